Source: an optimization exercise on an open RTL-to-GDS flow (aim: small area). Production flows keep margins and buffers that such runs may drop. In this exercise RTL edits were held to simulation tests only and were not proved equivalent to the original. Order is by start time. A run may have started before the one above it ended, and the first run may already hold edits. Some runs may be left out. An edit can pass the tests and still lose a function that they never use. The clock port is modelled as an ideal driver; clocking choices that lean on that would not hold on a real chip. Power and IR drop assume default switching activity.

==> design.v <==
`timescale 1ns / 1ps
module tel (input clk,
        input rst,
        input startCall, answerCall,
        input endCall,
        input sendChar,
        input [7:0] charSent,
        output reg [63:0] statusMsg,
        output reg [63:0] sentMsg
);
parameter IDLE = 0;
parameter BUSY = 1;
parameter REJECTED = 2;
parameter RINGING = 3;
parameter CALL = 4;
parameter COST = 5;
reg [2:0] curr_state, next_state;
reg [4:0] counter;
reg [15:0] cost;
reg counter_clr;
always @ (posedge clk or posedge rst)
begin
    if(rst)
        counter <= 0;
    else
    if(counter_clr)
        counter <= 0;
    else
    if(curr_state == RINGING | curr_state == REJECTED | curr_state == BUSY | curr_state == COST)begin
        if(counter == 10)
            counter <= 0;
        else
            counter <= counter + 1;
    end 
        else
            counter <= counter;
end
always @ (posedge clk or posedge rst)
begin
    if(rst)
        curr_state <= 0;
    else
        curr_state <= next_state;
end
always @ (*) begin
    counter_clr = 0;
    case(curr_state)
        IDLE:begin
            if(startCall == 1)
                next_state = RINGING;
            else
                next_state = IDLE;
        end
        RINGING:begin
            if(endCall == 1)
                begin
                    next_state = REJECTED;
                    counter_clr = 1;
                end
            else if(answerCall == 1)
                begin
                    next_state = CALL;
                    counter_clr = 1;
                end
            else if(counter == 10)
                next_state = BUSY;   
            else 
                next_state = RINGING;   
        end
        BUSY:begin
            if(counter == 10)
                next_state = IDLE;
            else
                next_state = BUSY;
        end
        REJECTED:begin
            if(counter == 10)
                next_state = IDLE;
            else
                next_state = REJECTED;
        end
        CALL:begin
            if(endCall == 1)
                next_state = COST;
            else if(charSent == 127)
                next_state = COST;
            else
                next_state = CALL;
        end
        COST:begin
            if(counter == 5)
                begin
                    next_state = IDLE;
                    counter_clr = 1;
                end
            else
                next_state = COST;
        end
        default:
            next_state = IDLE;
    endcase
end
always @ (posedge clk or posedge rst)begin
    if(rst)begin
        statusMsg <= 0;
        sentMsg[7:0] <= " ";
        sentMsg[15:8] <= " ";
        sentMsg[23:16] <= " ";
        sentMsg[31:24] <= " ";
        sentMsg[39:32] <= " ";
        sentMsg[47:40] <= " ";
        sentMsg[55:48] <= " ";
        sentMsg[63:56] <= " ";
        cost <= 0;
    end
    else begin
        case(curr_state)
            IDLE:begin
                statusMsg[7:0] <= " ";
                statusMsg[15:8] <= " ";
                statusMsg[23:16] <= " ";
                statusMsg[31:24] <= " ";
                statusMsg[39:32] <= "E";
                statusMsg[47:40] <= "L";
                statusMsg[55:48] <= "D";
                statusMsg[63:56] <= "I";
                sentMsg[7:0] <= " ";
                sentMsg[15:8] <= " ";
                sentMsg[23:16] <= " ";
                sentMsg[31:24] <= " ";
                sentMsg[39:32] <= " ";
                sentMsg[47:40] <= " ";
                sentMsg[55:48] <= " ";
                sentMsg[63:56] <= " ";
                cost <= 0;
            end
            RINGING:begin
                statusMsg[7:0] <= " ";
                statusMsg[15:8] <= "G";
                statusMsg[23:16] <= "N";
                statusMsg[31:24] <= "I";
                statusMsg[39:32] <= "G";
                statusMsg[47:40] <= "N";
                statusMsg[55:48] <= "I";
                statusMsg[63:56] <= "R"; 
            end
            REJECTED:begin
                statusMsg[7:0] <= "D";
                statusMsg[15:8] <= "E";
                statusMsg[23:16] <= "T";
                statusMsg[31:24] <= "C";
                statusMsg[39:32] <= "E";
                statusMsg[47:40] <= "J";
                statusMsg[55:48] <= "E";
                statusMsg[63:56] <= "R";
            end
            BUSY:begin
                statusMsg[7:0] <= " ";
                statusMsg[15:8] <= " ";
                statusMsg[23:16] <= " ";
                statusMsg[31:24] <= " ";
                statusMsg[39:32] <= "Y";
                statusMsg[47:40] <= "S";
                statusMsg[55:48] <= "U";
                statusMsg[63:56] <= "B";
            end
            CALL:begin
                statusMsg[7:0] <= " ";
                statusMsg[15:8] <= " ";
                statusMsg[23:16] <= " ";
                statusMsg[31:24] <= " ";
                statusMsg[39:32] <= "L";
                statusMsg[47:40] <= "L";
                statusMsg[55:48] <= "A";
                statusMsg[63:56] <= "C";
                if((charSent == 127) & (sendChar == 1))
                    cost <= cost + 2;  
                else if((charSent >= 48) & (charSent <= 57) & (sendChar == 1))
                    begin
                        cost <= cost + 1;
                        sentMsg[63:8] <= sentMsg[55:0];
                        sentMsg[7:0] <= charSent;
                    end
                else if((charSent >= 32) & (charSent <= 126) & (sendChar == 1))
                    begin
                        cost <= cost + 2;
                        sentMsg[63:8] <= sentMsg[55:0];
                        sentMsg[7:0] <= charSent;
                    end
            end
            COST:begin
                statusMsg[7:0] <= " ";
                statusMsg[15:8] <= " ";
                statusMsg[23:16] <= " ";
                statusMsg[31:24] <= " ";
                statusMsg[39:32] <= "T";
                statusMsg[47:40] <= "S";
                statusMsg[55:48] <= "O";
                statusMsg[63:56] <= "C"; 
                sentMsg <= {48'b0, cost};
            end
        endcase
    end
end
endmodule
==> run.sh <==
#!/bin/bash
# synth_recipe.tcl (not shown) runs the flow's synth.tcl, then flattens the netlist and writes it again
# the make line also repeats each setting of config.mk as NAME=value (left out here)
make -C /OpenROAD-flow-scripts/flow DESIGN_CONFIG=/design/flow/config.mk WORK_HOME=/design/flow/orfs CLKGATE_MAP_FILE= SYNTH_SCRIPT=/design/flow/synth_recipe.tcl finish
==> config.mk <==
export PLATFORM = sky130hd
export DESIGN_NAME = tel
export DESIGN_NICKNAME = tel
export VERILOG_FILES = /design/flow/design.v
export SDC_FILE = /design/flow/constraint.sdc
export NUM_CORES = 4
export LEC_CHECK = 0
export CAP_MARGIN = 20
export CORE_MARGIN = 2
export CORE_UTILIZATION = 40
export SLEW_MARGIN = 20
==> constraint.sdc <==
create_clock -name core_clock -period 4.0 [get_ports {clk}]
set_input_delay 0.8000 -clock core_clock [delete_from_list [all_inputs] [get_ports {clk}]]
set_output_delay 0.8000 -clock core_clock [all_outputs]
set_load 0.01 [all_outputs]
==> key figures, run 1 <==
Run status
  – Status: no timing/DRC/antenna violations

Global routing
  – Largest net degree at the start of global routing: 65
  – Initial antenna violation count: 0
  – Vias in the first global route: 4317
  – GRT Resource Usage Total: 0.178
  – Global-route wire length before repair: 22.5 mm
  – GR Overflow Total: 0

Route
  – Routed wire length: 13.7 mm
  – Vias/cell: roughly 5
  – Initial drt markers: 301
  – Drc violations: 0
  – Drt wl/cell: 15.6 µm
  – Post-route ant nets: 0
  – Detailed-route via count: roughly 4.4k
  – 1st-pass router iterations: 5

Yosys
  – Top-count cell post-synth: dfrtp_1
  – Number of synthesized flops with an enable pin: 0
  – Synth Flop Type: dfrtp_1
  – Post-synthesis mux area share: 0.152
  – Synthesized-area fraction occupied by adder cells: 0.0106
  – Largest family of logic cells by synthesized area: multiplexers
  – Syn Area/Cell: 10.1 µm²
  – Compound-cell area share of the yosys netlist: 0.0975
  – Largest area contributor in the netlist: dfrtp_1
  – Distinct cell type count after synthesis: 65
  – Synth Instances: 586
  – Synth Register Bits: 113
  – Sequential fraction of the synthesis area: 0.481
  – Synth area leaders: dfrtp_1, mux2i_1, buf_4
  – Yosys top cell area share: 0.445
  – Top cells by count, synth: dfrtp_1, nand2_1, mux2i_1
  – Post-synth ARST share: 1.00
  – Simple-gate share of the synthesized area: 0.136
  – Synth warn: 1
  – Post-synthesis cell area: 5900 µm²
  – Xor-xnor portion of the synthesized cell area: 0.00148

Floorplan
  – Core area: 14500 µm²
  – IO Pins: 142
  – Die width: 125 µm
  – Initial Util: 0.408
  – Die area: 15700 µm²
  – Cell Rows: 44
  – Chip height: 125 µm

CTS
  – Worst-Skew Late Latency: 0.41 ns
  – Root buf cell: clkbuf_16
  – Clk sinks: 113
  – CTS Hold Buffers Added: 0
  – Post-CTS Setup Repair Bufs: 0
  – CTS buffer count: 17
  – Reg clk slew, reported paths: approximately 0.05 ns
  – H-Tree Depth: 4
  – Clock tree from TritonCTS: yes
  – PostCTS Resize Cnt: 0
  – Clk buf depth: 2

Pwr
  – Leak: 0.00353 µW
  – Internal: 2570 µW
  – Pwr Density: 481 nW/µm²
  – Clock Power Share: 0.386
  – Switch share: 0.294
  – Logic pwr share: 0.237
  – Flop pwr share: 0.377
  – Pwr Total: 3650 µW
  – Switching Power: 1070 µW
  – Peak supply drop: 304 µV

Timing
  – Final Cycle Share: 0.651
  – Max-slew violation count: 0
  – Skew final: between 0.01 and 0.015 ns
  – # setup viols final: 0
  – Final Hold Viols: 0
  – Least-Margin Pin Slew: 1.02 ns
  – RSZ-0062 raised after global routing: no
  – Max Freq: 384 MHz
  – Final min period: 2.60 ns
  – Relative slew margins: 0.321
  – Worst Slack Setup Final: 1.40 ns
  – Setup_tns: 0 ns

Placed design
  – # port buffers: 119
  – RePlAce Congestion: roughly 0.82
  – Detail Placement HPWL: 9.61 mm
  – Post-Place Setup Slack: 1.05 ns

Final layout
  – Util after Layout: 0.523
  – Syn-to-layout area delta: 28.3%
  – ANT cells: 0
  – Final #Nets: roughly 700
  – Layout fillers: 1331
  – Layout cells sized above 1: 0.111

Setup path
  – FF-to-FF setup slack: 1.40 ns
  – Setup crit end kind: register
  – CP Class: reg2reg
  – CP max FO: 22
  – Worst Setup Start Kind: register
  – Worst Path Arrival: 2.95 ns
  – Critical Path RT: 4.34 ns

Flow run
  – Max-Cap Viols: 0

Hold path
  – Hold WC Path Type: reg2reg
power groups by stage:
stage	clock (µW)	combinational (µW)	sequential (µW)
after global routing	1480	930	1400
after detailed placement	0	868	1390
after floorplan	0	602	1370
after global placement	0	862	1380
final	1410	864	1370
after CTS	1430	871	1380
layout by cell type (no fill, tap or decap), types with 3 or more instances in the layout:
| cell type | instances |
|---|---|
| dfstp_2 | 8 |
| clkbuf_8 | 3 |
| nand3_1 | 13 |
| clkdlybuf4s50_1 | 119 |
| buf_4 | 5 |
| conb_1 | 22 |
| a21oi_1 | 18 |
| nor3_1 | 9 |
| inv_1 | 59 |
| o311ai_0 | 3 |
| o22ai_1 | 3 |
| clkinv_2 | 7 |
| nor2_1 | 34 |
| a31oi_1 | 5 |
| mux2_2 | 5 |
| a211o_1 | 4 |
| a21o_1 | 9 |
| dfrtp_1 | 105 |
| clkbuf_16 | 17 |
| mux2i_1 | 63 |
| nand2_1 | 75 |
| o21ai_0 | 18 |
| nor3b_1 | 3 |
| clkinvlp_4 | 3 |
| mux2_4 | 14 |
| a22oi_1 | 4 |
| nor4_1 | 3 |
| ha_1 | 5 |
| nand4_1 | 3 |
| nor2b_1 | 4 |
| nand2b_1 | 4 |
final timing paths:
path,start,endpoint,cells past startpoint
setup reg to reg,curr_state[2],cost[12],6
max in group asynchronous,rst,sentMsg[45],3
hold / removal,sentMsg[61],sentMsg[61],2
hold reg to reg,sentMsg[61],sentMsg[61],2
setup / recovery,curr_state[2],cost[12],6
min in group asynchronous,rst,sentMsg[62],2
registers in the layout (all words and copies together) (netlist names):
| register | count |
|---|---|
| counter | 5 |
| sentMsg | 64 |
| curr_state | 3 |
| cost | 16 |
| statusMsg | 25 |
critical path, cell delays in order (launching register included):
cell	delay [ns]
dfrtp_1	0.76
buf_4	0.33
nor3b_4	0.26
o2111ai_1	0.52
nor4_1	0.45
a22oi_1	0.12
nand2_1	0.10
routing by layer:
layer	GRT usage	share of wire	wire length, µm
met1	0.241	0.46	6360
met2	0.276	0.48	6600
met3	0.0441	0.039	540
met4	0.0647	0.017	227
met5	0	0	0
layout make-up:
type,instances,area [µm²],share of cell area
flip-flops and latches,113,2840,0.375
repair buffers,126,1270,0.168
multi-input cells,364,2450,0.323
clock buffers,21,470,0.0621
well taps,184,230,0.0304
inverters,61,231,0.0306
clock inverters,11,87.6,0.0116
cells by family (layout without fill, tap and decap cells):
group	after synthesis	in the layout
other cells	1	22
mux	82	82
xor+xnor	1	1
buf+inv	130	219
fa+ha+maj	5	5
simple gates	168	168
flops	113	113
compound gates	86	86
stage by stage:
stage               hold WS [ns]  cell area, µm²  std cells
floorplan                  0.450            5980        607
global placement           0.459            7010        848
detailed placement         0.465            7010        848
CTS                        0.474            7570        880
global route               0.490            7570        880
finish                     0.471            7570        880
==> run 2: changes to the inputs <==
==> design.v (replaced) <==
module tel (input clk,
        input rst,
        input startCall, answerCall,
        input endCall,
        input sendChar,
        input [7:0] charSent,
        output [63:0] statusMsg,
        output [63:0] sentMsg
);
localparam [2:0] IDLE = 3'd0, RINGING = 3'd1, BUSY = 3'd2, REJECTED = 3'd3,
                 CALL = 3'd4, COST = 3'd5, NONE = 3'd7;
reg [2:0] state;      
reg [2:0] shown;      
reg [3:0] counter;    
reg [15:0] cost;      
reg [41:0] msg_hi;    
reg [15:0] msg_lo;    
wire s_idle = state == IDLE;
wire s_ring = state == RINGING;
wire s_busy = state == BUSY;
wire s_rej  = state == REJECTED;
wire s_call = state == CALL;
wire s_cost = state == COST;
wire c10 = counter == 4'd10;
wire c5  = counter == 4'd5;
wire is_del   = charSent == 8'd127;
wire is_digit = charSent[7:4] == 4'h3 && charSent[3:0] <= 4'd9;
wire is_print = charSent >= 8'd32 && charSent <= 8'd126;
wire shift    = s_call && sendChar && is_print;
wire charge   = s_call && sendChar && (is_print || is_del);
reg [2:0] next_state;
always @(*) begin
    case (state)
        IDLE:     next_state = startCall ? RINGING : IDLE;
        RINGING:  next_state = endCall ? REJECTED : answerCall ? CALL : c10 ? BUSY : RINGING;
        BUSY:     next_state = c10 ? IDLE : BUSY;
        REJECTED: next_state = c10 ? IDLE : REJECTED;
        CALL:     next_state = (endCall || is_del) ? COST : CALL;
        COST:     next_state = c5 ? IDLE : COST;
        default:  next_state = IDLE;
    endcase
end
wire count = (s_ring && !endCall && !answerCall && !c10) ||
             ((s_busy || s_rej) && !c10) || (s_cost && !c5);
always @(posedge clk or posedge rst) begin
    if (rst) begin
        state <= IDLE;
        shown <= NONE;
    end else begin
        state <= next_state;
        shown <= state;
    end
end
always @(posedge clk) begin
    counter <= count ? counter + 4'd1 : 4'd0;
    if (s_call || s_cost)
        cost <= cost + (charge ? (is_digit ? 16'd1 : 16'd2) : 16'd0);
    else
        cost <= 16'd0;
end
localparam [41:0] SPACES = {6{7'h20}};
always @(posedge clk or posedge rst) begin
    if (rst) begin
        msg_hi <= SPACES;
        msg_lo <= 16'h2020;
    end else if (s_call) begin
        if (shift) begin
            msg_hi <= {msg_hi[34:0], msg_lo[14:8]};
            msg_lo <= {1'b0, msg_lo[6:0], 1'b0, charSent[6:0]};
        end
    end else if (s_cost) begin
        msg_hi <= 42'd0;
        msg_lo <= cost;
    end else begin
        msg_hi <= SPACES;
        msg_lo <= 16'h2020;
    end
end
assign sentMsg = {1'b0, msg_hi[41:35], 1'b0, msg_hi[34:28], 1'b0, msg_hi[27:21],
                  1'b0, msg_hi[20:14], 1'b0, msg_hi[13:7], 1'b0, msg_hi[6:0], msg_lo};
reg [63:0] status;
always @(*) begin
    case (shown)
        IDLE:     status = "IDLE    ";
        RINGING:  status = "RINGING ";
        BUSY:     status = "BUSY    ";
        REJECTED: status = "REJECTED";
        CALL:     status = "CALL    ";
        COST:     status = "COST    ";
        default:  status = 64'd0;
    endcase
end
assign statusMsg = status;
endmodule
==> key figures, run 2 <==
Floorplan
  – Die width: 108 µm
  – Core area: 10400 µm²
  – Die area: 11700 µm²
  – Chip height: 108 µm
  – Cell Rows: 37
  – IO Pins: between 100 and 150
  – Initial Util: 0.416

Timing
  – RSZ-0062 raised after global routing: no
  – # setup viols final: 0
  – Relative slew margins: 0.458
  – Max Freq: 301 MHz
  – Final min period: 3.32 ns
  – Final hold slack: 0.487 ns
  – Worst Slack Setup Final: approximately 0.7 ns
  – Max-slew violation count: 0
  – Setup_tns: 0 ns
  – Skew final: 0.0186 ns
  – Final Cycle Share: 0.829
  – Final Hold Viols: 0
  – Least-Margin Pin Slew: 0.811 ns

Setup path
  – Worst Setup Start Kind: primary input
  – Crit-path slowest cell: clkdlybuf4s50_1
  – Critical R2R Launch: state[2]
  – Critical Path RT: 4.29 ns
  – CP cell instances: clkdlybuf4s50_1 > nor2_1 > or4b_4 > nor2_1 > ha_1 > inv_1 > fa_1 > or4_1 > a21oi_1
  – CP peak stage delay: 0.61 ns
  – Most used cell, CP: nor2_1
  – Setup crit start: charSent[6]
  – Setup crit end kind: register
  – CP Class: in2reg
  – Worst Path Arrival: 3.61 ns
  – CP max FO: 10

Placed design
  – Post-Place Setup Slack: about 0.31 ns
  – Detail Placement HPWL: 7.15 mm
  – # port buffers: approximately 110
  – Post-DP Area: around 5300 µm²
  – RePlAce Congestion: slightly above 0.8

Final layout
  – ANT cells: 0
  – Most flop-heavy register: msg_hi
  – Most common cell after layout, fill and taps aside: clkdlybuf4s50_1
  – Util after Layout: 0.529
  – Max reg flops: 42
  – Largest regs: msg_hi: 42 flops, cost: 16 flops, msg_lo: 16 flops
  – Final instance area: 5510 µm²
  – Syn-to-layout area delta: 27.2%
  – Commonest cells after routing, fill and taps aside: clkdlybuf4s50_1, dfrtp_1, nor2_1, nand3_1, conb_1
  – Layout cells sized above 1: 0.0996
  – Final #Nets: ~550

Hold path
  – Hold WC Path Type: reg2reg
  – Worst min-delay path startpoint: counter[0]

Yosys
  – Synth Instances: roughly 440
  – Syn Area/Cell: 9.77 µm²
  – Top-count cell post-synth: dfrtp_1
  – Synth Flop Type: dfrtp_1
  – Distinct cell type count after synthesis: 53
  – Post-synthesis cell area: about 4300 µm²
  – Synth area leaders: dfrtp_1, dfxtp_1, buf_4
  – Sequential fraction of the synthesis area: 0.466
  – Synth Register Bits: 84
  – Top cells by count, synth: dfrtp_1, buf_4, nor2_1
  – Largest area contributor in the netlist: dfrtp_1
  – Number of synthesized flops with an enable pin: 0
  – Yosys top cell area share: 0.306
  – Synth warn: 1
  – Post-synth ARST share: 0.762

Global routing
  – GRT Resource Usage Total: 0.180
  – GR Overflow Total: 0
  – Global-route wire length before repair: 16.6 mm
  – Largest net degree at the start of global routing: 34
  – Initial antenna violation count: 0
  – Vias in the first global route: between 3k and 4k

Route
  – Initial drt markers: between 150 and 200
  – Routed wl met2: 5.04 mm
  – Met3 wire len: 435 µm
  – 1st-pass router iterations: 6
  – Post-route ant nets: 0
  – Routed wire length: between 10 and 15 mm
  – Vias/cell: around 5.2
  – Drt wl/cell: around 15 µm
  – Drc violations: 0
  – Wire length on met1: 4.59 mm
  – Detailed-route via count: 3445
  – Top sig layer: met4

CTS
  – Clk buf depth: 2
  – CTS Hold Buffers Added: 0
  – Clk sinks: 84
  – Clock tree from TritonCTS: yes
  – Reg clk slew, reported paths: around 0.090 ns
  – Worst-Skew Late Latency: 0.36 ns
  – Post-CTS Setup Repair Bufs: 0
  – Root buf cell: clkbuf_8
  – PostCTS Resize Cnt: 0
  – H-Tree Depth: 3
  – CTS buffer count: 9

Pwr
  – Leak: roughly 0.0022 µW
  – Logic pwr share: 0.414
  – Flop pwr share: 0.363
  – Clock Power Share: 0.223
  – Peak supply drop: 331 µV
  – Internal: between 1500 and 2000 µW
  – Pwr Density: between 500 and 600 nW/µm²
  – Switching Power: between 900 and 1000 µW
  – Switch share: 0.351

Flow run
  – Max-Cap Viols: 0

Run status
  – Status: no timing/DRC/antenna violations
[run 2: cell count changes after synthesis, moves of 7 or more]
cell | previous run | this run
nand2_1 | 75 | 16
dfrtp_1 | 105 | 53
mux2i_1 | 63 | 13
inv_1 | 60 | 20
dfxtp_1 | 0 | 20
nand3_1 | 13 | 33
a22o_1 | 2 | 16
mux2_4 | 14 | 0
a21oi_1 | 18 | 27
buf_4 | 41 | 50
a21o_1 | 9 | 1
o21ai_1 | 0 | 8
mux2_2 | 5 | 12
[run 2: critical path: cells and delay by family]
family | cells | cell delay, ns
compound gates | 1 | 0.14
fa+ha+maj | 2 | 0.68
buf+inv | 2 | 0.66
simple gates | 4 | 1.32
[run 2: final timing paths]
path	slack (ns)	cells past startpoint	to
max reg2reg	0.75	9	cost[12]
max	0.68	9	cost[12]
min in group asynchronous	0.83	3	msg_hi[37]
min reg2reg	0.49	1	counter[0]
max in group asynchronous	2.82	3	shown[2]
min	0.49	1	counter[0]
[run 2: area by class of cell]
| type | instances | area [µm²] |
|---|---|---|
| fillers | 987 | 4910 |
| flip-flops and latches | 84 | 2020 |
| multi-input cells | 290 | 1840 |
| repair buffers | 122 | 1200 |
| well taps | 136 | 170 |
| clock buffers | 9 | 124 |
| clock inverters | 7 | 82.6 |
| inverters | 20 | 75.1 |
[run 2: stage by stage]
| stage | power, µW | instances |
|---|---|---|
| global route | 2990 | 668 |
| detailed placement | 2220 | 652 |
| floorplan | 1760 | 470 |
| finish | 2820 | 668 |
| global placement | 2210 | 652 |
| CTS | 2860 | 668 |
[run 2: power by group through the flow]
stage	clock network [µW]	registers [µW]	logic, µW
6_report	628	1020	1170
5_1_grt	685	1040	1260
4_1_cts	651	1030	1180
3_5_place_dp	0	1040	1180
3_3_place_gp	0	1040	1170
2_1_floorplan	0	1000	757
[run 2: per-layer routing]
metal,vias up,GRT usage
met5,-,0
met4,0,0.0586
met3,13,0.0277
met2,96,0.297
met1,1686,0.244
li1,1650,-
[run 2: logic make-up after synthesis]
logic type | share of synthesized area
AND/OR/NAND/NOR | 0.155
other | 0.000866
multiplexers | 0.0613
adder cells (fa/ha/maj) | 0.0191
buffers and inverters | 0.133
flip-flops | 0.466
AO/OA/AOI/OAI | 0.141
XOR/XNOR | 0.0243
==> run 3: changes to the inputs <==
--- a/design.v
+++ b/design.v
@@ -13,4 +13,3 @@
 reg [2:0] shown;      
-reg [3:0] counter;    
-reg [15:0] cost;      
+reg [15:0] acc;       
 reg [41:0] msg_hi;    
@@ -23,9 +22,10 @@
 wire s_cost = state == COST;
-wire c10 = counter == 4'd10;
-wire c5  = counter == 4'd5;
+wire cost_first = s_cost & (shown == CALL);
+wire c10 = acc[3] & acc[1];
+wire cost_done = s_cost & ~cost_first & acc[2];
 wire is_del   = charSent == 8'd127;
-wire is_digit = charSent[7:4] == 4'h3 && charSent[3:0] <= 4'd9;
-wire is_print = charSent >= 8'd32 && charSent <= 8'd126;
-wire shift    = s_call && sendChar && is_print;
-wire charge   = s_call && sendChar && (is_print || is_del);
+wire in_range = ~charSent[7] & (charSent[6] | charSent[5]);       
+wire is_digit = charSent[7:4] == 4'h3 && !(charSent[3] && (charSent[2] || charSent[1]));
+wire shift    = sendChar & in_range & ~is_del;                    
+wire charge   = s_call & sendChar & in_range;
 reg [2:0] next_state;
@@ -38,3 +38,3 @@
         CALL:     next_state = (endCall || is_del) ? COST : CALL;
-        COST:     next_state = c5 ? IDLE : COST;
+        COST:     next_state = cost_done ? IDLE : COST;
         default:  next_state = IDLE;
@@ -42,4 +42,2 @@
 end
-wire count = (s_ring && !endCall && !answerCall && !c10) ||
-             ((s_busy || s_rej) && !c10) || (s_cost && !c5);
 always @(posedge clk or posedge rst) begin
@@ -53,10 +51,26 @@
 end
-always @(posedge clk) begin
-    counter <= count ? counter + 4'd1 : 4'd0;
-    if (s_call || s_cost)
-        cost <= cost + (charge ? (is_digit ? 16'd1 : 16'd2) : 16'd0);
-    else
-        cost <= 16'd0;
-end
+wire acc_clr = s_idle | cost_first | (s_ring & (endCall | answerCall)) |
+               ((s_ring | s_busy | s_rej) & c10);
+wire inc1 = ~s_call | (charge & is_digit);        
+wire inc2 = charge & ~is_digit;
+wire c1 = inc2 | (inc1 & acc[0]);
+wire [15:0] ones;    
+assign ones[0] = 1'b0;
+assign ones[1] = 1'b1;
+genvar i;
+generate
+    for (i = 2; i < 16; i = i + 1) begin : g_ones
+        assign ones[i] = ones[i-1] & acc[i-1];
+    end
+endgenerate
+wire [15:0] carry = {{15{c1}} & ones[15:1], inc1};
+wire [15:0] acc_sum = acc ^ carry;
+always @(posedge clk)
+    acc <= {16{~acc_clr}} & acc_sum;
 localparam [41:0] SPACES = {6{7'h20}};
+wire sel_shift = s_call & shift;                               
+wire sel_hold  = (s_call & ~shift) | (s_cost & ~cost_first);   
+wire sel_space = ~s_call & ~s_cost;                            
+wire [41:0] hi_in = {msg_hi[34:0], msg_lo[14:8]};
+wire [15:0] lo_in = {1'b0, msg_lo[6:0], 1'b0, charSent[6:0]};
 always @(posedge clk or posedge rst) begin
@@ -65,13 +79,6 @@
         msg_lo <= 16'h2020;
-    end else if (s_call) begin
-        if (shift) begin
-            msg_hi <= {msg_hi[34:0], msg_lo[14:8]};
-            msg_lo <= {1'b0, msg_lo[6:0], 1'b0, charSent[6:0]};
-        end
-    end else if (s_cost) begin
-        msg_hi <= 42'd0;
-        msg_lo <= cost;
     end else begin
-        msg_hi <= SPACES;
-        msg_lo <= 16'h2020;
+        msg_hi <= ({42{sel_shift}} & hi_in) | ({42{s_call & ~shift}} & msg_hi) | ({42{sel_space}} & SPACES);
+        msg_lo <= ({16{sel_shift}} & lo_in) | ({16{sel_hold}} & msg_lo) | ({16{sel_space}} & 16'h2020)
+                | ({16{cost_first}} & acc);
     end
==> flow/run.sh (new file) <==
#!/bin/bash
# Layout flow: the standard flow (standard.sh) with these changes:
#  - synthesis runs the standard flow's synthesis script unchanged, but ABC maps the logic with an
#    area-recovering script (flow/abc_area.script) in place of ORFS's abc_speed.script;
#    registers are mapped by the same dfflibmap step, so they keep their names and cells
#  - after floorplanning, logic cells are swapped to their smallest drive strength
#    (flow/downsize.tcl); later repair steps upsize where slew, capacitance or timing need it
#  - ports are buffered with buf_1
#  - constant outputs share one tie cell (no repair_tie_fanout)
#  - CTS builds its tree from clkbuf_8 without dummy loads; then each clock buffer is shrunk
#    while the flip-flop clock-pin slews stay under 110 ps (flow/clkdown.tcl)
# Each tool's output is in synth.log and layout.log here, and ORFS's own logs under orfs/logs.
set -euo pipefail
here=$(pwd)
flow=$here/flow
rm -rf "$here/scripts_abc"
cp -r "$FLOW_HOME/scripts" "$here/scripts_abc"
cp "$flow/abc_area.script" "$here/scripts_abc/abc_speed.script"
bash standard.sh synth "SCRIPTS_DIR=$here/scripts_abc" > "$here/synth.log" 2>&1
bash standard.sh finish \
  "BUFFER_PORTS_ARGS=-buffer_cell sky130_fd_sc_hd__buf_1" \
  "CTS_ARGS=-sink_clustering_enable -repair_clock_nets -dont_use_dummy_load -buf_list {sky130_fd_sc_hd__clkbuf_8}" \
  "POST_FLOORPLAN_TCL=$flow/downsize.tcl" \
  "POST_CTS_TCL=$flow/cts_post.tcl" \
  CLK_SLEW_TARGET=0.11 SKIP_REPAIR_TIE_FANOUT=1 > "$here/layout.log" 2>&1
==> flow/abc_area.script (new file) <==
&get -n
&st
&dch -f
&nf -a -R 1000
&put
strash
&get -n
&st
&syn2
&dch -f
&nf -a -R 1000
&put
topo
stime -c
==> flow/clkdown.tcl (new file) <==
set target [expr {[info exists ::env(CLK_SLEW_TARGET)] ? $::env(CLK_SLEW_TARGET) : 0.090}]
set db [ord::get_db]
set sizes {}
foreach s {1 2 4 8 16} { lappend sizes [$db findMaster sky130_fd_sc_hd__clkbuf_$s] }
proc max_clk_slew {} {
  estimate_parasitics -placement
  set mx 0
  foreach pin [all_registers -clock_pins] {
    foreach e {rise fall} {
      set s [get_property $pin slew_max_$e]
      if {$s > $mx} { set mx $s }
    }
  }
  return $mx
}
set bufs {}
foreach inst [[ord::get_db_block] getInsts] {
  if {[string match sky130_fd_sc_hd__clkbuf_* [[$inst getMaster] getName]] && [string match clkbuf_* [$inst getName]]} {
    lappend bufs $inst
  }
}
# leaves (names with _leaf_ or deeper levels) first, the root last
set bufs [lsort -command {apply {{a b} {string compare [$b getName] [$a getName]}}} $bufs]
set start [max_clk_slew]
set limit [expr {max($target, $start)}]
puts "clkdown: start max slew $start"
foreach inst $bufs {
  set orig [$inst getMaster]
  foreach m $sizes {
    if {[$m getWidth] >= [$orig getWidth]} { break }
    $inst swapMaster $m
    if {[max_clk_slew] <= $limit} { break }
    $inst swapMaster $orig
  }
  puts "clkdown: [$inst getName] [$orig getName] -> [[$inst getMaster] getName]"
}
puts "clkdown: end max slew [max_clk_slew]"
detailed_placement
==> flow/cts_post.tcl (new file) <==
source [file join [file dirname [info script]] clkdown.tcl]
==> flow/downsize.tcl (new file) <==
# Swap every logic cell to the smallest-area master of the same function family
# (same base name, any drive strength); later repair steps upsize where needed.
set db [ord::get_db]
set best [dict create]
foreach lib [$db getLibs] {
  foreach m [$lib getMasters] {
    set n [$m getName]
    if {![regexp {^(sky130_fd_sc_hd__[a-z0-9]+)_([0-9]+)$} $n -> base drv]} continue
    if {[string match *lpflow* $n] || [string match *probe* $n]} continue
    set a [expr {[$m getWidth] * [$m getHeight]}]
    if {![dict exists $best $base] || $a < [lindex [dict get $best $base] 1]} {
      dict set best $base [list $m $a]
    }
  }
}
set n_swapped 0
foreach inst [[ord::get_db_block] getInsts] {
  set m [$inst getMaster]
  set n [$m getName]
  if {![regexp {^(sky130_fd_sc_hd__[a-z0-9]+)_([0-9]+)$} $n -> base drv]} continue
  if {[string match *tap* $n] || [string match *fill* $n] || [string match *decap* $n] || [string match *conb* $n]} continue
  if {![dict exists $best $base]} continue
  lassign [dict get $best $base] bm ba
  set a [expr {[$m getWidth] * [$m getHeight]}]
  if {$ba < $a} {
    $inst swapMaster $bm
    incr n_swapped
  }
}
puts "downsize: swapped $n_swapped instances"
==> standard.sh (new file) <==
#!/bin/bash
# synth_recipe.tcl (not shown) runs the flow's synth.tcl, then flattens the netlist and writes it again
# the make line also repeats each setting of config.mk as NAME=value (left out here)
make -C /OpenROAD-flow-scripts/flow DESIGN_CONFIG=/design/flow/config.mk WORK_HOME=/design/flow/orfs CLKGATE_MAP_FILE= SYNTH_SCRIPT=/design/flow/synth_recipe.tcl "${@:-finish}"
removed: run.sh
==> key figures, run 3 <==
Route
  – Drt wl/cell: 14.8 µm
  – Vias/cell: ~5.3
  – Drc violations: 0
  – 1st-pass router iterations: 6
  – Routed wire length: roughly 7.5 mm
  – Initial drt markers: 145
  – Detailed-route via count: 2658
  – Post-route ant nets: 0

Setup path
  – FF-to-FF setup slack: 0.89 ns
  – Critical Path RT: 4.42 ns
  – Critical R2R Launch: state[1]
  – Setup crit end kind: register
  – Reg2Reg Depth: 12
  – Worst Setup Start Kind: register
  – RR Endpoint: acc[15]
  – CP Class: reg2reg
  – Critical Path End: acc[15]
  – CP max FO: 10
  – Worst Path Arrival: 3.54 ns
  – Setup crit start: state[1]

Final layout
  – Final #Nets: roughly 420
  – Most flop-heavy register: msg_hi
  – ANT cells: 0
  – Max reg flops: 42
  – Fin cells: just over 500
  – Layout cells sized above 1: 0.0680
  – Syn-to-layout area delta: 8.52%
  – Commonest cells after routing, fill and taps aside: buf_1, dfrtp_1, a22o_1, nor2_1, nand2_1
  – Largest regs: msg_hi: 42 flops, acc: 16 flops, msg_lo: 16 flops
  – Most common cell after layout, fill and taps aside: buf_1

Yosys
  – Top-count cell post-synth: dfrtp_1
  – Distinct cell type count after synthesis: 34
  – Post-synthesis cell area: 3510 µm²
  – Yosys top cell area share: 0.378
  – Synth area leaders: dfrtp_1, buf_4, a22o_1
  – Sequential fraction of the synthesis area: 0.552
  – Number of synthesized flops with an enable pin: 0
  – Synth Instances: 321
  – Post-synth ARST share: 0.800
  – Synth Register Bits: 80
  – Largest area contributor in the netlist: dfrtp_1
  – Top cells by count, synth: dfrtp_1, buf_4, a22o_1
  – Synth Flop Type: dfrtp_1
  – Syn Area/Cell: 10.9 µm²
  – Synth warn: 1

CTS
  – Worst-Skew Late Latency: 0.49 ns
  – Clock tree from TritonCTS: yes
  – Clk sinks: 80
  – Reg clk slew, reported paths: approximately 0.1 ns

Timing
  – Final Cycle Share: 0.779
  – Max Freq: 321 MHz
  – Final min period: 3.11 ns
  – Setup_tns: 0 ns
  – Relative slew margins: 0.438
  – # setup viols final: 0
  – Least-Margin Pin Slew: about 0.84 ns
  – RSZ-0062 raised after global routing: no
  – Final Hold Viols: 0
  – Max-slew violation count: 0
  – Skew final: 0.0252 ns

Global routing
  – Initial antenna violation count: 0
  – Largest net degree at the start of global routing: 57
  – Vias in the first global route: 2535
  – GRT Resource Usage Total: 0.161
  – GR Overflow Total: 0
  – Global-route wire length before repair: about 13 mm

Pwr
  – Clock Power Share: 0.167
  – Flop pwr share: 0.479
  – Pwr Density: between 500 and 600 nW/µm²
  – Internal: 1250 µW
  – Switching Power: 838 µW
  – Leak: 0.00158 µW
  – Peak supply drop: 262 µV
  – Logic pwr share: 0.353
  – Switch share: 0.401

Flow run
  – Max-Cap Viols: 0

Placed design
  – Detail Placement HPWL: approximately 5.2 mm
  – RePlAce Congestion: about 0.83
  – Placed insts: 496
  – # port buffers: 113

Hold path
  – Hold WC Path Type: reg2reg
  – Worst min-delay path startpoint: acc[5]

Floorplan
  – Die width: between 90 and 100 µm
  – Cell Rows: 34
  – Chip height: 97.7 µm
  – IO Pins: 142
  – Die area: roughly 9500 µm²
  – Initial Util: 0.408
  – Core area: 8590 µm²

Run status
  – Status: no timing/DRC/antenna violations
## run 3: cell types whose count changed in the layout (fill, tap and decap cells not counted), moves of 9 or more
cell / before / now
clkdlybuf4s50_1: 113 / 0
a21oi_1: 26 / 11
clkinv_1: 0 / 18
a222oi_1: 0 / 12
nor2_1: 37 / 27
a22o_1: 16 / 38
mux2_2: 12 / 0
buf_1: 0 / 113
conb_1: 28 / 1
o21ai_0: 19 / 10
mux2i_1: 13 / 0
nand3_1: 33 / 3
inv_1: 19 / 0
## run 3: cells by family (layout without fill, tap and decap cells)
group | after synthesis | in the layout | synth area share
buf+inv | 69 | 145 | 0.127
xor+xnor | 2 | 2 | 0.00499
other cells | 1 | 1 | 0.00107
compound gates | 89 | 89 | 0.203
simple gates | 78 | 78 | 0.104
fa+ha+maj | 2 | 2 | 0.00713
flops | 80 | 80 | 0.552
## run 3: through the flow
step | power, µW | utilization | cell area [µm²] | hold slack, ns | setup WS [ns]
floorplan | 1660 | - | 3510 | 0.388 | 0.770
global placement | 1760 | 0.434 | 3730 | 0.415 | 0.661
detailed placement | 1760 | 0.434 | 3730 | 0.423 | 0.548
global route | 2250 | 0.443 | 3810 | 0.439 | 0.516
finish | 2090 | 0.443 | 3810 | 0.431 | 0.886
## run 3: final cells by class
| cell class | count | area (µm²) |
|---|---|---|
| fillers | 846 | 4790 |
| inverters | 19 | 72.6 |
| repair buffers | 117 | 454 |
| clock buffers | 9 | 77.6 |
| flip-flops and latches | 80 | 1940 |
| well taps | 108 | 135 |
| multi-input cells | 172 | 1130 |
## run 3: power by group through the flow
stage          sequential [µW]  clock [µW]  combinational [µW]
6_report                  1000         349                 737
5_1_grt                   1020         400                 830
3_5_place_dp              1020           0                 744
3_3_place_gp              1020           0                 742
2_1_floorplan             1000           0                 659
## run 3: worst min-delay path by stage
stage / end / slack (ns) / depth (start not counted)
6_report: msg_lo[5] / 0.43 / 2
5_1_grt: state[1] / 0.44 / 2
3_5_place_dp: msg_lo[5] / 0.42 / 2
3_3_place_gp: msg_lo[5] / 0.42 / 2
2_1_floorplan: msg_lo[5] / 0.39 / 2
## run 3: metal layers
metal  track usage  wire, µm  vias up
met4        0.0385         8        0
met3        0.0496       475        2
li1              -         -     1281
met2         0.241      3380       94
met5             0         0        -
met1         0.229      3630     1281
## run 3: critical path, cell delays in order, from the launching register on
cell and delay, ns:
dfrtp_1 0.45, nand2b_1 0.40, nor2_1 0.19, o31ai_1 0.11, ha_1 0.18, a31oi_1 0.05
nor3b_1 0.39, and3_1 0.27, and2_0 0.19, and4_1 0.22, nand2_1 0.11, or3_1 0.36
a21oi_1 0.14
==> run 4: changes to the inputs <==
--- a/design.v
+++ b/design.v
@@ -15,3 +15,3 @@
 reg [41:0] msg_hi;    
-reg [15:0] msg_lo;    
+reg [13:0] msg_lo;    
 wire s_idle = state == IDLE;
@@ -51,5 +51,5 @@
 end
-wire acc_clr = s_idle | cost_first | (s_ring & (endCall | answerCall)) |
-               ((s_ring | s_busy | s_rej) & c10);
-wire inc1 = ~s_call | (charge & is_digit);        
+wire acc_clr_hi = s_idle | (s_ring & (endCall | answerCall)) | ((s_ring | s_busy | s_rej) & c10);
+wire acc_clr_lo = acc_clr_hi | cost_first;
+wire inc1 = ~(s_call | cost_first) | (charge & is_digit);    
 wire inc2 = charge & ~is_digit;
@@ -68,3 +68,3 @@
 always @(posedge clk)
-    acc <= {16{~acc_clr}} & acc_sum;
+    acc <= {{13{~acc_clr_hi}}, {3{~acc_clr_lo}}} & acc_sum;
 localparam [41:0] SPACES = {6{7'h20}};
@@ -73,4 +73,5 @@
 wire sel_space = ~s_call & ~s_cost;                            
-wire [41:0] hi_in = {msg_hi[34:0], msg_lo[14:8]};
-wire [15:0] lo_in = {1'b0, msg_lo[6:0], 1'b0, charSent[6:0]};
+wire [41:0] hi_in = {msg_hi[34:0], msg_lo[13:7]};
+wire [13:0] lo_in = {msg_lo[6:0], charSent[6:0]};
+wire [13:0] bill  = {acc[14:8], acc[6:0]};
 always @(posedge clk or posedge rst) begin
@@ -78,11 +79,13 @@
         msg_hi <= SPACES;
-        msg_lo <= 16'h2020;
+        msg_lo <= {7'h20, 7'h20};
     end else begin
         msg_hi <= ({42{sel_shift}} & hi_in) | ({42{s_call & ~shift}} & msg_hi) | ({42{sel_space}} & SPACES);
-        msg_lo <= ({16{sel_shift}} & lo_in) | ({16{sel_hold}} & msg_lo) | ({16{sel_space}} & 16'h2020)
-                | ({16{cost_first}} & acc);
+        msg_lo <= ({14{sel_shift}} & lo_in) | ({14{sel_hold}} & msg_lo) | ({14{sel_space}} & {7'h20, 7'h20})
+                | ({14{cost_first}} & bill);
     end
 end
+wire show_bill = shown == COST;
 assign sentMsg = {1'b0, msg_hi[41:35], 1'b0, msg_hi[34:28], 1'b0, msg_hi[27:21],
-                  1'b0, msg_hi[20:14], 1'b0, msg_hi[13:7], 1'b0, msg_hi[6:0], msg_lo};
+                  1'b0, msg_hi[20:14], 1'b0, msg_hi[13:7], 1'b0, msg_hi[6:0],
+                  show_bill & acc[15], msg_lo[13:7], show_bill & acc[7], msg_lo[6:0]};
 reg [63:0] status;
==> key figures, run 4 <==
Timing
  – Worst Slack Setup Final: slightly above 0.6 ns
  – Least-Margin Pin Slew: between 0.8 and 0.9 ns
  – Setup_tns: 0 ns
  – # setup viols final: 0
  – Skew final: between 0.015 and 0.02 ns
  – Relative slew margins: 0.465
  – Final min period: between 3 and 4 ns
  – RSZ-0062 raised after global routing: no
  – Max Freq: 295 MHz
  – Max-slew violation count: 0
  – Final Hold Viols: 0
  – Final Cycle Share: 0.847

Final layout
  – Final #Nets: ~400
  – ANT cells: 0
  – Most common cell after layout, fill and taps aside: buf_1
  – Max reg flops: 42
  – Largest regs: msg_hi: 42 flops, acc: 16 flops, msg_lo: 14 flops
  – Layout cells sized above 1: 0.0742
  – Commonest cells after routing, fill and taps aside: buf_1, dfrtp_1, a22o_1, nand2_1, nor2_1
  – Syn-to-layout area delta: 9.06%
  – Most flop-heavy register: msg_hi

Floorplan
  – Chip height: approximately 97 µm
  – Core area: 8260 µm²
  – Die area: about 9400 µm²
  – IO Pins: 142
  – Initial Util: 0.417
  – Die width: 96.7 µm
  – Cell Rows: 33

Yosys
  – Post-synthesis cell area: 3440 µm²
  – Post-synth ARST share: 0.795
  – Distinct cell type count after synthesis: 33
  – Sequential fraction of the synthesis area: 0.548
  – Synth area leaders: dfrtp_1, buf_4, dfxtp_1
  – Number of synthesized flops with an enable pin: 0
  – Top-count cell post-synth: dfrtp_1
  – Synth warn: 1
  – Largest area contributor in the netlist: dfrtp_1
  – Syn Area/Cell: 11.0 µm²
  – Top cells by count, synth: dfrtp_1, buf_4, a22o_1
  – Synth Instances: 313
  – Yosys top cell area share: 0.371
  – Synth Register Bits: just under 80
  – Synth Flop Type: dfrtp_1

Route
  – Initial drt markers: 184
  – Drc violations: 0
  – Post-route ant nets: 0
  – Vias/cell: about 5.3
  – 1st-pass router iterations: 6
  – Routed wire length: around 7.5 mm
  – Detailed-route via count: 2640
  – Drt wl/cell: 15.1 µm

Hold path
  – Hold WC Path Type: reg2reg
  – Worst min-delay path startpoint: acc[5]
  – Hold path depth: 2
  – WHS Endpoint: msg_lo[5]

CTS
  – Worst-Skew Late Latency: 0.48 ns
  – Clk sinks: 78
  – Clock tree from TritonCTS: yes
  – Reg clk slew, reported paths: about 0.1 ns

Setup path
  – FF-to-FF setup slack: 0.61 ns
  – Critical R2R Launch: state[1]
  – CP Class: reg2reg
  – Critical Path RT: 4.38 ns
  – Worst Setup Start Kind: register
  – Worst Path Arrival: roughly 3.8 ns
  – Reg2Reg Depth: 14
  – CP max FO: 9
  – RR Endpoint: acc[15]
  – Setup crit end kind: register

Global routing
  – GRT Resource Usage Total: 0.161
  – Initial antenna violation count: 0
  – Largest net degree at the start of global routing: 43
  – Vias in the first global route: 2404
  – Global-route wire length before repair: 12.2 mm
  – GR Overflow Total: 0

Run status
  – Status: no timing/DRC/antenna violations

Placed design
  – RePlAce Congestion: 0.787
  – # port buffers: 113
  – Post-Place Setup Slack: 0.560 ns
  – Detail Placement HPWL: 5.34 mm

Flow run
  – Max-Cap Viols: 0

Pwr
  – Leak: between 0.0015 and 0.002 µW
  – Pwr Density: 541 nW/µm²
  – Peak supply drop: 318 µV
==> run 4: cell types whose count changed after synthesis, sizes merged, moves of 3 or more <==
cell / previous run / this run
nor2: 27 / 20
and3: 6 / 9
nor3: 8 / 11
o21ai: 10 / 7
==> run 4: area by class of cell <==
cell class,instances,area (µm²)
sequential,78,1890
timing repair buffer,119,469
multi-input combinational,167,1120
inverter,18,67.6
clock buffer,9,77.6
fill,798,4510
tap,105,131
==> run 4: critical path: stages (launching register included) <==
cell and delay [ns]:
dfrtp_1 0.45, nand2b_1 0.34, nor2_1 0.33, nand2_1 0.17, o22ai_1 0.18, ha_1 0.18, a31oi_1 0.05, nor3b_1 0.22
buf_4 0.16, and3_1 0.23, and3_1 0.23, and3_1 0.26, and3_1 0.27, and3_1 0.18, nor3_1 0.04
==> run 4: metrics by stage <==
step	util	total power (µW)	instances	hold WS, ns	instance area (µm²)
3_5_place_dp	0.445	1700	487	0.412	3670
3_3_place_gp	0.445	1690	487	0.415	3670
6_report	0.454	2030	496	0.429	3750
5_1_grt	0.454	2170	496	0.459	3750
2_1_floorplan	-	1590	313	0.387	3440
==> run 4: worst max-delay path by stage <==
stage,from,endpoint,cells past startpoint
detailed placement,charSent[6],acc[15],15
finish,state[1],acc[15],14
global placement,charSent[5],acc[15],15
floorplan,charSent[5],msg_lo[12],6
global route,state[1],acc[15],14
==> run 4: layer usage <==
layer | part of all wire | track usage | up-vias
met5 | 0 | 0 | -
met1 | 0.47 | 0.229 | 1300
met3 | 0.061 | 0.0585 | 4
li1 | - | - | 1258
met2 | 0.46 | 0.238 | 78
met4 | 0.0045 | 0.0314 | 0
==> run 4: cell families (layout without fill, tap and decap cells) <==
kind of cell / Yosys count / after routing / synth area share
simple gates: 74 / 74 / 0.105
other cells: 1 / 1 / 0.00109
flops: 78 / 78 / 0.548
compound gates: 86 / 86 / 0.199
xor+xnor: 4 / 4 / 0.0102
buf+inv: 68 / 146 / 0.129
fa+ha+maj: 2 / 2 / 0.00727
==> run 4: where the power goes <==
part / switching, µW / total, µW / internal, µW
Clock: 231 / 350 / 119
Sequential: 106 / 988 / 882
Combinational: 463 / 690 / 227
Total: 799 / 2030 / 1230
==> run 5: changes to the inputs <==
--- a/flow/run.sh
+++ b/flow/run.sh
@@ -8,2 +8,4 @@
 #  - ports are buffered with buf_1
+#  - before detailed placement, cells left above their smallest size are shrunk where that
+#    adds no slew or capacitance violation and keeps setup slack above 0.3 ns (flow/shrink.tcl)
 #  - constant outputs share one tie cell (no repair_tie_fanout)
@@ -24,2 +26,3 @@
   "POST_CTS_TCL=$flow/cts_post.tcl" \
+  "PRE_DETAIL_PLACE_TCL=$flow/shrink.tcl" \
   CLK_SLEW_TARGET=0.11 SKIP_REPAIR_TIE_FANOUT=1 > "$here/layout.log" 2>&1
==> flow/shrink.tcl (new file) <==
# Before detailed placement: try each logic cell that is not at its smallest drive strength
# (clock and port buffers aside) at smaller sizes, and keep the smallest one that adds no
# max-slew or max-capacitance violation and keeps the worst setup slack above a margin.
set db [ord::get_db]
set fam [dict create]
foreach lib [$db getLibs] {
  foreach m [$lib getMasters] {
    set n [$m getName]
    if {![regexp {^(sky130_fd_sc_hd__[a-z0-9]+)_([0-9]+)$} $n -> base drv]} continue
    if {[string match *lpflow* $n] || [string match *probe* $n]} continue
    dict lappend fam $base $m
  }
}
# plain buffers may also become a smaller buf
proc area_of {m} { return [expr {[$m getWidth] * [$m getHeight]}] }
proc check {} {
  estimate_parasitics -placement
  return [list [sta::max_slew_violation_count] [sta::max_capacitance_violation_count] [sta::worst_slack_cmd max]]
}
set margin [expr {[info exists ::env(SHRINK_SLACK_MARGIN)] ? $::env(SHRINK_SLACK_MARGIN) : 0.3e-9}]
lassign [check] s0 c0 w0
set wmin [expr {min($w0, $margin)}]
puts "shrink: start slew $s0 cap $c0 ws $w0"
set saved 0.0
set cands {}
foreach inst [[ord::get_db_block] getInsts] {
  set m [$inst getMaster]
  set n [$m getName]
  if {[$inst isFixed]} continue
  if {[string match *clkbuf* $n] || [string match *tap* $n] || [string match *fill* $n] || [string match *conb* $n]} continue
  if {[string match input* [$inst getName]] || [string match output* [$inst getName]]} continue
  if {![regexp {^(sky130_fd_sc_hd__[a-z0-9]+)_([0-9]+)$} $n -> base drv]} continue
  lappend cands $inst
}
foreach inst $cands {
  set orig [$inst getMaster]
  regexp {^(sky130_fd_sc_hd__[a-z0-9]+)_([0-9]+)$} [$orig getName] -> base drv
  set opts {}
  foreach m [dict get $fam $base] { if {[area_of $m] < [area_of $orig]} { lappend opts $m } }
  set opts [lsort -command {apply {{a b} {expr {[area_of $a] - [area_of $b]}}}} $opts]
  foreach m $opts {
    $inst swapMaster $m
    lassign [check] s c w
    if {$s <= $s0 && $c <= $c0 && $w >= $wmin} {
      set saved [expr {$saved + ([area_of $orig] - [area_of $m]) / 1e6}]
      puts "shrink: [$inst getName] [$orig getName] -> [$m getName]"
      break
    }
    $inst swapMaster $orig
  }
}
lassign [check] s c w
puts "shrink: end slew $s cap $c ws $w saved $saved um2"
==> key figures, run 5 <==
Yosys
  – Synth area leaders: dfrtp_1, buf_4, dfxtp_1
  – Post-synthesis mux area share: 0
  – Distinct cell type count after synthesis: 33
  – Simple-gate share of the synthesized area: 0.105
  – Top-count cell post-synth: dfrtp_1
  – Largest family of logic cells by synthesized area: compound AO/OA/AOI/OAI gates
  – Synth Instances: 313
  – Number of synthesized flops with an enable pin: 0
  – Synth warn: 1
  – Synthesized-area fraction occupied by adder cells: 0.00728
  – Sequential fraction of the synthesis area: 0.548
  – Post-synth ARST share: 0.795
  – Xor-xnor portion of the synthesized cell area: 0.0102
  – Top cells by count, synth: dfrtp_1, buf_4, a22o_1
  – Post-synthesis cell area: 3440 µm²
  – Largest area contributor in the netlist: dfrtp_1
  – Syn Area/Cell: 11.0 µm²
  – Yosys top cell area share: 0.371
  – Synth Flop Type: dfrtp_1
  – Synth Register Bits: 78
  – Compound-cell area share of the yosys netlist: 0.199

Pwr
  – Leak: 0.00157 µW
  – Peak supply drop: 233 µV
  – Pwr Density: 543 nW/µm²

Timing
  – Max-slew violation count: 0
  – Least-Margin Pin Slew: roughly 0.89 ns
  – Skew final: ~0.028 ns
  – Worst Slack Setup Final: 0.574 ns
  – Setup_tns: 0 ns
  – Final Hold Viols: 0
  – Final min period: roughly 3.4 ns
  – Final Cycle Share: 0.856
  – Relative slew margins: 0.403
  – # setup viols final: 0
  – Max Freq: around 300 MHz
  – RSZ-0062 raised after global routing: no

Setup path
  – CP Class: reg2reg
  – Worst Path Arrival: ~3.7 ns
  – CP max FO: 9
  – FF-to-FF setup slack: 0.57 ns
  – Critical R2R Launch: state[1]
  – Setup crit start: state[1]
  – Critical Path RT: 4.28 ns
  – Setup crit end kind: register
  – Worst Setup Start Kind: register

Route
  – Vias/cell: 5.30
  – Post-route ant nets: 0
  – Initial drt markers: 210
  – Routed wire length: between 7 and 8 mm
  – Drt wl/cell: 15.0 µm
  – 1st-pass router iterations: 6
  – Drc violations: 0
  – Detailed-route via count: 2627

Floorplan
  – Die width: 96.7 µm
  – Die area: slightly above 9000 µm²
  – Chip height: around 97 µm
  – Cell Rows: 33
  – Core area: ~8300 µm²
  – Initial Util: 0.417
  – IO Pins: 142

CTS
  – Clock tree from TritonCTS: yes
  – Reg clk slew, reported paths: 0.10 ns
  – Clk sinks: 78
  – Worst-Skew Late Latency: around 0.4 ns

Final layout
  – Final #Nets: 409
  – Most common cell after layout, fill and taps aside: buf_1
  – Register area: approximately 1900 µm²
  – Layout cells sized above 1: 0.0639
  – Syn-to-layout area delta: 8.40%
  – Largest regs: msg_hi: 42 flops, acc: 16 flops, msg_lo: 14 flops
  – ANT cells: 0
  – Max reg flops: 42
  – Most flop-heavy register: msg_hi
  – Footprint of the multi-input gates: 1110 µm²
  – Commonest cells after routing, fill and taps aside: buf_1, dfrtp_1, a22o_1, nand2_1, nor2_1
  – Layout fillers: 818

Global routing
  – Largest net degree at the start of global routing: 43
  – Vias in the first global route: around 2.4k
  – GRT Resource Usage Total: 0.163
  – Initial antenna violation count: 0
  – Global-route wire length before repair: 12.5 mm
  – GR Overflow Total: 0

Hold path
  – Hold WC Path Type: reg2reg
  – Worst min-delay path startpoint: acc[5]

Run status
  – Status: no timing/DRC/antenna violations

Placed design
  – RePlAce Congestion: 0.787
  – # port buffers: 113
  – Detail Placement HPWL: 5.30 mm
  – Post-Place Setup Slack: ~0.54 ns

Flow run
  – Max-Cap Viols: 0
run 5: cell counts after synthesis:
Identical to the previous run, type by type.
run 5: where the power goes:
group / switching, µW / leakage (µW) / internal, µW
clock: 230 / 0.0000466 / 126
sequential: 105 / 0.000954 / 882
combinational: 461 / 0.000570 / 218
total: 796 / 0.00157 / 1230
run 5: metal layers:
layer / track usage / wire, µm
met4: 0.0401 / 59
met5: 0 / 0
met3: 0.0513 / 418
met1: 0.237 / 3500
met2: 0.237 / 3460
run 5: per-stage QoR:
step,utilization,hold slack [ns],cells,instance area (µm²),total power (µW)
final,0.452,0.424,496,3730,2020
after global routing,0.452,0.480,496,3730,2170
after detailed placement,0.442,0.416,487,3650,1690
after global placement,0.445,0.415,487,3670,1690
after floorplan,-,0.387,313,3440,1590
run 5: path summary, 6_finish.rpt:
| check | to | cells past startpoint |
|---|---|---|
| max | acc[15] | 14 |
| min | msg_lo[5] | 2 |
| max reg2reg | acc[15] | 14 |
| min reg2reg | msg_lo[5] | 2 |
| max in group asynchronous | msg_lo[5] | 3 |
| min in group asynchronous | msg_hi[15] | 2 |
run 5: layout make-up:
type,instances,area share
sequential,78,0.506
multi-input combinational,167,0.299
timing repair buffer,119,0.121
tap,105,0.0352
clock buffer,9,0.0215
inverter,18,0.0181
run 5: logic make-up after synthesis:
family,count (synthesis)
other cells,1
fa+ha+maj,2
compound gates,86
simple gates,74
flops,78
xor+xnor,4
buf+inv,68
run 5: worst max-delay path, stage by stage (launching register included):
cell,delay (ns)
dfrtp_1,0.45
nand2b_1,0.33
nor2_1,0.34
nand2_1,0.14
o22ai_1,0.16
ha_1,0.16
a31oi_1,0.05
nor3b_1,0.22
buf_1,0.21
and3_1,0.26
and3_1,0.23
and3_1,0.26
and3_1,0.27
and3_1,0.18
nor3_1,0.05
==> run 6: changes to the inputs <==
--- a/design.v
+++ b/design.v
@@ -9,4 +9,3 @@
 );
-localparam [2:0] IDLE = 3'd0, RINGING = 3'd1, BUSY = 3'd2, REJECTED = 3'd3,
-                 CALL = 3'd4, COST = 3'd5, NONE = 3'd7;
+localparam [2:0] IDLE = 3'd7, RINGING = 3'd3, BUSY = 3'd6, REJECTED = 3'd2, CALL = 3'd5, COST = 3'd4, NONE = 3'd0;
 reg [2:0] state;      
==> key figures, run 6 <==
Flow run
  – Max-Cap Viols: 0

Timing
  – Max-slew violation count: 0
  – # setup viols final: 0
  – Skew final: 0.0317 ns
  – Final min period: 3.48 ns
  – Max Freq: 287 MHz
  – Least-Margin Pin Slew: between 1 and 1.5 ns
  – Final Hold Viols: 0
  – Final Cycle Share: 0.870
  – RSZ-0062 raised after global routing: no
  – Relative slew margins: 0.296
  – Setup_tns: 0 ns

Setup path
  – FF-to-FF setup slack: 0.52 ns
  – Most used cell, CP: and3_1
  – Setup crit start: shown[1]
  – Worst Setup Start Kind: register
  – CP Class: reg2reg
  – CP peak stage delay: around 0.50 ns
  – Critical R2R Launch: shown[1]
  – CP max FO: 11
  – CP cell instances: nand3b_1 > nor3_1 > o22ai_1 > ha_1 > a31oi_1 > clkinv_1 > and3_1 > and2_0 > and3_1 > and2_0 > and3_1 > and3_1 > and3_1 > nor3_1
  – Worst Path Arrival: between 3 and 4 ns
  – Crit-path slowest cell: dfrtp_1
  – Critical Path RT: about 4.4 ns
  – Setup crit end kind: register
  – RR Endpoint: acc[15]
  – Reg2Reg Depth: 14

Final layout
  – Util after Layout: 0.450
  – Largest regs: msg_hi: 42 flops, acc: 16 flops, msg_lo: 14 flops
  – Layout fillers: 809
  – Max reg flops: between 40 and 50
  – Syn-to-layout area delta: 8.24%
  – ANT cells: 0
  – Commonest cells after routing, fill and taps aside: buf_1, dfrtp_1, a22o_1, nor2_1, clkinv_1
  – Final instance area: 3710 µm²
  – Most common cell after layout, fill and taps aside: buf_1
  – Final #Nets: 407
  – Most flop-heavy register: msg_hi
  – Layout cells sized above 1: 0.0591

Floorplan
  – Cell Rows: 33
  – Die width: 96.6 µm
  – Chip height: about 97 µm
  – IO Pins: 142
  – Initial Util: 0.416
  – Die area: 9340 µm²
  – Core area: 8260 µm²

Yosys
  – Top-count cell post-synth: dfrtp_1
  – Sequential fraction of the synthesis area: 0.549
  – Synth warn: 1
  – Syn Area/Cell: roughly 11 µm²
  – Number of synthesized flops with an enable pin: 0
  – Synth Register Bits: 78
  – Post-synthesis cell area: 3430 µm²
  – Synth area leaders: dfrtp_1, buf_4, dfxtp_1
  – Post-synth ARST share: 0.795
  – Yosys top cell area share: 0.372
  – Top cells by count, synth: dfrtp_1, buf_4, a22o_1
  – Synth Flop Type: dfrtp_1
  – Synth Instances: 313
  – Largest area contributor in the netlist: dfrtp_1
  – Distinct cell type count after synthesis: 31

Global routing
  – Vias in the first global route: 2446
  – GRT Resource Usage Total: 0.165
  – GR Overflow Total: 0
  – Global-route wire length before repair: 12.7 mm
  – Largest net degree at the start of global routing: 57
  – Initial antenna violation count: 0

Pwr
  – Peak supply drop: 302 µV
  – Pwr Density: 493 nW/µm²
  – Pwr Total: 1830 µW
  – Leak: 0.00158 µW

Route
  – Post-route ant nets: 0
  – Drt wl/cell: 15.5 µm
  – 1st-pass router iterations: 6
  – Detailed-route via count: roughly 2.6k
  – Drc violations: 0
  – Initial drt markers: a little over 200
  – Vias/cell: 5.27
  – Routed wire length: roughly 7.6 mm

Hold path
  – Worst min-delay path startpoint: state[1]
  – Hold WC Path Type: reg2reg
  – WHS Endpoint: shown[1]
  – Hold path depth: 0

CTS
  – Clock tree from TritonCTS: yes
  – Reg clk slew, reported paths: 0.10 ns
  – Worst-Skew Late Latency: 0.47 ns
  – Clk sinks: just under 80

Run status
  – Status: no timing/DRC/antenna violations

Placed design
  – Post-DP Area: 3630 µm²
  – # port buffers: approximately 110
  – RePlAce Congestion: 0.852
  – Detail Placement HPWL: 5.35 mm
## run 6: kinds of logic (layout without fill, tap and decap cells)
kind of cell	count (synthesis)	count (layout)	share of synthesized area
fa+ha+maj	3	3	0.0102
simple gates	74	74	0.101
buf+inv	73	149	0.135
xor+xnor	6	6	0.0153
other cells	1	1	0.00109
flops	78	78	0.549
compound gates	78	78	0.188
## run 6: per-stage QoR
step / cells / setup WS [ns] / hold slack (ns)
after global placement: 485 / 0.391 / 0.416
after detailed placement: 485 / 0.335 / 0.415
after floorplan: 313 / 0.0455 / 0.405
after global routing: 494 / 0.177 / 0.442
final: 494 / 0.518 / 0.430
## run 6: final cells by class
cell class / instances / area (µm²) / share of cell area
clock buffers: 9 / 83.8 / 0.0226
inverters: 21 / 80.1 / 0.0216
multi-input cells: 162 / 1080 / 0.292
flip-flops and latches: 78 / 1890 / 0.508
well taps: 105 / 131 / 0.0354
repair buffers: 119 / 449 / 0.121
## run 6: metal layers
metal  up-vias  wire, µm  track usage
li1       1239         -            -
met1      1268      3650        0.245
met2        84      3490        0.236
met3        11       417       0.0354
met4         0        92       0.0607
met5         -         0            0
## run 6: how the worst max path moves through the flow
stage	slack, ns	endpoint
after floorplan	0.05	acc[15]
final	0.52	acc[15]
after global routing	0.18	acc[15]
after global placement	0.39	acc[15]
after detailed placement	0.34	acc[15]
## run 6: power by group
group / leakage [µW] / internal [µW] / switching, µW
Clock: 0.0000487 / 130 / 234
Combinational: 0.000576 / 175 / 370
Sequential: 0.000950 / 855 / 68.3
Total: 0.00158 / 1160 / 673
## run 6: worst max-delay path: cells and delay by family (launching register included)
family                     cells  cell delay, ns
DFF                            1            0.50
and+or+nand+nor               10            2.27
buffers and inverters          1            0.11
AOI/OAI and AO/OA              2            0.28
adders and majority gates      1            0.20
==> run 7: changes to the inputs <==
--- a/flow/run.sh
+++ b/flow/run.sh
@@ -12,3 +12,3 @@
 #  - CTS builds its tree from clkbuf_8 without dummy loads; then each clock buffer is shrunk
-#    while the flip-flop clock-pin slews stay under 110 ps (flow/clkdown.tcl)
+#    while the flip-flop clock-pin slews stay under 120 ps (flow/clkdown.tcl)
 # Each tool's output is in synth.log and layout.log here, and ORFS's own logs under orfs/logs.
@@ -27,2 +27,2 @@
   "PRE_DETAIL_PLACE_TCL=$flow/shrink.tcl" \
-  CLK_SLEW_TARGET=0.11 SKIP_REPAIR_TIE_FANOUT=1 > "$here/layout.log" 2>&1
+  CLK_SLEW_TARGET=0.12 SKIP_REPAIR_TIE_FANOUT=1 > "$here/layout.log" 2>&1
==> key figures, run 7 <==
Final layout
  – Register area: 1890 µm²
  – Most flop-heavy register: msg_hi
  – ANT cells: 0
  – Footprint of the multi-input gates: 1080 µm²
  – Max reg flops: 42
  – Layout fillers: about 810
  – Largest regs: msg_hi: 42 flops, acc: 16 flops, msg_lo: 14 flops
  – Final #Nets: 407
  – Syn-to-layout area delta: 8.06%
  – Commonest cells after routing, fill and taps aside: buf_1, dfrtp_1, a22o_1, nor2_1, clkinv_1
  – Layout cells sized above 1: 0.0591
  – Most common cell after layout, fill and taps aside: buf_1
  – Util after Layout: 0.449

CTS
  – Clk sinks: 78
  – Reg clk slew, reported paths: 0.11 ns
  – Worst-Skew Late Latency: 0.47 ns
  – Clock tree from TritonCTS: yes

Route
  – Post-route ant nets: 0
  – 1st-pass router iterations: 5
  – Routed wire length: 7.61 mm
  – Drt wl/cell: about 15 µm
  – Detailed-route via count: ~2.6k
  – Drc violations: 0
  – Initial drt markers: ~190
  – Vias/cell: 5.30

Setup path
  – Worst Path Arrival: between 3 and 4 ns
  – CP max FO: 11
  – Setup crit end kind: register
  – Worst Setup Start Kind: register
  – CP Class: reg2reg
  – CP cell instances: nand3b_1 > nor3_1 > o22ai_1 > ha_1 > a31oi_1 > clkinv_1 > and3_1 > and2_0 > and3_1 > and2_0 > and3_1 > and3_1 > and3_1 > nor3_1
  – Most used cell, CP: and3_1
  – Crit-path slowest cell: dfrtp_1
  – Worst path bufs/invs: 1
  – CP top delay family: simple AND/OR/NAND/NOR gates
  – CP peak stage delay: 0.50 ns
  – Critical Path RT: ~4.4 ns

Yosys
  – Sequential fraction of the synthesis area: 0.549
  – Distinct cell type count after synthesis: 31
  – Post-synth ARST share: 0.795
  – Top-count cell post-synth: dfrtp_1
  – Synth area leaders: dfrtp_1, buf_4, dfxtp_1
  – Syn Area/Cell: 11.0 µm²
  – Largest area contributor in the netlist: dfrtp_1
  – Synth Instances: around 310
  – Synth Flop Type: dfrtp_1
  – Synth Register Bits: slightly below 80
  – Top cells by count, synth: dfrtp_1, buf_4, a22o_1
  – Yosys top cell area share: 0.372
  – Number of synthesized flops with an enable pin: 0
  – Post-synthesis cell area: 3430 µm²
  – Synth warn: 1

Pwr
  – Clock Power Share: 0.192
  – Pwr Density: 491 nW/µm²
  – Leak: 0.00157 µW
  – Peak supply drop: 302 µV
  – Internal: 1150 µW
  – Switch share: 0.368
  – Logic pwr share: 0.300
  – Switching Power: 669 µW
  – Flop pwr share: 0.508

Timing
  – Relative slew margins: 0.292
  – Least-Margin Pin Slew: 1.06 ns
  – # setup viols final: 0
  – Final Hold Viols: 0
  – RSZ-0062 raised after global routing: no
  – Max-slew violation count: 0
  – Max Freq: roughly 300 MHz
  – Setup_tns: 0 ns
  – Skew final: approximately 0.027 ns
  – Final min period: 3.43 ns
  – Final Cycle Share: 0.858

Run status
  – Status: no timing/DRC/antenna violations

Global routing
  – GR Overflow Total: 0
  – Initial antenna violation count: 0
  – Largest net degree at the start of global routing: 57
  – GRT Resource Usage Total: 0.164
  – Vias in the first global route: 2450
  – Global-route wire length before repair: roughly 13 mm

Floorplan
  – Die area: about 9300 µm²
  – Die width: 96.6 µm
  – Cell Rows: 33
  – Chip height: 96.6 µm
  – Core area: 8260 µm²
  – Initial Util: 0.416
  – IO Pins: approximately 140

Flow run
  – Max-Cap Viols: 0

Hold path
  – Hold WC Path Type: reg2reg

Placed design
  – RePlAce Congestion: 0.852
  – # port buffers: 113
  – Detail Placement HPWL: between 5 and 6 mm
## run 7: cell families after synthesis
| group | synth area share |
|---|---|
| xor gates and xnor gates | 0.0153 |
| other | 0.00109 |
| DFF | 0.549 |
| AOI/OAI and AO/OA | 0.188 |
| and+or+nand+nor | 0.101 |
| buffers and inverters | 0.135 |
| adders and majority gates | 0.0102 |
## run 7: layer usage
layer,global-route usage,wire (µm),vias up
met3,0.0354,355,11
met1,0.244,3700,1289
met4,0.0607,92,0
met2,0.237,3450,77
met5,0,0,-
li1,-,-,1239
## run 7: area by class of cell
class / count / area share
Timing Repair Buffer: 119 / 0.121
Tap cell: 105 / 0.0354
Inverter: 21 / 0.0216
Clock buffer: 9 / 0.0209
Sequential cell: 78 / 0.508
Multi-Input combinational cell: 162 / 0.293
## run 7: metrics by stage
| stage | hold slack, ns | setup WS (ns) | cell area (µm²) | power (µW) | std cells |
|---|---|---|---|---|---|
| after global routing | 0.442 | 0.224 | 3710 | 1960 | 494 |
| after global placement | 0.416 | 0.391 | 3670 | 1500 | 485 |
| after floorplan | 0.405 | 0.0455 | 3440 | 1440 | 313 |
| after detailed placement | 0.415 | 0.335 | 3630 | 1490 | 485 |
| final | 0.430 | 0.569 | 3710 | 1820 | 494 |
## run 7: worst reg2reg max path, cell delays in order, from the launching register on
cell      delay, ns
dfrtp_1        0.50
nand3b_1       0.30
nor3_1         0.27
o22ai_1        0.13
ha_1           0.20
a31oi_1        0.15
clkinv_1       0.11
and3_1         0.22
and2_0         0.22
and3_1         0.22
and2_0         0.21
and3_1         0.26
and3_1         0.23
and3_1         0.19
nor3_1         0.15
## run 7: final timing paths
| check | from | endpoint | slack (ns) | depth (start not counted) |
|---|---|---|---|---|
| setup reg to reg | shown[1] | acc[15] | 0.57 | 14 |
| hold / removal | state[1] | shown[1] | 0.43 | 0 |
| setup / recovery | shown[1] | acc[15] | 0.57 | 14 |
| hold reg to reg | state[1] | shown[1] | 0.43 | 0 |
| max in group asynchronous | rst | msg_lo[11] | 2.59 | 3 |
| min in group asynchronous | rst | msg_hi[30] | 0.49 | 2 |
## run 7: power groups by stage
stage               clock [µW]  combinational [µW]  sequential [µW]
global route               400                 620              938
detailed placement           0                 555              940
floorplan                    0                 514              923
finish                     350                 546              924
global placement             0                 563              940

[port drivers added, routing unchanged]
The results above use ideal ports. As a check the final layouts listed here were re-extracted and re-timed, cells and wires unchanged.
Step 1 (the two cells are an assumption about what drives the block):
set clk [get_ports {clk}]
set_driving_cell -lib_cell sky130_fd_sc_hd__clkbuf_16 $clk
set_driving_cell -lib_cell sky130_fd_sc_hd__buf_2 [delete_from_list [all_inputs] $clk]
Step 2 adds t to the input delays and takes it off the output delays; t is the mean of the earliest and latest rising clock arrival at the registers after step 1. Input paths then give back, and output paths get back, about the clock's delay inside the block.
Three values: no drivers, after step 1, after step 2; two values: the first two.
run | t (ns) | setup WS [ns] | worst hold slack (ns) | worst setup path after step 2 | slew at the worst register clock pin (ns)
run 1 | 0.447 | 1.396 / 1.396 / 1.017 | 0.471 / 0.471 / 0.471 | input to register | 0.05 / 0.05
run 2 | 0.386 | 0.682 / 0.693 / 0.307 | 0.487 / 0.487 / 0.487 | input to register | 0.11 / 0.11
run 3 | 0.498 | 0.886 / 0.886 / 0.574 | 0.431 / 0.431 / 0.431 | input to register | 0.10 / 0.10
run 4 | 0.493 | 0.614 / 0.614 / 0.559 | 0.429 / 0.429 / 0.429 | input to register | 0.10 / 0.10
run 5 | 0.420 | 0.574 / 0.574 / 0.545 | 0.424 / 0.424 / 0.424 | input to register | 0.11 / 0.11
run 6 | 0.484 | 0.518 / 0.518 / 0.342 | 0.430 / 0.430 / 0.430 | input to register | 0.10 / 0.10
run 7 | 0.479 | 0.569 / 0.569 / 0.379 | 0.430 / 0.430 / 0.430 | input to register | 0.11 / 0.11
After both steps setup and hold are still met in every run listed. For run 1, which loses most, drivers alone change the setup slack by 0.000 ns; drivers and shift together by -0.379 ns.
